What follows belongs to an exercise in optimizing a design on an open flow for small area and a short achievable clock period; a production flow would make more cautious choices. Only simulation tests tie the RTL to the original design; equivalence was not proved. Runs are listed by start time; runs that overlapped did not see each other's results, and the first one shown may already differ from the original design. The series may have gaps, and a smaller design here may also do less where the tests do not look. No activity file was given, so power comes from the tool's default toggle rates.

==> flow/design.v <==
module flopr #(parameter N=64)
				 (input logic clk,reset,
				 input logic [N-1:0] d,
				 output logic [N-1:0] q);
	always_ff @(posedge clk)
		if (reset) q <= 64'h0; 
		else q <= d;
endmodule 
module mux2 #(parameter N = 64)
				(input logic [N-1:0] d0, d1,
				input logic s,
				output logic [N-1:0] y);
	assign y = s ? d1 : d0;
endmodule
module adder #(parameter N = 64)
					(input logic [N-1:0] a, b,
					output logic [N-1:0] y);
	assign y = a + b;
endmodule
module sl2 #(parameter N = 64)
				(input logic [N-1:0] a,					
				output logic [N-1:0] y);
	assign y[0] = 1'b0;
	assign y[1] = 1'b0;
	assign y[63:2] = a[61:0];
endmodule
module signext (input logic [31:0] a,
                     output logic [63:0] y);
    always_comb
        casez(a[31:21])
            11'b111_1100_0010: y = {{55{a[20]}},a[20:12]};
            11'b111_1100_0000: y = {{55{a[20]}},a[20:12]};
            11'b101_1010_0???: y = {{45{a[23]}},a[23:5]};
				11'b010_1010_0???: y = {{45{a[23]}},a[23:5]};
            default: y = 64'b0;
        endcase 
endmodule 
module regfile(input logic clk, we3,
					input logic [4:0] ra1, ra2, wa3,
					input logic [63:0] wd3,
					output logic [63:0] rd1, rd2);
	logic [61:0] regf [0:31];
	assign rd1 = (ra1 === 5'd31) ? 64'b0 : ((wa3 === ra1) ? wd3 : regf[ra1]);
	assign rd2 = (ra2 === 5'd31) ? 64'b0 : ((wa3 === ra2) ? wd3 : regf[ra2]);
	always_ff @(posedge clk)
		if (we3) regf[wa3] <= wd3;
endmodule 
module alu (input logic [63:0] a, b, 
                input logic [3:0] ALUControl,
                output logic [63:0] result,
                output logic zero, write_flags,
                output logic [3:0] CPSR_flags);
    logic V,N, Z, C;
    always_comb begin
        case(ALUControl)
                4'b0000: {C,result} = a & b;
                4'b0001: {C,result} = a | b;
                4'b0010: {C,result} = a + b;   
                4'b0110: {C,result} = a - b; 
                4'b0111: {C,result} = b; 
                4'b1100: {C,result} = ~(a | b);
                4'b1010: {C,result} = a + b;  
                4'b1110: {C,result} = a + (~b + 64'b1);  
                4'b1001: {C,result} = a;  
            default: {C,result} = 64'b0; 
        endcase
          write_flags = ((ALUControl === 4'b1010) || (ALUControl === 4'b1110));
          zero = (result === 0); 
          V = (a[63] ^ b[63]) ? '0 : (result[63] ^ a[63]);
          N = (result < 0);
          Z = zero;
          if (write_flags) begin
                CPSR_flags[0] = V;
                CPSR_flags[1] = C;
                CPSR_flags[2] = N;
                CPSR_flags[3] = Z;
          end
          else begin
                CPSR_flags = 4'b0;
            end
    end
endmodule 
module bcondcheck(input logic [3:0] CPSR_flags,                  					
						input logic [4:0] qIF_ID,					
						output logic condBranch);
logic Z,N,C,V;
assign Z = CPSR_flags[0];
assign N = CPSR_flags[1];
assign C = CPSR_flags[2];
assign V = CPSR_flags[3];
always_comb
	case(qIF_ID)
		5'b00000: condBranch =  Z;								 
		5'b00001: condBranch = ~Z;								 
		5'b01010: condBranch = (N===V);						 
		5'b01011: condBranch = (N !== V);						 
		5'b01100: condBranch = (Z===0) & (N===V);			 
		5'b01101: condBranch = ~((Z===0) & (N===V));		 
		5'b01000: condBranch = (Z===0) & C;					 
		5'b01001: condBranch = ~((Z===0) & C); 				 
		5'b00010: condBranch =  C;								 
		5'b00011: condBranch = ~C;								 
		5'b00100: condBranch =  N;								 
		5'b00101: condBranch = ~N;								 
		5'b00110: condBranch =  V;								 
		5'b00111: condBranch = ~V;						 		 
		default: condBranch = 1'b0;
	endcase
endmodule 
module maindec(input logic [10:0] Op,
					output logic Reg2Loc, ALUSrc, MemtoReg, RegWrite, MemRead, MemWrite, Branch, 
					output logic [1:0] ALUOp);
	logic [0:8] outp;
	always_comb begin	
		casez(Op)
			11'b111_1100_0010: outp = 9'b0_1111_0000;
			11'b111_1100_0000: outp = 9'b1_1000_1000;
			11'b101_1010_0???: outp = 9'b1_0000_0101;
			11'b010_1010_0???: outp = 9'b1_0000_0101;
			11'b100_0101_1000: outp = 9'b0_0010_0010;
			11'b110_0101_1000: outp = 9'b0_0010_0010;
			11'b100_0101_0000: outp = 9'b0_0010_0010;
			11'b101_0101_0000: outp = 9'b0_0010_0010;
			11'b101_0101_1000: outp = 9'b0_0010_0010;
			11'b111_0101_1000: outp = 9'b0_0010_0010;
			default: outp = 9'b0;
		endcase 
	end 
	assign Reg2Loc = outp[0];
	assign ALUSrc = outp[1];
	assign MemtoReg = outp[2]; 
	assign RegWrite = outp[3];
	assign MemRead = outp[4];
	assign MemWrite = outp[5];
	assign Branch = outp[6];
	assign ALUOp = outp[7:8];
endmodule 
module aludec (input  logic [10:0] funct,  
					input  logic [1:0]  aluop,  
					output logic [3:0] alucontrol);  				
	logic [7:0] fun;
	always_comb
		if (aluop == 2'b00) alucontrol = 4'b0010;			 
		else if ((aluop == 2'b01) & (funct[10:3] == 8'b10110100)) alucontrol = 4'b0111; 	 
		else if ((aluop == 2'b01)  & (funct[10:3] == 8'b01010100)) alucontrol = 4'b1001;  
		else if((aluop == 2'b10)  & (funct == 11'b10001011000)) alucontrol = 4'b0010;	 
		else if((aluop == 2'b10)  & (funct == 11'b11001011000)) alucontrol = 4'b0110;	 
		else if((aluop == 2'b10)  & (funct == 11'b10001010000)) alucontrol = 4'b0000;	 
		else if((aluop == 2'b10)  & (funct == 11'b10101010000)) alucontrol = 4'b0001;	 
		else if((aluop == 2'b10)  & (funct == 11'b10101011000)) alucontrol = 4'b1010;  
		else if((aluop == 2'b10)  & (funct == 11'b11101011000)) alucontrol = 4'b1110;  
		else alucontrol = 4'b0000;
endmodule
module controller(input logic [10:0] instr,
						output logic [3:0] AluControl,						
						output logic reg2loc, regWrite, AluSrc, Branch,
											memtoReg, memRead, memWrite);
	logic [1:0] AluOp_s;
	maindec 	decPpal 	(.Op(instr), 
							.Reg2Loc(reg2loc), 
							.ALUSrc(AluSrc), 
							.MemtoReg(memtoReg), 
							.RegWrite(regWrite), 
							.MemRead(memRead), 
							.MemWrite(memWrite), 
							.Branch(Branch), 
							.ALUOp(AluOp_s));	
	aludec 	decAlu 	(.funct(instr), 
							.aluop(AluOp_s), 
							.alucontrol(AluControl));
endmodule
module fetch #(parameter N = 64)
				(input logic PCSrc_F, clk, reset, 
				 input logic [N-1:0] PCBranch_F,
				 output logic [N-1:0] imem_addr_F);
	logic [N-1:0] addResult, muxResult;			 
	mux2 mux2 (.d0(addResult), .d1(PCBranch_F), .s(PCSrc_F), .y(muxResult));
	flopr fflop (.clk(clk), .reset(reset), .d(muxResult), .q(imem_addr_F));
	adder adder (.a(imem_addr_F), .b(64'b100), .y(addResult));
endmodule
module decode #(parameter N = 64)
					(input logic regWrite_D, reg2loc_D, clk,
					input logic [N-1:0] writeData3_D,
					input logic [31:0] instr_D,
					output logic [N-1:0] signImm_D, readData1_D, readData2_D, 
					input logic [4:0] wa3_D);  
	logic [4:0] ra2;			
	mux2 	#(5) 	ra2mux	(.d0(instr_D[20:16]), .d1(instr_D[4:0]), .s(reg2loc_D), .y(ra2));
	regfile 		registers(.clk(clk), .we3(regWrite_D), .ra1(instr_D[9:5]), .ra2(ra2), .wa3(wa3_D), 
								 .wd3(writeData3_D), .rd1(readData1_D), .rd2(readData2_D));
	signext 		ext		(.a(instr_D), .y(signImm_D));	
endmodule
module execute #(parameter N = 64)
					(input logic AluSrc,
					input logic [3:0] AluControl,
					input logic [N-1:0] PC_E, signImm_E, readData1_E, readData2_E,
					output logic [N-1:0] PCBranch_E, aluResult_E, writeData_E,
					output logic zero_E, write_flags,
					output logic [3:0] CPSR_flags_E);
	logic [N-1:0] y_mux, y_sl2;				
	mux2 alumux (.d0(readData2_E), .d1(signImm_E), .s(AluSrc), .y(y_mux));
	alu alu (.a(readData1_E), .b(y_mux), .ALUControl(AluControl), .result(aluResult_E), .write_flags(write_flags), .zero(zero_E), .CPSR_flags(CPSR_flags_E));
	sl2 sl2 (.a(signImm_E), .y(y_sl2));
	adder add (.a(PC_E), .b(y_sl2), .y(PCBranch_E));
	assign writeData_E = readData2_E;
endmodule 
module memory     (input logic Branch_M, zero_M, write_flags,
						 input logic [3:0] CPSR_flags,
                     input logic [4:0] qIF_ID,
                     output logic PCSrc_M);
    logic condBranch;
    bcondcheck branch (.CPSR_flags(CPSR_flags), .qIF_ID(qIF_ID), .condBranch(condBranch));
    assign PCSrc_M = (write_flags) ? condBranch : (Branch_M & zero_M);
 endmodule
module writeback #(parameter N = 64)
					(input logic [N-1:0] aluResult_W, DM_readData_W,
					input logic memtoReg,
					output logic [N-1:0] writeData3_W);					
	mux2 #(64) MtoRmux (.d0(aluResult_W), .d1(DM_readData_W), .s(memtoReg), .y(writeData3_W));
endmodule
module datapath #(parameter N = 64)
					(input logic reset, clk,
					input logic reg2loc,									
					input logic AluSrc,
					input logic [3:0] AluControl,
					input logic	Branch,
					input logic memRead,
					input logic memWrite,
					input logic regWrite,	
					input logic memtoReg,									
					input logic [31:0] IM_readData,
					input logic [N-1:0] DM_readData,
					output logic [N-1:0] IM_addr, DM_addr, DM_writeData,
					output logic DM_writeEnable, DM_readEnable );					
	logic PCSrc, write_flags_E, write_flags_M;
	logic [3:0] CPSR_flags_E, CPSR_flags_M;
	logic [N-1:0] PCBranch_E, aluResult_E, writeData_E, writeData3; 
	logic [N-1:0] signImm_D, readData1_D, readData2_D;
	logic zero_E;
	logic [95:0] qIF_ID;
	logic [270:0] qID_EX;
	logic [207:0] qEX_MEM;
	logic [134:0] qMEM_WB;
	logic [9:0] qCOND_B;
	fetch 	#(64) 	FETCH 	(.PCSrc_F(PCSrc),
										.clk(clk),
										.reset(reset),
										.PCBranch_F(qEX_MEM[197:134]),
										.imem_addr_F(IM_addr));								
	flopr 	#(96)		IF_ID 	(.clk(clk),
										.reset(reset), 
										.d({IM_addr, IM_readData}),
										.q(qIF_ID));
	decode 	#(64) 	DECODE 	(.regWrite_D(qMEM_WB[134]),
										.reg2loc_D(reg2loc), 
										.clk(clk),
										.writeData3_D(writeData3),
										.instr_D(qIF_ID[31:0]), 
										.signImm_D(signImm_D), 
										.readData1_D(readData1_D),
										.readData2_D(readData2_D),
										.wa3_D(qMEM_WB[4:0]));				
	flopr 	#(271)	ID_EX 	(.clk(clk),
										.reset(reset), 
										.d({AluSrc, AluControl, Branch, memRead, memWrite, regWrite, memtoReg,	
											qIF_ID[95:32], signImm_D, readData1_D, readData2_D, qIF_ID[4:0]}),
										.q(qID_EX));	
	execute 	#(64) 	EXECUTE 	(.AluSrc(qID_EX[270]),
										.AluControl(qID_EX[269:266]),
										.PC_E(qID_EX[260:197]), 
										.signImm_E(qID_EX[196:133]), 
										.readData1_E(qID_EX[132:69]), 
										.readData2_E(qID_EX[68:5]), 
										.PCBranch_E(PCBranch_E), 
										.aluResult_E(aluResult_E), 
										.writeData_E(writeData_E), 
										.zero_E(zero_E),
										.write_flags(write_flags_E),
										.CPSR_flags_E(CPSR_flags_E));											
	flopr 	#(208)	EX_MEM 	(.clk(clk),
										.reset(reset), 
										.d({CPSR_flags_E, write_flags_E, qID_EX[265:261], PCBranch_E, zero_E, aluResult_E, writeData_E, qID_EX[4:0]}),
										.q(qEX_MEM));	
	memory				MEMORY	(.Branch_M(qEX_MEM[202]), 
										.zero_M(qEX_MEM[133]), 
										.CPSR_flags(qCOND_B[5:1]),
										.write_flags(qCOND_B[0]),
										.qIF_ID(qEX_MEM[4:0]),
										.PCSrc_M(PCSrc));
	flopr #(5) COND_B (.clk(clk),
							 .reset(reset),
							 .d({qEX_MEM[207:204], qEX_MEM[203]}),
							 .q(qCOND_B));
	assign DM_writeData = qEX_MEM[68:5];
	assign DM_addr = qEX_MEM[132:69];
	assign DM_writeEnable = qEX_MEM[200];
	assign DM_readEnable = qEX_MEM[201];
	flopr 	#(135)	MEM_WB 	(.clk(clk),
										.reset(reset), 
										.d({qEX_MEM[199:198], qEX_MEM[132:69],	DM_readData, qEX_MEM[4:0]}),
										.q(qMEM_WB));
	writeback #(64) 	WRITEBACK (.aluResult_W(qMEM_WB[132:69]), 
										.DM_readData_W(qMEM_WB[68:5]), 
										.memtoReg(qMEM_WB[133]), 
										.writeData3_W(writeData3));		
endmodule
module processor_arm #(parameter N = 64)
							(input logic CLOCK_50, reset,
							input logic [31:0] IM_readData,
							input logic [N-1:0] DM_readData,
							output logic [N-1:0] IM_addr,
							output logic [N-1:0] DM_writeData, DM_addr,
							output logic DM_writeEnable, DM_readEnable);
	logic [3:0] AluControl;
	logic reg2loc, regWrite, AluSrc, Branch, memtoReg, memRead, memWrite;
	logic [10:0] instr;
	controller 		c 			(.instr(instr), 
									.AluControl(AluControl), 
									.reg2loc(reg2loc), 
									.regWrite(regWrite), 
									.AluSrc(AluSrc), 
									.Branch(Branch),
									.memtoReg(memtoReg), 
									.memRead(memRead), 
									.memWrite(memWrite));
	datapath #(64) dp 		(.reset(reset), 
									.clk(CLOCK_50), 
									.reg2loc(reg2loc), 
									.AluSrc(AluSrc), 
									.AluControl(AluControl), 
									.Branch(Branch), 
									.memRead(memRead),
									.memWrite(memWrite), 
									.regWrite(regWrite), 
									.memtoReg(memtoReg), 
									.IM_readData(IM_readData), 
									.DM_readData(DM_readData), 
									.IM_addr(IM_addr), 
									.DM_addr(DM_addr), 
									.DM_writeData(DM_writeData), 
									.DM_writeEnable(DM_writeEnable), 
									.DM_readEnable(DM_readEnable));				
	flopr #(11)		IF_ID_TOP(.clk(CLOCK_50),
									.reset(reset), 
									.d(IM_readData[31:21]), 
									.q(instr));
endmodule
==> flow/run.sh <==
#!/bin/bash
# synth_recipe.tcl (not shown) runs the flow's synth.tcl, then flattens the netlist and writes it again
# the make line also repeats each setting of config.mk as NAME=value (left out here)
make -C /OpenROAD-flow-scripts/flow DESIGN_CONFIG=/design/flow/config.mk WORK_HOME=/design/flow/orfs CLKGATE_MAP_FILE= SYNTH_SCRIPT=/design/flow/synth_recipe.tcl finish
==> flow/config.mk <==
export PLATFORM = sky130hd
export DESIGN_NAME = processor_arm
export DESIGN_NICKNAME = processor_arm
export VERILOG_FILES = /design/flow/design.v
export SDC_FILE = /design/flow/constraint.sdc
export NUM_CORES = 4
export LEC_CHECK = 0
export CAP_MARGIN = 20
export CORE_MARGIN = 2
export CORE_UTILIZATION = 40
export SLEW_MARGIN = 20
==> flow/constraint.sdc <==
create_clock -name core_clock -period 9.0 [get_ports {CLOCK_50}]
set_input_delay 1.8000 -clock core_clock [delete_from_list [all_inputs] [get_ports {CLOCK_50}]]
set_output_delay 1.8000 -clock core_clock [all_outputs]
set_load 0.01 [all_outputs]
==> results by group, run 1 <==
Run status
  – Outcome: no timing/DRC/antenna violations

Global routing
  – Grt ovf: 0
  – Initial antenna violation count: 65
  – Number of global-route vias before repair: 97709
  – Global-route usage over all layers: 28.6%
  – First-pass GRT wire length: 721 mm
  – Largest net degree at the start of global routing: 197

Critical path
  – WP data arrival: 9150 ps
  – Worst r2r src: dp.ID_EX.q[270]
  – Worst Setup End Kind: register
  – Critical Path Source: dp.ID_EX.q[270]
  – CP Class: reg -> reg
  – CP max FO: 9
  – Worst setup SP type: register
  – Critical Path RT: 9830 ps

Yosys
  – Syn_nets: 11854
  – Seq/Total Area, Yosys: 54.1%
  – Number of flops mapped to enable cells by yosys: 1984
  – Synth async-reset ratio: 0%
  – Synthesized flop and latch total: 2714
  – Top FF cell, synth: edfxtp_1
  – Synth Cell Area: 137000 um^2
  – Mean Syn Cell Area: 12.0 um^2
  – Syn. warnings: 15
  – Post-Syn Instances: 11419
  – Synth cell types: 103

Timing
  – Setup Skew: 77.4 ps
  – RSZ-0062 raised after global routing: no
  – Final setup fails: 0
  – Fin. Hold Viols: 0
  – Max-slew violation count: 0
  – Final Cycle Share: 92.5%
  – TNS Setup: 0 ps
  – Worst-margin pin slew: 1280 ps
  – Fmax: 120 MHz
  – Crit path time final: 8320 ps
  – Max_slew headroom: 13.7%

Clocking
  – CTS buffer count: 304
  – Root buf cell: clkbuf_16
  – Num Clock Sinks: 2714
  – Clock latency (worst-skew pair): 970 ps
  – Post-CTS Hold Buffers: 0
  – CTS H-tree lvls: 5
  – CTS tree: done
  – Max Root-Sink Buffers: 4
  – Reg clk slew, reported paths: 60 ps

Layout
  – Area Growth Syn to Fin: 12.8%
  – Util after Layout: 45.4%
  – Final #Nets: 11771
  – FILL cells: 30395
  – Share of layout cells above drive strength 1: 11.0%
  – Seq. cell area: 74200 um^2
  – Multi-input logic area: 58400 um^2

Place
  – Global placement routability congestion: 1.02
  – Hpwl dp: 327 mm
  – IO buf count: 291

Floorplanning
  – # rows: 214
  – Io pins: 292
  – Chip width: 589 um
  – DIE HEIGHT: 589 um
  – Die ar.: 347000 um^2
  – Core ar.: 340000 um^2
  – Initial Utilization: 40.3%

Pwr
  – Post-route total power: 31.8 mW
  – Maximum vdd drop: 155 uV
  – Cell Pwr Density: 206 nW/um^2
  – P_leak: 53.0 nW

Min path
  – Hold crit path type: reg -> reg
  – Hold path startpoint: dp.ID_EX.q[198]

Drt
  – Initial DRC count: 12752
  – Detail Route Antenna Nets: 0
  – Aggregate routed wire length: 514 mm
  – DR vias: 102232
  – Vias per cell: 6.34
  – Routed WL per cell: 31.9 um
  – Drt first pass iters: 6
  – Drc violations: 0

Job
  – Max-cap violations: 0
cell usage in the layout (no fill, tap or decap), drive strengths merged, types with 170 or more instances in the layout:
master,synthesis,layout
a211oi,537,537
ha,334,334
edfxtp,1984,1984
clkdlybuf4s50,0,290
xnor2,170,170
buf,287,252
a21oi,566,566
o221ai,211,211
dfxtp,730,730
mux4,372,372
nor2,594,594
nor2b,532,532
and2,295,295
o21ai,327,327
nand2,951,951
clkbuf,646,408
mux2i,1049,1049
inv,251,270
sequential cells by signal, indices dropped and copies added, names as in the netlist:
signal                    count
dp.MEM_WB.q                 135
dp.EX_MEM.q                 206
dp.IF_ID.q                   96
dp.ID_EX.q                  225
dp.COND_B.q                   4
dp.DECODE.registers.regf   1984
dp.FETCH.fflop.q             64
critical path: stages, from the launching register on:
cell	delay, ps
dfxtp_4	410
mux2i_1	570
ha_1	350
o221ai_1	210
nor3_1	370
nor3b_1	500
nand2_1	350
nor3_2	430
nand3_1	340
nor3_1	350
nand3_1	270
o21ai_0	330
xnor2_1	130
ha_1	340
nand2_1	190
nor3_1	470
nand3_1	140
nand4_1	210
a21oi_1	150
and3_1	210
o21ai_0	170
nand4b_1	170
a311oi_1	340
nand4_1	230
or4_1	620
nor4_1	320
per-layer routing:
layer	vias up	part of all wire (%)	global-route usage (%)	wire, um
li1	43270	-	-	-
met1	51885	41	39.7	212000
met2	5957	44	44.3	228000
met3	1110	10	5.64	52700
met4	10	4.3	10.8	21900
met5	-	0.014	0	72
power by group:
| group | internal [mW] | switching [mW] | leakage (nW) |
|---|---|---|---|
| Sequential | 13.7 | 0.400 | 24.3 |
| Clock | 7.46 | 5.24 | 4.95 |
| Combinational | 1.67 | 3.33 | 23.7 |
through the flow:
stage / area [um^2] / hold WS (ps) / worst slack [ps] / instances
finish: 155000 / 430 / 677 / 16127
global route: 155000 / 444 / 178 / 16119
global placement: 144000 / 424 / 718 / 15563
detailed placement: 144000 / 422 / 751 / 15564
floorplan: 137000 / 408 / 2930 / 11419
CTS: 155000 / 433 / 688 / 16115
worst paths after layout:
check / to / slack, ps / cells after the start
max: dp.EX_MEM.q[133] / 680 / 25
min: dp.EX_MEM.q[135] / 430 / 1
max reg2reg: dp.EX_MEM.q[133] / 680 / 25
min reg2reg: dp.EX_MEM.q[135] / 430 / 1
Yosys cell counts, types with 135 or more instances:
cell / instances / area share (%)
nor2_1: 594 / 1.6
edfxtp_1: 1984 / 43
dfxtp_1: 730 / 11
xnor2_1: 170 / 1.1
clkbuf_1: 646 / 1.8
a31oi_1: 163 / 0.74
nand2_1: 951 / 2.6
a211oi_1: 533 / 2.9
and2_1: 265 / 1.2
ha_1: 334 / 3.0
buf_4: 135 / 0.74
nor2b_1: 532 / 2.4
o21ai_0: 317 / 1.2
mux2i_1: 1048 / 7.7
a21oi_1: 565 / 2.1
o22ai_1: 146 / 0.67
o221ai_1: 211 / 1.3
inv_1: 250 / 0.68
mux4_2: 372 / 6.1
cell type report:
class,instances,area share (%)
diodes,10,0.0162
clock buffers,406,5.45
clock inverters,145,1.12
inverters,252,0.612
multi-input cells,7520,37.7
flip-flops and latches,2714,48.0
well taps,4536,3.67
repair buffers,544,3.39
kinds of logic (layout without fill, tap and decap cells):
kind of cell / count (synthesis) / after routing / share of synthesized area [%]
xor gates and xnor gates: 259 / 259 / 1.66
and+or+nand+nor: 2856 / 2856 / 10.2
adders and majority gates: 337 / 337 / 3.09
buffers and inverters: 1185 / 1347 / 3.66
other: 0 / 10 / 0
AOI/OAI and AO/OA: 2579 / 2579 / 12.9
muxes: 1489 / 1489 / 14.3
DFF: 2714 / 2714 / 54.1
timing repair:
action	4_1_cts	5_1_grt
endpoints found under the setup margin	0	2
buffers inserted	0	0
gates resized for setup	0	1
==> run 2: changes to the inputs <==
==> flow/design.v (replaced) <==
module rf_aoi3 (input  logic [2:0] s, d,
                output logic       y_n);
	assign y_n = ~|(s & d);
endmodule
module rf_aoi2 (input  logic [1:0] s, d,
                output logic       y_n);
	assign y_n = ~|(s & d);
endmodule
module rf_read (input  logic [30:0][61:0] regs,
                input  logic [63:0]       wd,
                input  logic [4:0]        ra,
                input  logic              byp, zero,
                output logic [63:0]       rd);
	logic [30:0] s;
	logic        sb;
	always_comb
		for (int i = 0; i < 31; i++)
			s[i] = ~zero & ~byp & (ra == i[4:0]);
	assign sb = ~zero & byp;
	for (genvar b = 0; b < 62; b++) begin : bit_
		logic [10:0] g_n;
		for (genvar k = 0; k < 10; k++) begin : grp
			rf_aoi3 u (.s(s[3*k +: 3]),
			           .d({regs[3*k+2][b], regs[3*k+1][b], regs[3*k][b]}),
			           .y_n(g_n[k]));
		end
		rf_aoi2 u10 (.s({sb, s[30]}), .d({wd[b], regs[30][b]}), .y_n(g_n[10]));
		assign rd[b] = ~&g_n;
	end
	assign rd[63:62] = {2{sb}} & wd[63:62];
endmodule
module regfile (input  logic        clk, we,
                input  logic [4:0]  wa,
                input  logic [63:0] wd,
                input  logic [4:0]  ra1, ra2,
                input  logic        byp1, byp2,
                input  logic        zero1, zero2,
                output logic [63:0] rd1, rd2);
	logic [30:0][61:0] regs;
	always_ff @(posedge clk)
		for (int i = 0; i < 31; i++)
			if (we && wa == i[4:0]) regs[i] <= wd[61:0];
	rf_read port1 (.regs(regs), .wd(wd), .ra(ra1), .byp(byp1), .zero(zero1), .rd(rd1));
	rf_read port2 (.regs(regs), .wd(wd), .ra(ra2), .byp(byp2), .zero(zero2), .rd(rd2));
endmodule
module processor_arm #(parameter N = 64)
							(input logic CLOCK_50, reset,
							input logic [31:0] IM_readData,
							input logic [N-1:0] DM_readData,
							output logic [N-1:0] IM_addr,
							output logic [N-1:0] DM_writeData, DM_addr,
							output logic DM_writeEnable, DM_readEnable);
	logic clk;
	assign clk = CLOCK_50;
	logic [63:0] pcF, tgtM;
	logic pcSrc;
	always_ff @(posedge clk)
		if (reset) pcF <= 64'd0;
		else if (pcSrc) pcF <= tgtM;
		else pcF <= pcF + 64'd4;
	assign IM_addr = pcF;
	logic [31:0] insF;
	logic [10:0] opF;
	logic isLDUR, isSTUR, isCBZ, isBC, isADD, isSUB, isAND, isORR, isADDS, isSUBS;
	logic isR, isMem, isBr, reg2loc;
	assign insF   = reset ? 32'd0 : IM_readData;
	assign opF    = insF[31:21];
	assign isLDUR = (opF == 11'b11111000010);
	assign isSTUR = (opF == 11'b11111000000);
	assign isCBZ  = (opF[10:3] == 8'b10110100);
	assign isBC   = (opF[10:3] == 8'b01010100);
	assign isADD  = (opF == 11'b10001011000);
	assign isSUB  = (opF == 11'b11001011000);
	assign isAND  = (opF == 11'b10001010000);
	assign isORR  = (opF == 11'b10101010000);
	assign isADDS = (opF == 11'b10101011000);
	assign isSUBS = (opF == 11'b11101011000);
	assign isR    = isADD | isSUB | isAND | isORR | isADDS | isSUBS;
	assign isMem  = isLDUR | isSTUR;
	assign isBr   = isCBZ | isBC;
	assign reg2loc = isSTUR | isBr;
	logic [1:0] aluF;
	assign aluF = (isSUB | isSUBS)        ? 2'b01 :
	              isAND                   ? 2'b10 :
	              (isORR | isBr)          ? 2'b11 : 2'b00;
	logic [18:0] offF;
	assign offF = isMem ? {{10{insF[20]}}, insF[20:12]} :
	              isBr  ? insF[23:5] : 19'd0;
	logic [63:0] wdW;
	logic [4:0]  rdW, rdM;
	logic        regWriteW, nzW, nzM;
	logic [4:0]  ra1F, ra2F;
	logic        nzWn, z1F, z2F, b1F, b2F;
	assign ra1F = insF[9:5];
	assign ra2F = reg2loc ? insF[4:0] : insF[20:16];
	assign nzWn = ~reset & nzM;
	assign z1F = (ra1F == 5'd31) | (~nzWn & (ra1F == 5'd0)) | isCBZ;
	assign z2F = (ra2F == 5'd31) | (~nzWn & (ra2F == 5'd0)) | isBC;
	assign b1F = nzWn & (rdM == ra1F);
	assign b2F = nzWn & (rdM == ra2F);
	logic [63:0] pcD;
	logic [18:0] offD;
	logic [4:0]  ra1D, ra2D, rdD;
	logic [1:0]  aluD;
	logic        z1D, z2D, b1D, b2D, memD, ldD, stD, brD, wfD, rwD;
	always_ff @(posedge clk) begin
		pcD  <= pcF;
		offD <= offF;
		ra1D <= ra1F;
		ra2D <= ra2F;
		rdD  <= insF[4:0];
		z1D  <= z1F;
		z2D  <= z2F;
		b1D  <= b1F & ~z1F;
		b2D  <= b2F & ~z2F;
		aluD <= aluF;
		memD <= isMem;
		ldD  <= isLDUR;
		stD  <= isSTUR;
		brD  <= isBr;
		wfD  <= isADDS | isSUBS;
		rwD  <= isLDUR | isR;
	end
	logic [63:0] tgtD;
	assign tgtD = pcD + {{43{offD[18]}}, offD, 2'b00};
	logic [63:0] rd1, rd2;
	regfile registers (.clk(clk), .we(regWriteW), .wa(rdW), .wd(wdW),
	                   .ra1(ra1D), .ra2(ra2D), .byp1(b1D), .byp2(b2D),
	                   .zero1(z1D), .zero2(z2D), .rd1(rd1), .rd2(rd2));
	logic [63:0] aE, r2E, tgtE;
	logic [8:0]  immE;
	logic [4:0]  rdE;
	logic [1:0]  aluE;
	logic        memE, regWriteE, memReadE, memWriteE, branchE, wfE, nzE;
	always_ff @(posedge clk) begin
		aE   <= rd1;
		r2E  <= rd2;
		tgtE <= tgtD;
		immE <= offD[8:0];
		rdE  <= rdD;
		aluE <= aluD;
		memE <= memD;
		if (reset) begin
			regWriteE <= 1'b0; memReadE <= 1'b0; memWriteE <= 1'b0;
			branchE <= 1'b0; wfE <= 1'b0; nzE <= 1'b0;
		end else begin
			regWriteE <= rwD;
			memReadE  <= ldD;
			memWriteE <= stD;
			branchE   <= brD;
			wfE       <= wfD;
			nzE       <= 1'b1;
		end
	end
	logic [63:0] bE, bxE, resE;
	logic [64:0] sumE;
	logic        subE, cE, vE, bzE;
	assign bE   = memE ? {{55{immE[8]}}, immE} : r2E;
	assign subE = (aluE == 2'b01);
	assign bxE  = subE ? ~bE : bE;
	assign sumE = {1'b0, aE} + {1'b0, bxE} + {64'd0, subE};
	always_comb
		case (aluE)
			2'b10:   resE = aE & bE;
			2'b11:   resE = aE | bE;
			default: resE = sumE[63:0];
		endcase
	assign cE  = sumE[64] ^ subE;
	assign vE  = ~(aE[63] ^ bE[63]) & (sumE[63] ^ aE[63]);
	assign bzE = branchE & ~|(aE | bE);
	logic [63:0] resM, wM;
	logic        vM, cM, regWriteM, memReadM, memWriteM, wfM, bzM;
	always_ff @(posedge clk) begin
		resM <= resE;
		wM   <= r2E;
		tgtM <= tgtE;
		rdM  <= rdE;
		vM   <= vE;
		cM   <= cE;
		if (reset) begin
			regWriteM <= 1'b0; memReadM <= 1'b0; memWriteM <= 1'b0;
			wfM <= 1'b0; bzM <= 1'b0; nzM <= 1'b0;
		end else begin
			regWriteM <= regWriteE;
			memReadM  <= memReadE;
			memWriteM <= memWriteE;
			wfM       <= wfE;
			bzM       <= bzE;
			nzM       <= nzE;
		end
	end
	assign DM_addr        = resM;
	assign DM_writeData   = wM;
	assign DM_writeEnable = memWriteM;
	assign DM_readEnable  = memReadM;
	logic zM, condM;
	assign zM = (resM == 64'd0);
	always_comb
		case (rdE)
			5'b00000: condM = vM;
			5'b00001: condM = ~vM;
			5'b00011: condM = 1'b1;
			5'b00100: condM = cM;
			5'b00101: condM = ~cM;
			5'b00110: condM = zM;
			5'b00111: condM = ~zM;
			5'b01001: condM = 1'b1;
			5'b01010: condM = (cM == zM);
			5'b01011: condM = (cM != zM);
			5'b01100: condM = ~vM & (cM == zM);
			5'b01101: condM = vM | (cM != zM);
			default:  condM = 1'b0;
		endcase
	logic wfW, condW;
	always_ff @(posedge clk) begin
		condW <= condM;
		if (reset) wfW <= 1'b0;
		else wfW <= wfM;
	end
	assign pcSrc = wfW ? condW : bzM;
	always_ff @(posedge clk) begin
		wdW <= memReadM ? DM_readData : resM;
		rdW <= rdM;
		if (reset) begin
			regWriteW <= 1'b0; nzW <= 1'b0;
		end else begin
			regWriteW <= regWriteM;
			nzW       <= nzM;
		end
	end
endmodule
--- a/flow/config.mk
+++ b/flow/config.mk
@@ -5,7 +5,12 @@
 export SDC_FILE = /design/flow/constraint.sdc
 export NUM_CORES = 4
 export LEC_CHECK = 0
+export ABC_CLOCK_PERIOD_IN_PS = 3000
 export CAP_MARGIN = 20
 export CORE_MARGIN = 2
-export CORE_UTILIZATION = 40
+export CORE_UTILIZATION = 45
+export CTS_CLUSTER_DIAMETER = 100
+export CTS_CLUSTER_SIZE = 30
+export SETUP_SLACK_MARGIN = 5
 export SLEW_MARGIN = 20
+export SYNTH_HIERARCHICAL = 1
==> run 2 against run 1 <==
Power decreased by 22%. Critical path depth decreased by 24. Clock power down 51%. Sequential share of layout area rose by 13 points. Synthesized cell count decreased by 42%. Global-route usage up 8.0 points.
==> results by group, run 2 <==
Yosys
  – Ranking of synthesized cells by area: edfxtp_1 (56%), dfxtp_1 (13%), a222oi_1 (12%), nand4_1 (1.8%), ha_1 (1.6%)
  – Synth cell types: 89 (-14%)
  – Mean Syn Cell Area: 15.4 um^2 (+28%)
  – Synthesized flop and latch total: 2588 (-4.6%)
  – Count leader, synth: edfxtp_1
  – Syn_nets: 6898 (-42%)
  – Leading area contributor after synthesis: edfxtp_1
  – Top FF cell, synth: edfxtp_1
  – Number of flops mapped to enable cells by yosys: 1922 (-3.1%)
  – Syn. warnings: 9 (-6)
  – Synth async-reset ratio: 0% (unchanged)
  – Synth top area share: 56.2% (+13 points)
  – Post-Syn Instances: 6669 (-42%)
  – Synth top cells by count: edfxtp_1 (1922), a222oi_1 (1240), dfxtp_1 (666)
  – Synth Cell Area: 103000 um^2 (-25%)
  – Seq/Total Area, Yosys: 69.1% (+15 points)

Critical path
  – Critical Path Slowest Stage Cell: dfxtp_1
  – Critical path's top delay family: flip-flops
  – CP Class: reg -> out
  – Worst r2r src: memE
  – WP data arrival: 2220 ps (-6930 ps)
  – Worst setup SP type: register
  – Worst Setup End Kind: output port
  – Cell Chain, Critical Path: clkdlybuf4s50_1
  – Worst reg-to-reg setup slack: 5050 ps (+4370 ps)
  – CP max FO: 3 (-6)
  – CP peak stage delay: 730 ps (+110 ps)
  – Critical Path RT: 7200 ps (-2630 ps)
  – CP Buf/Inv Count: 1 (+1)
  – Critical Path Source: resM[63]

Min path
  – Hold path startpoint: tgtE[52]
  – Hold crit path type: reg -> reg

Floorplanning
  – Chip width: 482 um (-18%)
  – Io pins: 292 (unchanged)
  – Initial Utilization: 45.2% (+4.9 points)
  – Core ar.: 227000 um^2 (-33%)
  – DIE HEIGHT: 482 um (-18%)
  – Die ar.: 232000 um^2 (-33%)
  – # rows: 175 (-18%)

Clocking
  – Max Root-Sink Buffers: 3 (-1)
  – Num Clock Sinks: 2588 (-4.6%)
  – Reg clk slew, reported paths: 110 ps (+50 ps)
  – CTS H-tree lvls: 3 (-2)
  – Clock latency (worst-skew pair): 860 ps (-110 ps)
  – CTS buffer count: 104 (-66%)
  – CTS tree: done
  – Post-CTS Hold Buffers: 0 (unchanged)
  – Root buf cell: clkbuf_16

Layout
  – Largest Register: registers.regs
  – Final #Nets: 7419 (-37%)
  – Non-filler cells, final: 10303 (-36%)
  – Share of layout cells above drive strength 1: 11.1% (+0.099 points)
  – Most common cell after layout, fill and taps aside: edfxtp_1
  – FILL cells: 18971 (-38%)
  – Design area: 116000 um^2 (-25%)
  – Most frequent cells in the layout: edfxtp_1 (1922), a222oi_1 (1240), dfxtp_1 (636)
  – Max reg flops: 1922 (-3.1%)
  – Area Growth Syn to Fin: 12.7%

Drt
  – Vias per cell: 7.66 (+21%)
  – Drc violations: 0 (unchanged)
  – Routed WL per cell: 42.8 um (+34%)
  – Initial DRC count: 21899 (+72%)
  – Drt first pass iters: 13 (+7)
  – Aggregate routed wire length: 441 mm (-14%)
  – DR vias: 78954 (-23%)
  – Detail Route Antenna Nets: 0 (unchanged)

Global routing
  – Largest net degree at the start of global routing: 84 (-57%)
  – First-pass GRT wire length: 592 mm (-18%)
  – Initial antenna violation count: 39 (-40%)
  – Grt ovf: 0 (unchanged)
  – Global-route usage over all layers: 36.6% (+8.0 points)
  – Number of global-route vias before repair: 74326 (-24%)

Timing
  – Setup Skew: 75.9 ps (-1.44 ps)
  – Worst-margin pin slew: 1200 ps (-80.2 ps)
  – Fmax: 249 MHz (+110%)
  – Crit path time final: 4020 ps (-4300 ps)
  – RSZ-0062 raised after global routing: yes
  – Final setup fails: 0 (unchanged)
  – Fin. Hold Viols: 0 (unchanged)
  – Max_slew headroom: 19.9% (+6.1 points)
  – Hold Slack: 323 ps (-107 ps)
  – Max-slew violation count: 0 (unchanged)
  – TNS Setup: 0 ps (unchanged)
  – Final Cycle Share: 44.6% (-48 points)

Pwr
  – Maximum vdd drop: 173 uV (+12%)
  – P_leak: 38.4 nW (-27%)
  – Cell Pwr Density: 215 nW/um^2 (+4.2%)

Run status
  – Outcome: no timing/DRC/antenna violations

Place
  – Hpwl dp: 258 mm (-21%)
  – Placed Instances: 10056 (-35%)
  – Global placement routability congestion: 1.02 (+0.26%)
  – IO buf count: 291 (unchanged)
  – Area post-placement: 112000 um^2 (-23%)

Job
  – Max-cap violations: 0 (unchanged)
## run 2: cell count changes in the layout (fill, tap and decap cells not counted), sizes merged, moves of 243 or more
cell,change
a211oi,-478
mux2i,-1037
a222oi,+1236
and2,-274
clkbuf,-243
nor2,-400
mux4,-372
a21oi,-391
nor2b,-486
nand2,-751
## run 2: layer usage
metal | GRT usage [%] | vias to the layer above | routed length (um)
met4 | 23.8 | 28 | 35200
met1 | 46.3 | 38970 | 149000
met5 | 0.145 | - | 219
met2 | 54.6 | 7699 | 189000
li1 | - | 30681 | -
met3 | 11.0 | 1576 | 67200
## run 2: layout make-up
| type | count | area [um^2] | share of cell area (%) |
|---|---|---|---|
| diodes | 19 | 47.5 | 0.0411 |
| multi-input cells | 3894 | 32000 | 27.6 |
| repair buffers | 558 | 5290 | 4.57 |
| well taps | 3009 | 3760 | 3.25 |
| inverters | 44 | 170 | 0.147 |
| clock buffers | 164 | 3000 | 2.59 |
| clock inverters | 27 | 400 | 0.346 |
| flip-flops and latches | 2588 | 71100 | 61.4 |
## run 2: what timing repair did
action,CTS,global route
endpoints found under the hold margin,0,0
endpoints found under the setup margin,67,26
gates resized for setup,46,43
setup buffers,26,4
cloned,4,2
pin swaps,8,13
## run 2: per-module statistics from Yosys, one instance, submodules excluded
module	cells	cell area, um^2	copies in the design	flops+latches
processor_arm	2733	27100	1	666
regfile	1968	57900	1	1922
rf_aoi2	1	12.5	124	0
rf_aoi3	1	10.0	1240	0
rf_read	302	1880	2	0
## run 2: worst paths after layout
path                      end  cells past startpoint
setup / recovery  DM_addr[63]                      1
hold / removal       tgtM[52]                      0
setup reg to reg     resM[58]                     15
hold reg to reg      tgtM[52]                      0
## run 2: through the flow
step                      power, mW  setup slack [ps]  utilization, %
final                          24.8              4980            50.9
after floorplan                16.5              4960               -
after CTS                      24.7              4860            50.8
after detailed placement       18.6              3030            49.1
after global routing           25.4              4940            50.9
after global placement         18.6              3070            49.0
## run 2: power by group
group	total (mW)	internal, mW	switching (mW)
clock network	6.27	2.43	3.84
registers	15.7	14.3	1.38
logic	2.84	1.04	1.80
total	24.8	17.8	7.02
## run 2: kinds of logic (layout without fill, tap and decap cells)
logic type	after synthesis	in the layout	share of synthesized area, %
other	0	19	0
DFF	2588	2588	69.1
AOI/OAI and AO/OA	2047	2048	17.9
buffers and inverters	191	793	0.771
and+or+nand+nor	1330	1333	7.08
adders and majority gates	184	184	2.13
xor gates and xnor gates	247	247	2.12
muxes	82	82	0.888
==> run 3: changes to the inputs <==
--- a/flow/design.v
+++ b/flow/design.v
@@ -63,7 +63,7 @@
 	logic [10:0] opF;
 	logic isLDUR, isSTUR, isCBZ, isBC, isADD, isSUB, isAND, isORR, isADDS, isSUBS;
 	logic isR, isMem, isBr, reg2loc;
-	assign insF   = reset ? 32'd0 : IM_readData;
+	assign insF   = IM_readData;
 	assign opF    = insF[31:21];
 	assign isLDUR = (opF == 11'b11111000010);
 	assign isSTUR = (opF == 11'b11111000000);
@@ -89,15 +89,21 @@
 	logic [63:0] wdW;
 	logic [4:0]  rdW, rdM;
 	logic        regWriteW, nzW, nzM;
-	logic [4:0]  ra1F, ra2F;
-	logic        nzWn, z1F, z2F, b1F, b2F;
+	logic [4:0]  ra1F, ra2F, raA, raB;
+	logic        nzWn, z1F, z2F, b1F, b2F, zA, zB, eqA, eqB;
 	assign ra1F = insF[9:5];
-	assign ra2F = reg2loc ? insF[4:0] : insF[20:16];
-	assign nzWn = ~reset & nzM;
+	assign raA  = insF[4:0];
+	assign raB  = insF[20:16];
+	assign ra2F = reg2loc ? raA : raB;
+	assign nzWn = nzM;
 	assign z1F = (ra1F == 5'd31) | (~nzWn & (ra1F == 5'd0)) | isCBZ;
-	assign z2F = (ra2F == 5'd31) | (~nzWn & (ra2F == 5'd0)) | isBC;
-	assign b1F = nzWn & (rdM == ra1F);
-	assign b2F = nzWn & (rdM == ra2F);
+	assign zA  = (raA == 5'd31) | (~nzWn & (raA == 5'd0));
+	assign zB  = (raB == 5'd31) | (~nzWn & (raB == 5'd0));
+	assign z2F = isBC | (reg2loc ? zA : zB);
+	assign eqA = (rdM == raA);
+	assign eqB = (rdM == raB);
+	assign b1F = nzWn & (rdM == ra1F) & ~z1F;
+	assign b2F = nzWn & (reg2loc ? eqA : eqB) & ~z2F;
 	logic [63:0] pcD;
 	logic [18:0] offD;
 	logic [4:0]  ra1D, ra2D, rdD;
@@ -108,18 +114,24 @@
 		offD <= offF;
 		ra1D <= ra1F;
 		ra2D <= ra2F;
-		rdD  <= insF[4:0];
-		z1D  <= z1F;
-		z2D  <= z2F;
-		b1D  <= b1F & ~z1F;
-		b2D  <= b2F & ~z2F;
 		aluD <= aluF;
-		memD <= isMem;
-		ldD  <= isLDUR;
-		stD  <= isSTUR;
-		brD  <= isBr;
-		wfD  <= isADDS | isSUBS;
-		rwD  <= isLDUR | isR;
+		if (reset) begin
+			rdD <= 5'd0;
+			z1D <= 1'b1; z2D <= 1'b1; b1D <= 1'b0; b2D <= 1'b0;
+			memD <= 1'b0; ldD <= 1'b0; stD <= 1'b0; brD <= 1'b0; wfD <= 1'b0; rwD <= 1'b0;
+		end else begin
+			rdD  <= insF[4:0];
+			z1D  <= z1F;
+			z2D  <= z2F;
+			b1D  <= b1F;
+			b2D  <= b2F;
+			memD <= isMem;
+			ldD  <= isLDUR;
+			stD  <= isSTUR;
+			brD  <= isBr;
+			wfD  <= isADDS | isSUBS;
+			rwD  <= isLDUR | isR;
+		end
 	end
 	logic [63:0] tgtD;
 	assign tgtD = pcD + {{43{offD[18]}}, offD, 2'b00};
@@ -127,19 +139,19 @@
 	regfile registers (.clk(clk), .we(regWriteW), .wa(rdW), .wd(wdW),
 	                   .ra1(ra1D), .ra2(ra2D), .byp1(b1D), .byp2(b2D),
 	                   .zero1(z1D), .zero2(z2D), .rd1(rd1), .rd2(rd2));
-	logic [63:0] aE, r2E, tgtE;
-	logic [8:0]  immE;
+	logic [63:0] bD;
+	assign bD = (memD ? {{55{offD[8]}}, offD[8:0]} : rd2) ^ {64{aluD == 2'b01}};
+	logic [63:0] aE, bE, wE, tgtE;
 	logic [4:0]  rdE;
 	logic [1:0]  aluE;
-	logic        memE, regWriteE, memReadE, memWriteE, branchE, wfE, nzE;
+	logic        regWriteE, memReadE, memWriteE, branchE, wfE, nzE;
 	always_ff @(posedge clk) begin
 		aE   <= rd1;
-		r2E  <= rd2;
+		bE   <= bD;
+		wE   <= rd2;
 		tgtE <= tgtD;
-		immE <= offD[8:0];
 		rdE  <= rdD;
 		aluE <= aluD;
-		memE <= memD;
 		if (reset) begin
 			regWriteE <= 1'b0; memReadE <= 1'b0; memWriteE <= 1'b0;
 			branchE <= 1'b0; wfE <= 1'b0; nzE <= 1'b0;
@@ -152,13 +164,11 @@
 			nzE       <= 1'b1;
 		end
 	end
-	logic [63:0] bE, bxE, resE;
+	logic [63:0] resE;
 	logic [64:0] sumE;
 	logic        subE, cE, vE, bzE;
-	assign bE   = memE ? {{55{immE[8]}}, immE} : r2E;
 	assign subE = (aluE == 2'b01);
-	assign bxE  = subE ? ~bE : bE;
-	assign sumE = {1'b0, aE} + {1'b0, bxE} + {64'd0, subE};
+	assign sumE = {1'b0, aE} + {1'b0, bE} + {64'd0, subE};
 	always_comb
 		case (aluE)
 			2'b10:   resE = aE & bE;
@@ -166,13 +176,13 @@
 			default: resE = sumE[63:0];
 		endcase
 	assign cE  = sumE[64] ^ subE;
-	assign vE  = ~(aE[63] ^ bE[63]) & (sumE[63] ^ aE[63]);
+	assign vE  = ~(aE[63] ^ bE[63] ^ subE) & (sumE[63] ^ aE[63]);
 	assign bzE = branchE & ~|(aE | bE);
 	logic [63:0] resM, wM;
 	logic        vM, cM, regWriteM, memReadM, memWriteM, wfM, bzM;
 	always_ff @(posedge clk) begin
 		resM <= resE;
-		wM   <= r2E;
+		wM   <= wE;
 		tgtM <= tgtE;
 		rdM  <= rdE;
 		vM   <= vE;
==> flow/flow/run.sh (new file) <==
#!/bin/bash
set -euo pipefail
bash standard.sh SETUP_SLACK_MARGIN=5.7 finish > standard.log 2>&1
==> flow/standard.sh (new file) <==
#!/bin/bash
# synth_recipe.tcl (not shown) runs the flow's synth.tcl, then flattens the netlist and writes it again
# the make line also repeats each setting of config.mk as NAME=value (left out here)
make -C /OpenROAD-flow-scripts/flow DESIGN_CONFIG=/design/flow/config.mk WORK_HOME=/design/flow/orfs CLKGATE_MAP_FILE= SYNTH_SCRIPT=/design/flow/synth_recipe.tcl "${@:-finish}"
--- a/flow/config.mk
+++ b/flow/config.mk
@@ -5,12 +5,10 @@
 export SDC_FILE = /design/flow/constraint.sdc
 export NUM_CORES = 4
 export LEC_CHECK = 0
-export ABC_CLOCK_PERIOD_IN_PS = 3000
 export CAP_MARGIN = 20
 export CORE_MARGIN = 2
 export CORE_UTILIZATION = 45
 export CTS_CLUSTER_DIAMETER = 100
 export CTS_CLUSTER_SIZE = 30
-export SETUP_SLACK_MARGIN = 5
 export SLEW_MARGIN = 20
 export SYNTH_HIERARCHICAL = 1
removed: flow/run.sh
==> run 3 against run 2 <==
Sequential share of layout area shrank 0.78 points. Register-to-register slack improved by 540 ps. Design area increased by 3.5%. Clock power rose by 4.9%. Largest power group unchanged. First-iteration DRC count is 2.0% higher.
==> results by group, run 3 <==
Clocking
  – Post-CTS Hold Buffers: 0 (unchanged)
  – CTS buffer count: 110 (+5.8%)
  – CTS H-tree lvls: 3 (unchanged)
  – CTS tree: done
  – Root buf cell: clkbuf_16
  – Num Clock Sinks: 2642 (+2.1%)
  – Max Root-Sink Buffers: 3 (unchanged)
  – Clock latency (worst-skew pair): 890 ps (+30 ps)
  – Reg clk slew, reported paths: 110 ps (about the same)

Yosys
  – Post-synthesis compound-gate area fraction: 17.8% (-0.083 points)
  – Post-synthesis xor/xnor area fraction: 2.05% (-0.071 points)
  – Post-Syn Instances: 6885 (+3.2%)
  – Synth top cells by count: edfxtp_1 (1922), a222oi_1 (1240), dfxtp_1 (720)
  – Synth async-reset ratio: 0% (unchanged)
  – Synthesized flop and latch total: 2642 (+2.1%)
  – Ranking of synthesized cells by area: edfxtp_1 (55%), dfxtp_1 (14%), a222oi_1 (12%), ha_1 (2.3%), nand4_1 (1.9%)
  – Multiplexer area fraction after synthesis: 0.936% (+0.048 points)
  – Main combinational cell family by area after synthesis: compound AO/OA/AOI/OAI gates
  – Syn. warnings: 9 (unchanged)
  – Mean Syn Cell Area: 15.2 um^2 (-1.2%)
  – Synth top area share: 55.1% (-1.1 points)
  – Synth Area in Adders: 2.33% (+0.20 points)
  – Syn_nets: 7176 (+4.0%)
  – Number of flops mapped to enable cells by yosys: 1922 (unchanged)
  – Post-synthesis simple-gate area fraction: 6.79% (-0.28 points)
  – Leading area contributor after synthesis: edfxtp_1
  – Top FF cell, synth: edfxtp_1
  – Synth cell types: 89 (unchanged)
  – Count leader, synth: edfxtp_1
  – Synth Cell Area: 105000 um^2 (+2.0%)
  – Seq/Total Area, Yosys: 68.8% (-0.31 points)

Drt
  – Drt first pass iters: 14 (+1)
  – Drc violations: 0 (unchanged)
  – Routed WL per cell: 41.5 um (-3.0%)
  – DR vias: 80204 (+1.6%)
  – Vias per cell: 7.51 (-2.0%)
  – Aggregate routed wire length: 444 mm (+0.60%)
  – Detail Route Antenna Nets: 0 (unchanged)
  – Initial DRC count: 22345 (+2.0%)

Floorplanning
  – Core ar.: 232000 um^2 (+2.1%)
  – # rows: 177 (+1.1%)
  – DIE HEIGHT: 487 um (+0.97%)
  – Die ar.: 237000 um^2 (+2.0%)
  – Chip width: 487 um (+0.97%)
  – Io pins: 292 (unchanged)
  – Initial Utilization: 45.2% (-0.064 points)

Place
  – Area post-placement: 114000 um^2 (+2.0%)
  – IO buf count: 291 (unchanged)
  – Hpwl dp: 251 mm (-2.6%)
  – Global placement routability congestion: 0.994 (-2.6%)

Layout
  – Design area: 120000 um^2 (+3.5%)
  – Most frequent cells in the layout: edfxtp_1 (1922), a222oi_1 (1240), dfxtp_1 (560)
  – Largest Register: registers.regs
  – Area Growth Syn to Fin: 14.3%
  – Share of layout cells above drive strength 1: 17.0% (+5.8 points)
  – Max reg flops: 1922 (unchanged)
  – Final #Nets: 7820 (+5.4%)
  – Most common cell after layout, fill and taps aside: edfxtp_1

Timing
  – Fmax: 293 MHz (+18%)
  – Worst-margin pin slew: 1310 ps (+107 ps)
  – Max_slew headroom: 12.9% (-7.0 points)
  – Max-slew violation count: 0 (unchanged)
  – Setup Skew: 72.2 ps (-3.76 ps)
  – Final setup fails: 0 (unchanged)
  – Fin. Hold Viols: 0 (unchanged)
  – TNS Setup: 0 ps (unchanged)
  – Final Cycle Share: 37.9% (-6.7 points)
  – Crit path time final: 3410 ps (-604 ps)
  – RSZ-0062 raised after global routing: yes

Global routing
  – Global-route usage over all layers: 35.9% (-0.66 points)
  – Initial antenna violation count: 49 (+26%)
  – First-pass GRT wire length: 594 mm (+0.47%)
  – Grt ovf: 0 (unchanged)
  – Number of global-route vias before repair: 75691 (+1.8%)
  – Largest net degree at the start of global routing: 86 (+2.4%)

Pwr
  – Gate power share: 10.5% (-0.9 points)
  – Pint: 17.7 mW (-0.87%)
  – Switching share of power: 27.4% (-0.91 points)
  – Clock power frac: 27.1% (+1.8 points)
  – Cell Pwr Density: 203 nW/um^2 (-5.4%)
  – Maximum vdd drop: 198 uV (+14%)
  – P_leak: 40.2 nW (+4.6%)
  – Post-route total power: 24.3 mW (-2.1%)
  – Flop pwr share: 62.4% (-0.9 points)
  – Net switching power: 6.65 mW (-5.3%)

Critical path
  – Worst setup SP type: register
  – WP data arrival: 4130 ps (+1910 ps)
  – Critical Path RT: 9710 ps (+2510 ps)
  – CP max FO: 44 (+41)
  – Worst reg-to-reg setup slack: 5590 ps (+540 ps)
  – Worst Setup End Kind: register
  – CP Class: reg -> reg

Min path
  – Hold crit path type: reg -> reg

Job
  – Max-cap violations: 0 (unchanged)

Run status
  – Outcome: no timing/DRC/antenna violations
==> run 3: cell types whose count changed after synthesis, sizes merged, moves of 21 or more <==
cell    delta
a21o      -57
maj3      -53
ha        +61
inv      +137
nor4      -21
xor2      -55
xnor2     +54
o211ai    +51
dfxtp     +54
a21oi     +39
==> run 3: final timing paths <==
| check | from | endpoint | cells past startpoint |
|---|---|---|---|
| hold / removal | wE[57] | wM[57] | 0 |
| setup / recovery | z2D | bE[32] | 9 |
| hold reg to reg | wE[57] | wM[57] | 0 |
| setup reg to reg | z2D | bE[32] | 9 |
==> run 3: timing repair <==
item | in CTS | in global routing
setup endpoints to repair | 543 | 166
buffers inserted | 128 | 26
gates resized for setup | 892 | 158
cloned | 1 | 0
pin swaps | 22 | 22
==> run 3: cell type report <==
cell class	instances	area [um^2]
well taps	3043	3810
flip-flops and latches	2642	72600
inverters	180	678
clock inverters	39	593
fillers	19341	112000
clock buffers	166	3040
diodes	17	42.5
multi-input cells	3912	32900
repair buffers	683	6080
==> run 3: metrics by stage <==
step / util (%) / instances / hold WS (ps) / worst slack, ps
after floorplan: - / 6885 / 310 / 4960
after global placement: 49.0 / 10300 / 310 / 4310
after detailed placement: 49.0 / 10304 / 312 / 4390
after CTS: 51.3 / 10638 / 333 / 5640
after global routing: 51.6 / 10670 / 338 / 5550
final: 51.6 / 10682 / 335 / 5590
==> run 3: kinds of logic after synthesis <==
kind of cell | Yosys count
flops | 2642
compound gates | 2088
simple gates | 1296
buf+inv | 332
xor+xnor | 245
fa+ha+maj | 193
mux | 89
==> run 3: Yosys stat by module (local to each module, per instance) <==
module	area [um^2]	copies in the design	cells inside
regfile	57900	1	1968
processor_arm	29100	1	2949
rf_read	1880	2	302
rf_aoi2	12.5	124	1
rf_aoi3	10.0	1240	1
==> run 3: metal layers <==
layer | wire length [um] | GRT usage (%) | vias to the layer above
met2 | 185000 | 52.0 | 7664
met3 | 74200 | 14.2 | 1516
met5 | 652 | 1.67 | -
met1 | 153000 | 45.5 | 39536
li1 | - | - | 31459
met4 | 30400 | 20.6 | 29
==> run 3: worst max-delay path: stages, from the launching register on <==
cell      delay, ps
dfxtp_1         360
or3_1           370
clkbuf_8        250
nor3_4          220
buf_4          1000
a222oi_1        230
nand4_1         180
or3_1           370
a21oi_2         100
xnor2_1         160
==> run 3: power groups by stage <==
stage | registers (mW) | logic, mW | clock network, mW
floorplan | 15.2 | 0.871 | 0
global placement | 15.4 | 2.19 | 0
detailed placement | 15.4 | 2.20 | 0
CTS | 15.1 | 2.43 | 6.60
global route | 15.2 | 2.65 | 6.97
finish | 15.2 | 2.56 | 6.58
==> run 4: changes to the inputs <==
--- a/flow/design.v
+++ b/flow/design.v
@@ -1,3 +1,40 @@
+module pg_black (input  logic gh, ph, gl, pl,
+                 output logic g, p);
+	assign g = gh | (ph & gl);
+	assign p = ph & pl;
+endmodule
+module pg_gray (input  logic gh, ph, gl,
+                output logic g);
+	assign g = gh | (ph & gl);
+endmodule
+module adder #(parameter N = 64)
+					(input  logic [N-1:0] a, b,
+					 output logic [N-1:0] y,
+					 output logic         cout);
+	localparam L = 6;    
+	logic [N-1:0] g [0:L];
+	logic [N-1:0] p [0:L];
+	logic [N-1:0] hp;
+	assign hp   = a ^ b;
+	assign g[0] = a & b;
+	assign p[0] = hp;
+	for (genvar l = 0; l < L; l++) begin : lvl
+		for (genvar i = 0; i < N; i++) begin : bit_
+			if (i >= (2 << l)) begin : blk
+				pg_black c (.gh(g[l][i]), .ph(p[l][i]), .gl(g[l][i - (1 << l)]), .pl(p[l][i - (1 << l)]),
+				            .g(g[l+1][i]), .p(p[l+1][i]));
+			end else if (i >= (1 << l)) begin : gry
+				pg_gray c (.gh(g[l][i]), .ph(p[l][i]), .gl(g[l][i - (1 << l)]), .g(g[l+1][i]));
+				assign p[l+1][i] = 1'b0;
+			end else begin : pas
+				assign g[l+1][i] = g[l][i];
+				assign p[l+1][i] = 1'b0;
+			end
+		end
+	end
+	assign y    = hp ^ {g[L][N-2:0], 1'b0};
+	assign cout = g[L][N-1];
+endmodule
 module rf_aoi3 (input  logic [2:0] s, d,
                 output logic       y_n);
 	assign y_n = ~|(s & d);
@@ -133,23 +170,31 @@
 			rwD  <= isLDUR | isR;
 		end
 	end
-	logic [63:0] tgtD;
-	assign tgtD = pcD + {{43{offD[18]}}, offD, 2'b00};
+	logic [19:0] tgtLoD;
+	logic [1:0]  tgtAdjD;
+	assign tgtLoD  = {1'b0, pcD[20:2]} + {1'b0, offD};
+	assign tgtAdjD = {~tgtLoD[19] & offD[18], tgtLoD[19] ^ offD[18]};
 	logic [63:0] rd1, rd2;
 	regfile registers (.clk(clk), .we(regWriteW), .wa(rdW), .wd(wdW),
 	                   .ra1(ra1D), .ra2(ra2D), .byp1(b1D), .byp2(b2D),
 	                   .zero1(z1D), .zero2(z2D), .rd1(rd1), .rd2(rd2));
-	logic [63:0] bD;
-	assign bD = (memD ? {{55{offD[8]}}, offD[8:0]} : rd2) ^ {64{aluD == 2'b01}};
-	logic [63:0] aE, bE, wE, tgtE;
+	logic [63:0] aD, bD;
+	assign aD = rd1 ^ {64{aluD == 2'b01}};
+	assign bD = memD ? {{55{offD[8]}}, offD[8:0]} : rd2;
+	logic [63:0] aE, bE, wE;
+	logic [42:0] pcHiE;
+	logic [20:0] tgtLoE;
+	logic [1:0]  tgtAdjE;
 	logic [4:0]  rdE;
 	logic [1:0]  aluE;
 	logic        regWriteE, memReadE, memWriteE, branchE, wfE, nzE;
 	always_ff @(posedge clk) begin
-		aE   <= rd1;
+		aE   <= aD;
 		bE   <= bD;
 		wE   <= rd2;
-		tgtE <= tgtD;
+		pcHiE   <= pcD[63:21];
+		tgtLoE  <= {tgtLoD[18:0], pcD[1:0]};
+		tgtAdjE <= tgtAdjD;
 		rdE  <= rdD;
 		aluE <= aluD;
 		if (reset) begin
@@ -164,24 +209,45 @@
 			nzE       <= 1'b1;
 		end
 	end
+	logic [63:0] tgtE;
+	logic [42:0] allOne [0:6];
+	logic [42:0] allZero [0:6];
+	assign allOne[0]  = {pcHiE[41:0], 1'b1};
+	assign allZero[0] = {~pcHiE[41:0], 1'b1};
+	for (genvar l = 0; l < 6; l++) begin : pfx
+		for (genvar i = 0; i < 43; i++) begin : b_
+			if (i >= (1 << l)) begin : m
+				assign allOne[l+1][i]  = allOne[l][i] & allOne[l][i - (1 << l)];
+				assign allZero[l+1][i] = allZero[l][i] & allZero[l][i - (1 << l)];
+			end else begin : k
+				assign allOne[l+1][i]  = allOne[l][i];
+				assign allZero[l+1][i] = allZero[l][i];
+			end
+		end
+	end
+	assign tgtE = {pcHiE ^ ({43{tgtAdjE[0] & ~tgtAdjE[1]}} & allOne[6] |
+	                        {43{tgtAdjE[0] &  tgtAdjE[1]}} & allZero[6]), tgtLoE};
 	logic [63:0] resE;
 	logic [64:0] sumE;
 	logic        subE, cE, vE, bzE;
+	logic [64:0] sE;
 	assign subE = (aluE == 2'b01);
-	assign sumE = {1'b0, aE} + {1'b0, bE} + {64'd0, subE};
+	adder #(64) alu_add (.a(aE), .b(bE), .y(sE[63:0]), .cout(sE[64]));
+	assign sumE = {sE[64], sE[63:0] ^ {64{subE}}};
 	always_comb
 		case (aluE)
 			2'b10:   resE = aE & bE;
 			2'b11:   resE = aE | bE;
 			default: resE = sumE[63:0];
 		endcase
-	assign cE  = sumE[64] ^ subE;
-	assign vE  = ~(aE[63] ^ bE[63] ^ subE) & (sumE[63] ^ aE[63]);
+	assign cE  = sumE[64];
+	assign vE  = ~(aE[63] ^ subE ^ bE[63]) & (sumE[63] ^ aE[63] ^ subE);
 	assign bzE = branchE & ~|(aE | bE);
-	logic [63:0] resM, wM;
+	logic [63:0] resM, addrM, wM;
 	logic        vM, cM, regWriteM, memReadM, memWriteM, wfM, bzM;
 	always_ff @(posedge clk) begin
 		resM <= resE;
+		addrM <= resE & {64{memReadE | memWriteE}};
 		wM   <= wE;
 		tgtM <= tgtE;
 		rdM  <= rdE;
@@ -199,7 +265,7 @@
 			nzM       <= nzE;
 		end
 	end
-	assign DM_addr        = resM;
+	assign DM_addr        = addrM;
 	assign DM_writeData   = wM;
 	assign DM_writeEnable = memWriteM;
 	assign DM_readEnable  = memReadM;
==> flow/flow/run.sh (replaced) <==
#!/bin/bash
set -euo pipefail
bash standard.sh \
  'BUFFER_PORTS_ARGS=-inputs -outputs -buffer_cell sky130_fd_sc_hd__buf_2' \
  SETUP_SLACK_MARGIN=5.9 \
  finish > standard.log 2>&1
==> flow/config.mk (replaced) <==
export PLATFORM = sky130hd
export DESIGN_NAME = processor_arm
export DESIGN_NICKNAME = processor_arm
export VERILOG_FILES = /design/flow/design.v
export SDC_FILE = /design/flow/constraint.sdc
export NUM_CORES = 4
export LEC_CHECK = 0
export CAP_MARGIN = 10
export CORE_MARGIN = 2
export CORE_UTILIZATION = 52
export CTS_CLUSTER_DIAMETER = 100
export CTS_CLUSTER_SIZE = 30
export PLACE_DENSITY = 0.62
export SLEW_MARGIN = 10
export SYNTH_HIERARCHICAL = 1
==> run 4 against run 3 <==
Non-clock buffer count fell by 39. Final cell count fell by 3.4%. Critical endpoint is now DM_readEnable. Synthesized area rose by 1.5%. Sequential share of layout area rose by 1.1 points. Die area fell by 12%. Fmax rose by 6.3%. Global-route usage rose by 6.5 points. Wire length rose by 3.8%. Still clean on timing, DRC and antenna. Clock skew fell by 23 ps. Worst setup slack improved by 200 ps.
==> results by group, run 4 <==
Timing
  – Final Cycle Share: 35.7% (-2.2 points)
  – Final setup fails: 0 (unchanged)
  – Fmax: 311 MHz (+6.3%)
  – Setup Skew: 49.1 ps (-23.0 ps)
  – Crit path time final: 3210 ps (-201 ps)
  – Max_slew headroom: 13.3% (+0.48 points)
  – TNS Setup: 0 ps (unchanged)
  – Max-slew violation count: 0 (unchanged)
  – Worst-margin pin slew: 1300 ps (-9.04 ps)
  – Fin. Hold Viols: 0 (unchanged)
  – RSZ-0062 raised after global routing: yes

Floorplanning
  – # rows: 165 (-6.8%)
  – Io pins: 292 (unchanged)
  – Initial Utilization: 52.5% (+7.3 points)
  – Chip width: 456 um (-6.2%)
  – Die ar.: 208000 um^2 (-12%)
  – Core ar.: 203000 um^2 (-13%)
  – DIE HEIGHT: 456 um (-6.2%)

Pwr
  – Post-route total power: 24.2 mW (-0.55%)
  – P_leak: 42.6 nW (+5.9%)
  – Cell Pwr Density: 202 nW/um^2 (-0.63%)
  – Maximum vdd drop: 237 uV (+19%)

Yosys
  – Mean Syn Cell Area: 15.4 um^2 (+1.1%)
  – Leading area contributor after synthesis: edfxtp_1
  – Synthesized flop and latch total: 2708 (+2.5%)
  – Syn_nets: 7098 (-1.1%)
  – Count leader, synth: edfxtp_1
  – Synth cell types: 78 (-12%)
  – Number of flops mapped to enable cells by yosys: 1922 (unchanged)
  – Ranking of synthesized cells by area: edfxtp_1 (54%), dfxtp_1 (15%), a222oi_1 (12%), a21o_1 (2.4%), nand4_1 (1.7%)
  – Top FF cell, synth: edfxtp_1
  – Syn. warnings: 16 (+7)
  – Seq/Total Area, Yosys: 69.1% (+0.24 points)
  – Synth async-reset ratio: 0% (unchanged)
  – Synth top cells by count: edfxtp_1 (1922), a222oi_1 (1240), dfxtp_1 (786)
  – Synth Cell Area: 106000 um^2 (+1.5%)
  – Synth top area share: 54.3% (-0.80 points)
  – Post-Syn Instances: 6914 (+0.42%)

Layout
  – Non-filler cells, final: 10315 (-3.4%)
  – Most common cell after layout, fill and taps aside: edfxtp_1
  – Share of layout cells above drive strength 1: 18.5% (+1.5 points)
  – Multi-input logic area: 33400 um^2 (+1.4%)
  – Max reg flops: 1922 (unchanged)
  – FILL cells: 15751 (-19%)
  – Most frequent cells in the layout: edfxtp_1 (1922), a222oi_1 (1240), dfxtp_1 (554)
  – Largest Register: registers.regs
  – Area Growth Syn to Fin: 12.7%
  – Final #Nets: 7721 (-1.3%)
  – Seq. cell area: 74000 um^2 (+1.8%)

Drt
  – Vias per cell: 7.97 (+6.2%)
  – DR vias: 82242 (+2.5%)
  – Initial DRC count: 24529 (+9.8%)
  – Routed WL per cell: 44.6 um (+7.5%)
  – Detail Route Antenna Nets: 0 (unchanged)
  – Drc violations: 0 (unchanged)
  – Aggregate routed wire length: 460 mm (+3.8%)
  – Drt first pass iters: 15 (+1)

Critical path
  – Critical Path Slowest Stage Cell: dfxtp_4
  – RR Endpoint: registers.regs[1830]
  – Cell Chain, Critical Path: buf_6
  – Worst reg-to-reg path cell count: 4 (-5)
  – Worst Setup End Kind: output port
  – Worst reg-to-reg setup slack: 5790 ps (+200 ps)
  – CP Buf/Inv Count: 1 (-1)
  – CP max FO: 2 (-95%)
  – WP data arrival: 1410 ps (-2720 ps)
  – CP Class: reg -> out
  – CP Capture Point: DM_readEnable
  – Critical path's top delay family: flip-flops
  – CP peak stage delay: 450 ps (-550 ps)
  – Critical Path RT: 7200 ps (-2510 ps)
  – Stages on worst setup path: 1 (-8)
  – Worst setup SP type: register
  – Worst r2r src: regWriteW
  – Critical Path Source: memReadM

Run status
  – Outcome: no timing/DRC/antenna violations

Clocking
  – CTS buffer count: 104 (-5.5%)
  – Max Root-Sink Buffers: 3 (unchanged)
  – CTS tree: done
  – Clock latency (worst-skew pair): 850 ps (-40 ps)
  – Reg clk slew, reported paths: 120 ps (about the same)
  – Post-CTS Hold Buffers: 0 (unchanged)
  – CTS H-tree lvls: 3 (unchanged)
  – Num Clock Sinks: 2708 (+2.5%)
  – Root buf cell: clkbuf_16

Job
  – Max-cap violations: 0 (unchanged)

Place
  – Global placement routability congestion: 1.08 (+8.6%)
  – Hpwl dp: 262 mm (+4.5%)
  – Placed Instances: 9992 (-3.0%)
  – IO buf count: 291 (unchanged)

Global routing
  – Grt ovf: 0 (unchanged)
  – Number of global-route vias before repair: 77036 (+1.8%)
  – First-pass GRT wire length: 612 mm (+2.9%)
  – Largest net degree at the start of global routing: 79 (-8.1%)
  – Global-route usage over all layers: 42.4% (+6.5 points)
  – Initial antenna violation count: 31 (-37%)

Min path
  – Hold crit path type: reg -> reg
-- run 4: worst min path at each step --
stage	startpoint	endpoint	slack, ps	depth (start not counted)
2_1_floorplan	pcD[21]	pcHiE[0]	310	0
3_3_place_gp	pcD[37]	pcHiE[16]	310	0
3_5_place_dp	pcD[39]	pcHiE[18]	310	0
4_1_cts	wE[4]	wM[4]	330	0
5_1_grt	rdD[3]	rdE[3]	340	0
6_report	wE[4]	wM[4]	330	0
-- run 4: cell families after synthesis --
group                      count (synthesis)  synth area share, %
DFF                                     2708                 69.1
AOI/OAI and AO/OA                       2186                 18.2
and+or+nand+nor                         1327                 7.44
xor gates and xnor gates                 314                 2.59
buffers and inverters                    209                0.809
adders and majority gates                 86                 1.02
muxes                                     84                0.879
-- run 4: area by class of cell --
class / count / area share, %
tap: 2672 / 2.79
antenna: 21 / 0.0438
clock inverter: 18 / 0.247
multi-input combinational: 3998 / 27.9
inverter: 81 / 0.254
clock buffer: 173 / 2.48
sequential: 2708 / 61.7
timing repair buffer: 644 / 4.65
-- run 4: through the flow --
stage,setup WS [ps],hold slack (ps),cell area (um^2),util [%]
detailed placement,4430,312,113000,55.9
finish,5790,334,120000,59.1
CTS,5770,334,119000,58.7
floorplan,4960,310,107000,-
global placement,4430,310,113000,55.9
global route,5760,337,120000,59.1
-- run 4: timing repair --
action,CTS,global route
resized for setup,514,210
pin swaps,29,20
setup buffers,89,20
setup endpoints to repair,681,423
cloned,1,1
-- run 4: Yosys stat by module (local to each module, per instance), excerpt --
| module | copies in the design | cells inside |
|---|---|---|
| pg_black | 258 | 2 |
| rf_aoi2 | 124 | 1 |
| processor_arm | 1 | 2271 |
| rf_aoi3 | 1240 | 1 |
| pg_gray | 63 | 1 |
| rf_read | 2 | 302 |
| regfile | 1 | 1968 |
-- run 4: report_power, final --
part           switching (mW)  internal [mW]
clock                    3.87           2.45
combinational            1.55          0.776
sequential              0.959           14.6
-- run 4: routing by layer --
| layer | part of all wire, % | wire length, um | up-vias | GRT usage, % |
|---|---|---|---|---|
| li1 | - | - | 31595 | - |
| met1 | 33 | 154000 | 40547 | 53.7 |
| met2 | 42 | 191000 | 8203 | 60.8 |
| met3 | 17 | 78300 | 1873 | 16.7 |
| met4 | 7.9 | 36400 | 24 | 26.7 |
| met5 | 0.093 | 429 | - | 1.06 |
==> run 5: changes to the inputs <==
--- a/flow/design.v
+++ b/flow/design.v
@@ -7,33 +7,50 @@
                 output logic g);
 	assign g = gh | (ph & gl);
 endmodule
-module adder #(parameter N = 64)
-					(input  logic [N-1:0] a, b,
-					 output logic [N-1:0] y,
-					 output logic         cout);
-	localparam L = 6;    
-	logic [N-1:0] g [0:L];
-	logic [N-1:0] p [0:L];
-	logic [N-1:0] hp;
+module adder (input  logic [63:0] a, b,
+              output logic [63:0] y,
+              output logic        cout);
+	logic [63:0] g [0:6];
+	logic [63:0] p [0:6];
+	logic [63:0] hp, cy;
 	assign hp   = a ^ b;
 	assign g[0] = a & b;
 	assign p[0] = hp;
-	for (genvar l = 0; l < L; l++) begin : lvl
-		for (genvar i = 0; i < N; i++) begin : bit_
-			if (i >= (2 << l)) begin : blk
-				pg_black c (.gh(g[l][i]), .ph(p[l][i]), .gl(g[l][i - (1 << l)]), .pl(p[l][i - (1 << l)]),
-				            .g(g[l+1][i]), .p(p[l+1][i]));
-			end else if (i >= (1 << l)) begin : gry
-				pg_gray c (.gh(g[l][i]), .ph(p[l][i]), .gl(g[l][i - (1 << l)]), .g(g[l+1][i]));
-				assign p[l+1][i] = 1'b0;
-			end else begin : pas
-				assign g[l+1][i] = g[l][i];
-				assign p[l+1][i] = 1'b0;
+	for (genvar i = 0; i < 64; i++) begin : s1
+		if (i % 2 == 0) begin : ev
+			assign g[1][i] = g[0][i];
+			assign p[1][i] = p[0][i];
+		end else if (i == 1) begin : gry
+			pg_gray c (.gh(g[0][i]), .ph(p[0][i]), .gl(g[0][i-1]), .g(g[1][i]));
+			assign p[1][i] = 1'b0;
+		end else begin : blk
+			pg_black c (.gh(g[0][i]), .ph(p[0][i]), .gl(g[0][i-1]), .pl(p[0][i-1]),
+			            .g(g[1][i]), .p(p[1][i]));
+		end
+	end
+	for (genvar k = 1; k < 6; k++) begin : ks
+		for (genvar i = 0; i < 64; i++) begin : b_
+			if (i % 2 == 0 || i < (1 << k) + 1) begin : pas
+				assign g[k+1][i] = g[k][i];
+				assign p[k+1][i] = p[k][i];
+			end else if (i <= (2 << k) - 1) begin : gry
+				pg_gray c (.gh(g[k][i]), .ph(p[k][i]), .gl(g[k][i - (1 << k)]), .g(g[k+1][i]));
+				assign p[k+1][i] = 1'b0;
+			end else begin : blk
+				pg_black c (.gh(g[k][i]), .ph(p[k][i]), .gl(g[k][i - (1 << k)]), .pl(p[k][i - (1 << k)]),
+				            .g(g[k+1][i]), .p(p[k+1][i]));
 			end
 		end
 	end
-	assign y    = hp ^ {g[L][N-2:0], 1'b0};
-	assign cout = g[L][N-1];
+	for (genvar i = 0; i < 64; i++) begin : s7
+		if (i % 2 == 1 || i == 0) begin : od
+			assign cy[i] = g[6][i];
+		end else begin : ev
+			pg_gray c (.gh(g[6][i]), .ph(p[6][i]), .gl(g[6][i-1]), .g(cy[i]));
+		end
+	end
+	assign y    = hp ^ {cy[62:0], 1'b0};
+	assign cout = cy[63];
 endmodule
 module rf_aoi3 (input  logic [2:0] s, d,
                 output logic       y_n);
@@ -188,6 +205,7 @@
 	logic [4:0]  rdE;
 	logic [1:0]  aluE;
 	logic        regWriteE, memReadE, memWriteE, branchE, wfE, nzE;
+	logic        ldSelE;
 	always_ff @(posedge clk) begin
 		aE   <= aD;
 		bE   <= bD;
@@ -197,6 +215,7 @@
 		tgtAdjE <= tgtAdjD;
 		rdE  <= rdD;
 		aluE <= aluD;
+		ldSelE <= ldD;
 		if (reset) begin
 			regWriteE <= 1'b0; memReadE <= 1'b0; memWriteE <= 1'b0;
 			branchE <= 1'b0; wfE <= 1'b0; nzE <= 1'b0;
@@ -232,7 +251,7 @@
 	logic        subE, cE, vE, bzE;
 	logic [64:0] sE;
 	assign subE = (aluE == 2'b01);
-	adder #(64) alu_add (.a(aE), .b(bE), .y(sE[63:0]), .cout(sE[64]));
+	adder alu_add (.a(aE), .b(bE), .y(sE[63:0]), .cout(sE[64]));
 	assign sumE = {sE[64], sE[63:0] ^ {64{subE}}};
 	always_comb
 		case (aluE)
@@ -244,13 +263,14 @@
 	assign vE  = ~(aE[63] ^ subE ^ bE[63]) & (sumE[63] ^ aE[63] ^ subE);
 	assign bzE = branchE & ~|(aE | bE);
 	logic [63:0] resM, addrM, wM;
-	logic        vM, cM, regWriteM, memReadM, memWriteM, wfM, bzM;
+	logic        vM, cM, regWriteM, memReadM, memWriteM, wfM, bzM, ldSelM;
 	always_ff @(posedge clk) begin
 		resM <= resE;
 		addrM <= resE & {64{memReadE | memWriteE}};
 		wM   <= wE;
 		tgtM <= tgtE;
 		rdM  <= rdE;
+		ldSelM <= ldSelE;
 		vM   <= vE;
 		cM   <= cE;
 		if (reset) begin
@@ -295,7 +315,7 @@
 	end
 	assign pcSrc = wfW ? condW : bzM;
 	always_ff @(posedge clk) begin
-		wdW <= memReadM ? DM_readData : resM;
+		wdW <= ldSelM ? DM_readData : resM;
 		rdW <= rdM;
 		if (reset) begin
 			regWriteW <= 1'b0; nzW <= 1'b0;
--- a/flow/config.mk
+++ b/flow/config.mk
@@ -8,8 +8,8 @@
 export CAP_MARGIN = 10
 export CORE_MARGIN = 2
 export CORE_UTILIZATION = 52
-export CTS_CLUSTER_DIAMETER = 100
-export CTS_CLUSTER_SIZE = 30
+export CTS_CLUSTER_DIAMETER = 80
+export CTS_CLUSTER_SIZE = 26
 export PLACE_DENSITY = 0.62
 export SLEW_MARGIN = 10
 export SYNTH_HIERARCHICAL = 1
==> run 5 against run 4 <==
Combinational power is essentially flat. Global-route usage shrank 0.86 points. Largest power group unchanged. Clock power up 15%. Design area shrank 0.36%. Largest cell class unchanged. Via count is 2.2% lower. Clock-buffer cell count up 24.
==> results by group, run 5 <==
Layout
  – Area Growth Syn to Fin: 14.0%
  – Share of layout cells above drive strength 1: 20.0% (+1.5 points)
  – Final #Nets: 7497 (-2.9%)
  – Seq. cell area: 74000 um^2 (about the same)
  – Max reg flops: 1922 (unchanged)
  – Multi-input logic area: 31800 um^2 (-4.8%)
  – Util after Layout: 59.7% (+0.57 points)
  – Most common cell after layout, fill and taps aside: edfxtp_1
  – Largest Register: registers.regs
  – FILL cells: 15231 (-3.3%)
  – Most frequent cells in the layout: edfxtp_1 (1922), a222oi_1 (1240), dfxtp_1 (558)

Yosys
  – Synth async-reset ratio: 0% (unchanged)
  – Mean Syn Cell Area: 15.7 um^2 (+2.3%)
  – Ranking of synthesized cells by area: edfxtp_1 (55%), dfxtp_1 (15%), a222oi_1 (12%), nand4_1 (1.7%), xnor2_1 (1.5%)
  – Syn. warnings: 16 (unchanged)
  – Count leader, synth: edfxtp_1
  – Seq/Total Area, Yosys: 70.1% (+1.1 points)
  – Leading area contributor after synthesis: edfxtp_1
  – Post-Syn Instances: 6663 (-3.6%)
  – Synth top area share: 55.1% (+0.80 points)
  – Synth top cells by count: edfxtp_1 (1922), a222oi_1 (1240), dfxtp_1 (788)
  – Top FF cell, synth: edfxtp_1
  – Synth Cell Area: 105000 um^2 (-1.4%)
  – Syn_nets: 6847 (-3.5%)
  – Synthesized flop and latch total: 2710 (+0.074%)
  – Number of flops mapped to enable cells by yosys: 1922 (unchanged)
  – Synth cell types: 89 (+14%)

Place
  – Hpwl dp: 252 mm (-3.8%)
  – Global placement routability congestion: 1.02 (-5.7%)
  – Pre-CTS setup slack: 5110 ps (+681 ps)
  – IO buf count: 291 (unchanged)

Clocking
  – Num Clock Sinks: 2710 (+0.074%)
  – Root buf cell: clkbuf_16
  – Clock latency (worst-skew pair): 860 ps (about the same)
  – Max Root-Sink Buffers: 3 (unchanged)
  – Reg clk slew, reported paths: 110 ps (about the same)
  – CTS tree: done
  – CTS buffer count: 133 (+28%)
  – Post-CTS Hold Buffers: 0 (unchanged)
  – CTS H-tree lvls: 4 (+1)

Timing
  – Final worst slack: 5730 ps (-56.4 ps)
  – Setup Skew: 49.9 ps (+0.803 ps)
  – Fin. Hold Viols: 0 (unchanged)
  – Fmax: 306 MHz (-1.7%)
  – Final Cycle Share: 36.3% (+0.63 points)
  – Crit path time final: 3270 ps (+56.4 ps)
  – Final setup fails: 0 (unchanged)
  – TNS Setup: 0 ps (unchanged)
  – Hold Slack: 330 ps (-3.97 ps)
  – Max_slew headroom: 4.73% (-8.6 points)
  – Max-slew violation count: 0 (unchanged)
  – Worst-margin pin slew: 1430 ps (+129 ps)
  – RSZ-0062 raised after global routing: yes

Critical path
  – CP Buf/Inv Count: 1 (unchanged)
  – Worst Setup End Kind: output port
  – Critical Path Slowest Stage Cell: dfxtp_4
  – Critical path's top delay family: flip-flops
  – WP data arrival: 1470 ps (+60 ps)
  – CP Class: reg -> out
  – CP peak stage delay: 490 ps (+40 ps)
  – Cell Chain, Critical Path: buf_6
  – Critical Path RT: 7200 ps (about the same)
  – CP max FO: 1 (-1)
  – Worst setup SP type: register

Global routing
  – Global-route usage over all layers: 41.6% (-0.86 points)
  – Largest net degree at the start of global routing: 89 (+13%)
  – Grt ovf: 0 (unchanged)
  – First-pass GRT wire length: 591 mm (-3.4%)
  – Initial antenna violation count: 33 (+6.5%)
  – Number of global-route vias before repair: 75143 (-2.5%)

Floorplanning
  – Die ar.: 205000 um^2 (-1.4%)
  – Core ar.: 200000 um^2 (-1.3%)
  – Initial Utilization: 52.4% (-0.070 points)
  – Chip width: 453 um (-0.72%)
  – DIE HEIGHT: 453 um (-0.72%)
  – # rows: 164 (-0.61%)
  – Io pins: 292 (unchanged)

Pwr
  – P_leak: 41.6 nW (-2.3%)
  – Maximum vdd drop: 289 uV (+22%)
  – Gate power share: 9.3% (-0.3 points)
  – Cell Pwr Density: 210 nW/um^2 (+4.0%)
  – Pint: 18.5 mW (+3.7%)
  – Flop pwr share: 61.7% (-2.6 points)
  – Net switching power: 6.58 mW (+3.2%)
  – Clock power frac: 29.0% (+2.9 points)
  – Switching share of power: 26.3% (-0.099 points)

Drt
  – Drc violations: 0 (unchanged)
  – Routed WL per cell: 44.0 um (-1.3%)
  – Drt first pass iters: 17 (+2)
  – Vias per cell: 7.97 (about the same)
  – DR vias: 80440 (-2.2%)
  – Aggregate routed wire length: 444 mm (-3.5%)
  – Detail Route Antenna Nets: 0 (unchanged)
  – Initial DRC count: 24953 (+1.7%)

Min path
  – Hold crit path type: reg -> reg

Job
  – Max-cap violations: 0 (unchanged)

Run status
  – Outcome: no timing/DRC/antenna violations
run 5: layer usage:
| layer | vias up | wire (um) | GRT usage (%) |
|---|---|---|---|
| li1 | 30792 | - | - |
| met1 | 39227 | 146000 | 52.6 |
| met2 | 8433 | 182000 | 58.6 |
| met3 | 1956 | 77300 | 16.5 |
| met4 | 32 | 38400 | 28.2 |
| met5 | - | 422 | 0.350 |
run 5: power by group through the flow:
stage / Clock (mW) / Combinational, mW / Sequential, mW
floorplan: 0 / 0.882 / 15.5
global placement: 0 / 2.08 / 15.6
detailed placement: 0 / 2.11 / 15.7
CTS: 7.26 / 2.19 / 15.4
global route: 7.67 / 2.40 / 15.5
finish: 7.27 / 2.32 / 15.5
run 5: what timing repair did:
item,in CTS,in global routing
setup endpoints to repair,655,515
setup buffers,94,20
resized for setup,487,237
cloned,3,4
pin swaps,30,19
run 5: cells by family (layout without fill, tap and decap cells):
logic type               count (synthesis)  in the layout  synth area share [%]
flip-flops                            2710           2710                  70.1
AO/OA/AOI/OAI                         2062           2062                  17.7
AND/OR/NAND/NOR                       1200           1203                  6.82
XOR/XNOR                               313            313                  2.62
buffers and inverters                  207            963                 0.848
adder cells (fa/ha/maj)                 86             86                  1.03
multiplexers                            85             85                 0.906
other                                    0             11                     0
run 5: modules after synthesis, one instance, submodules excluded:
module	area, um^2	copies in the design
rf_aoi3	10.0	1240
adder	1360	1
regfile	57900	1
processor_arm	25500	1
rf_aoi2	12.5	124
pg_black	13.8	129
pg_gray	7.51	63
rf_read	1880	2
run 5: worst paths after layout:
kind / start / to / slack (ps) / cells after the start
setup / recovery: addrM[63] / DM_addr[63] / 5730 / 1
hold / removal: rdD[4] / rdE[4] / 330 / 0
setup reg to reg: regWriteW / registers.regs[877] / 5800 / 5
hold reg to reg: rdD[4] / rdE[4] / 330 / 0
run 5: final cells by class:
class | instances | area share [%]
Timing Repair Buffer | 644 | 4.79
Inverter | 75 | 0.236
Sequential cell | 2710 | 61.9
Multi-Input combinational cell | 3749 | 26.6
Clock inverter | 47 | 0.490
Tap cell | 2656 | 2.78
Antenna cell | 11 | 0.0230
Clock buffer | 197 | 3.12
run 5: stage by stage:
step / cell area (um^2) / power (mW) / instances
final: 119000 / 25.0 / 10089
after global routing: 119000 / 25.6 / 10080
after CTS: 118000 / 24.8 / 10053
after detailed placement: 112000 / 17.8 / 9712
after global placement: 112000 / 17.7 / 9712
after floorplan: 105000 / 16.4 / 6663

==> re-timing with driven ports <==
The results above use ideal ports. As a check the final layouts listed here were re-extracted and re-timed, cells and wires unchanged.
Step 1 assumes that a clkbuf_16 drives the clock port and a buf_2 every other input.
Step 2, shift: input delay + t, output delay - t, t = (earliest + latest rising clock arrival at the registers) / 2. This alone moves slack from input paths to output paths.
Three values: ideal, step 1, step 2; two values: the first two.
run	t (ns)	setup slack, ns	hold slack, ns	worst setup path at the end	worst register clock-pin slew, ns
run 1	1.022	0.677 / 0.677 / 0.677	0.430 / 0.430 / 0.430	register to register	0.07 / 0.07
run 2	0.913	4.982 / 4.890 / 4.291	0.323 / 0.323 / 0.323	input to register	0.12 / 0.12
run 3	0.936	5.586 / 5.586 / 4.893	0.335 / 0.335 / 0.335	input to register	0.12 / 0.12
run 4	0.923	5.787 / 5.696 / 5.057	0.334 / 0.334 / 0.334	input to register	0.12 / 0.12
run 5	0.939	5.731 / 5.632 / 5.167	0.330 / 0.330 / 0.330	input to register	0.11 / 0.11
After both steps setup and hold are still met in every run listed. The setup slack of run 4, which loses most, moves by -0.091 ns with the drivers and by -0.730 ns with both steps.
